What follows belongs to an exercise in optimizing a design on an open flow for small area; a production flow would make more cautious choices. In this exercise RTL edits were held to simulation tests only and were not proved equivalent to the original. Order is by start time. A run may have started before the one above it ended, and the first run may already hold edits. The series may have gaps, and a smaller design here may also do less where the tests do not look. No driver is modelled on the clock port, so clocking that relies on it looks cheaper here than on a real chip. Power is estimated from default activity; no workload was simulated.

==> flow/design.v <==
module top(
    input clk,
    input rstb,
    input uart_rx,
    output uart_tx,
    output logic [7:0] led_out,
    output logic [3:0] led_enb
);
    logic [26:0] cnt;
    wire led_tick = &cnt[23:0];
    logic [2:0] m7;
    always @(posedge clk or negedge rstb) begin
        if(~rstb) begin
            cnt <= 0;
            m7 <= 0;
        end else begin
            cnt <= cnt + 1;
            m7 <= {m7[1:0], ~(m7[2] ^ m7[1])};
        end
    end
    wire rx_en = (cnt[1:0] == 2'd3) && (m7 == 3'b100);    
    wire tx_en = rx_en && (cnt[5:2] == 4'hf);             
    wire ph1 = (cnt[1:0] == 2'd1) && (m7 == 3'b001);      
    wire ph2 = (cnt[1:0] == 2'd2) && (m7 == 3'b011);      
    logic rx_run;
    logic [3:0] bit_sel;
    logic [3:0] sample;
    logic [7:0] rx_data;
    always @(posedge clk or negedge rstb) begin
        if(~rstb) begin
            rx_run <= 0;
            bit_sel <= 0;
            sample <= 0;
        end else begin
            rx_run <= rx_run ? !(bit_sel == 4'd9 && sample == 4'd9) : !uart_rx;
            if(rx_en) begin
                if(!rx_run) begin
                    bit_sel <= 0;
                    sample <= 0;
                end else begin
                    sample <= sample + 1;
                    if(sample == 4'hf) bit_sel <= bit_sel + 1;
                end
            end
        end
    end
    always @(posedge clk) begin
        if(rx_en && rx_run && sample == 4'd8) rx_data <= {uart_rx, rx_data[7:1]};
    end
    wire rx_hold = rx_run && bit_sel == 4'd8 && sample == 4'd9;
    wire take1 = rx_hold && ph1;
    wire take2 = rx_hold && ph2;
    logic [2:0] cmd;
    wire hi_zero = rx_data[7:2] == 0;
    always @(posedge clk or negedge rstb) begin
        if(~rstb) begin
            cmd <= 0;
        end else if(take2) begin
            case(cmd)
                3'b000: cmd <= (hi_zero && !rx_data[1]) ? {1'b0, rx_data[0], !rx_data[0]} : 3'b000;
                3'b001: cmd <= hi_zero ? {1'b1, rx_data[1:0]} : 3'b011;
                default: cmd <= 3'b000;
            endcase
        end
    end
    logic [7:0] digit_ctrl;
    logic [7:0] digit_status;
    logic digit_run;
    always @(posedge clk or negedge rstb) begin
        if(~rstb) begin
            digit_ctrl <= 0;
        end else if(take1 && cmd[2]) begin
            digit_ctrl <= (cmd[1:0] == 2'b00) ? rx_data : 8'h0;
        end
    end
    always @(posedge clk or negedge rstb) begin
        if(~rstb) begin
            digit_run <= 0;
        end else if(take2 && rx_data[0] && cmd[2] && (cmd[1] ^ cmd[0])) begin
            digit_run <= cmd[0];
        end
    end
    always @(posedge clk or negedge rstb) begin
        if(~rstb) begin
            digit_status <= 0;
        end else if(digit_run && led_tick) begin
            digit_status <= digit_status + 1;
        end
    end
    logic [9:0] tx_sh;
    wire [7:0] answer = !hi_zero ? 8'h0 :
                        (rx_data[1:0] == 2'd0) ? digit_ctrl :
                        (rx_data[1:0] == 2'd3) ? digit_status : 8'h0;
    always @(posedge clk or negedge rstb) begin
        if(~rstb) begin
            tx_sh <= 10'h3ff;
        end else if(take1 && cmd == 3'b010) begin
            tx_sh <= {answer, 2'b01};
        end else if(tx_en) begin
            tx_sh <= {1'b1, tx_sh[9:1]};
        end
    end
    assign uart_tx = tx_sh[0];
    wire [1:0] digit = cnt[17:16];
    wire [7:0] loop = 8'h1 << cnt[26:24];
    assign led_enb = ~(4'h1 << digit);
    assign led_out = digit == 2'd0 ? digit_ctrl :
                     digit == 2'd1 ? digit_status :
                     digit == 2'd2 ? loop : ~loop;
endmodule
==> flow/run.sh <==
#!/bin/bash
# synth_recipe.tcl (not shown) runs the flow's synth.tcl, then flattens the netlist and writes it again
# the make line also repeats each setting of config.mk as NAME=value (left out here)
make -C /OpenROAD-flow-scripts/flow DESIGN_CONFIG=/design/flow/config.mk WORK_HOME=/design/flow/orfs CLKGATE_MAP_FILE= SYNTH_SCRIPT=/design/flow/synth_recipe.tcl finish
==> flow/config.mk <==
export PLATFORM = sky130hd
export DESIGN_NAME = top
export DESIGN_NICKNAME = top
export VERILOG_FILES = /design/flow/design.v
export SDC_FILE = /design/flow/constraint.sdc
export NUM_CORES = 4
export LEC_CHECK = 0
export CAP_MARGIN = 20
export CORE_MARGIN = 2
export CORE_UTILIZATION = 40
export SLEW_MARGIN = 20
==> flow/constraint.sdc <==
create_clock -name core_clock -period 5.0 [get_ports {clk}]
set_input_delay 1.0000 -clock core_clock [delete_from_list [all_inputs] [get_ports {clk}]]
set_output_delay 1.0000 -clock core_clock [all_outputs]
set_load 0.01 [all_outputs]
==> results of run 1 <==
-- final cells by class --
cell class	instances	area (um2)	area share (%)
multi-input cells	269	1860	41.9
clock buffers	9	124	2.79
clock inverters	7	71.3	1.60
inverters	23	86.3	1.94
flip-flops and latches	77	1980	44.5
repair buffers	16	153	3.43
well taps	133	166	3.74
-- per-stage QoR --
stage / hold slack (ns) / worst slack, ns
floorplan: 0.360 / 2.77
global placement: 0.375 / 1.85
detailed placement: 0.401 / 1.79
CTS: 0.410 / 1.36
global route: 0.421 / 1.22
finish: 0.402 / 1.37
-- per-layer routing --
metal | up-vias | GRT usage (%) | routed length (um)
li1 | 1388 | - | -
met1 | 1353 | 20.1 | 3780
met2 | 39 | 25.1 | 3750
met3 | 18 | 2.69 | 225
met4 | 0 | 7.53 | 192
met5 | - | 0 | 0
-- cell families (layout without fill, tap and decap cells) --
logic type / after synthesis / after routing / share of synthesized area, %
buffers and inverters: 39 / 55 / 3.92
adders and majority gates: 13 / 13 / 4.07
DFF: 77 / 77 / 49.6
muxes: 21 / 21 / 5.33
and+or+nand+nor: 143 / 143 / 20.0
xor gates and xnor gates: 33 / 33 / 7.24
AOI/OAI and AO/OA: 59 / 59 / 9.87
-- cell usage in the layout, fill, tap and decap left out, types with 12 or more instances in the layout --
| cell | instances |
|---|---|
| nand2_1 | 42 |
| o21ai_0 | 12 |
| xnor2_1 | 18 |
| ha_1 | 13 |
| o22ai_1 | 13 |
| mux2i_1 | 19 |
| nor2_1 | 21 |
| inv_1 | 23 |
| clkdlybuf4s50_1 | 14 |
| xor2_1 | 15 |
| dfrtp_1 | 59 |
| nand3_1 | 22 |
-- state kept, by name, indices dropped and copies added, names as in the netlist, 4 cells and up --
register,count
digit_ctrl,8
tx_sh,10
bit_sel,4
digit_status,8
cnt,27
rx_data,8
sample,4
-- worst min path at each step --
stage,start,to,cells after the start
floorplan,m7[0]$_DFF_PN0_,m7[1]$_DFF_PN0_,0
global placement,m7[0]$_DFF_PN0_,m7[1]$_DFF_PN0_,0
detailed placement,m7[0]$_DFF_PN0_,m7[1]$_DFF_PN0_,0
CTS,m7[0]$_DFF_PN0_,m7[1]$_DFF_PN0_,0
global route,m7[0]$_DFF_PN0_,m7[1]$_DFF_PN0_,0
finish,m7[0]$_DFF_PN0_,m7[1]$_DFF_PN0_,0
-- worst reg2reg max path, stage by stage, from the launching register on --
cell       delay [ns]
dfrtp_1          0.45
ha_1             0.36
nand4bb_1        0.52
nor2_2           0.74
mux2i_1          0.28
mux2i_1          0.09
==> notes.md, run 1 <==
r2r setup slk 2.49 ns; remaining antenna violation count after routing 0; CP Data Required Time 4.00 ns; Setup crit end led_out[0]; Max-cap violations 0; CTS tree built; Core Region 0.00973 mm2; Cell Chain, Critical Path nand2b_1 > o32ai_1 > nor2_1 > a21oi_1 > clkdlybuf4s50_1; DR WL/cell around 15 um; FF+latch count, synth 77; final setup TNS 0 ns; Rel. slew slack between 30 and 40%; Synth Flop Type dfrtp_1; Hold Buf Count CTS 0; syn avg cell area between 10 and 15 um2; Total Routing Usage GR 15.5%; worst-case reg-to-reg path depth 5; part of the cycle the worst path needs 72.6%; global-route wire length before repair approximately 13000 um; diode count 0; htree depth 3; DR pass1 iterations 4; Arr. time, crit path 2.63 ns; RSZ-0062 raised after global routing false; vias in the first global route around 2700; most common cell in the netlist dfrtp_1; Commonest cells post-synth dfrtp_1 (59), nand2_1 (42), inv_1 (23), nand3_1 (22), nor2_1 (22); f_max approximately 0.28 GHz; Final nets 412; Crit Path Class register to output pin; fillers 915; share of layout cells above drive strength 1 between 10% and 20%; dpl cells 518; Overflow after GRT 0; crit-path leading delay family flip-flops; via count 2798; GP Congestion 0.775; Routed WL 7940 um; Layout Cells excl Fill 534; dpl hpwl 5530 um; post-synth top area share between 30% and 40%; Seq/Total Area, Yosys 49.6%; largest net degree at the start of global routing 40; Die ar. 0.0108 mm2; Async SR Flop Fraction 89.6%; CTS clock-pin slew for the worst setup and hold paths 0.09 ns; cell area after synthesis 0.00399 mm2; Clock Tree Root clkbuf_8; DRC 0; die span in x 104 um; Max Clock Skew 0.0210 ns; Fin. Hold Viols 0; Resized cells post-CTS 0; cell depth of the worst setup path 5; Initial Util 41.0%; Synth area leader dfrtp_1; Layout area overhead 11.3%; worst r2r dst tx_sh[6]$_DFFE_PN1P_; Yosys Warn Count 1; syn_nets 401; final instance area 0.00444 mm2; slowest library cell on the worst path dfrtp_1; Clock Path Buffers 2; Post-CTS Setup Inserts 0; min Tclk post-route roughly 3.6 ns; Worst Path Buf+Inv 1; placed cell area 0.00425 mm2; # rows 36; I/O Buffers 15; initial antenna violation count 0; crit path capture type output pin; CP max FO 26; Setup crit start cnt[17]$_DFF_PN0_; Top Ports 16; Post-synth EDFFs 8; Vias/cell 5.24; fin. max-slew vios 0; final setup fails 0; final core utilization 45.7%; Hold Crit Class register to register; worst slew pin tran between 0.9 and 1 ns; Critical Path Max Stage Delay 0.83 ns; worst reg2reg startpoint cnt[0]$_DFF_PN0_; violation count after the first detailed-route iteration 127; Die Y just over 100 um; Critical Path Source Type register; Worst-Skew Late Latency 0.38 ns; status finished clean; synth top area cells dfrtp_1 (37%), dfstp_2 (6.6%), edfxtp_1 (6.0%); clock tree sinks 77; Num CTS Buffers 9; post-synth cell types 49; Gate Count Post-Synth approximately 390
Power of run 1 is not shown: the default activity estimate is doubtful for this run.
==> inputs of run 2 (changes only) <==
--- a/flow/config.mk
+++ b/flow/config.mk
@@ -8,4 +8,7 @@
 export CAP_MARGIN = 20
 export CORE_MARGIN = 2
 export CORE_UTILIZATION = 40
+export CTS_BUF_LIST = sky130_fd_sc_hd__clkbuf_8
+export CTS_CLUSTER_DIAMETER = 150
+export CTS_CLUSTER_SIZE = 40
 export SLEW_MARGIN = 20
==> notes.md, run 2 <==
DR WL/cell 14.9 um (unchanged); CP max FO 26 (unchanged); htree depth 3 (unchanged); final core utilization 45.7% (unchanged); via count 2798 (unchanged); part of the cycle the worst path needs 72.6% (unchanged); Num CTS Buffers 9 (unchanged); syn_nets 401 (unchanged); fillers 915 (unchanged); Async SR Flop Fraction 89.6% (unchanged); largest net degree at the start of global routing 40 (unchanged); Synth area leader dfrtp_1; Crit Path Class register to output pin; worst slew pin tran 0.992 ns (unchanged); Fin. Hold Viols 0 (unchanged); Hold Buf Count CTS 0 (unchanged); I/O Buffers 15 (unchanged); Post-CTS Setup Inserts 0 (unchanged); Seq/Total Area, Yosys 49.6% (unchanged); Initial Util 41.0% (unchanged); Clock Path Buffers 2 (unchanged); Setup crit start cnt[17]$_DFF_PN0_; FF+latch count, synth 77 (unchanged); most frequent cells in the layout dfrtp_1 (59), nand2_1 (42), inv_1 (23); Core Region 0.00973 mm2 (unchanged); final instance area 0.00444 mm2 (unchanged); most common cell in the netlist dfrtp_1; Yosys Warn Count 1 (unchanged); die span in x 104 um (unchanged); Largest regs cnt: 27 flops, tx_sh: 10 flops; dpl hpwl 5530 um (unchanged); remaining antenna violation count after routing 0 (unchanged); Vias/cell 5.24 (unchanged); placed cell area 0.00425 mm2 (unchanged); Arr. time, crit path 2.63 ns (about the same); CP Data Required Time 4.00 ns (about the same); Final nets 412 (unchanged); cell area after synthesis 0.00399 mm2 (unchanged); CTS clock-pin slew for the worst setup and hold paths 0.09 ns (about the same); Clock Tree Root clkbuf_8; global-route wire length before repair 13300 um (unchanged); Die ar. 0.0108 mm2 (unchanged); status finished clean; most flop-heavy register cnt; Hold Crit Class register to register; diode count 0 (unchanged); Max Clock Skew 0.0210 ns (unchanged); final setup fails 0 (unchanged); crit path capture type output pin; post-synth cell types 49 (unchanged); commonest non-fill, non-tap cell in the layout dfrtp_1; Resized cells post-CTS 0 (unchanged); Total Routing Usage GR 15.5% (unchanged); Die Y 104 um (unchanged); post-route setup slack 1.37 ns (unchanged); violation count after the first detailed-route iteration 127 (unchanged); Routed WL 7940 um (unchanged); worst reg2reg startpoint cnt[0]$_DFF_PN0_; syn avg cell area 10.4 um2 (unchanged); Gate Count Post-Synth 385 (unchanged); # rows 36 (unchanged); max reg flops 27 (unchanged); clock tree sinks 77 (unchanged); Worst-Skew Late Latency 0.38 ns (about the same); initial antenna violation count 0 (unchanged); Rel. slew slack 33.6% (unchanged); GP Congestion 0.775 (unchanged); Layout area overhead 11.3% (unchanged); final setup TNS 0 ns (unchanged); CTS tree built; Overflow after GRT 0 (unchanged); Commonest cells post-synth dfrtp_1 (59), nand2_1 (42), inv_1 (23), nand3_1 (22), nor2_1 (22); DRC 0 (unchanged); Max-cap violations 0 (unchanged); Post-synth EDFFs 8 (unchanged); share of layout cells above drive strength 1 10.7% (unchanged); DR pass1 iterations 4 (unchanged); min Tclk post-route 3.63 ns (unchanged); setup slack after placement 1.79 ns (unchanged); synth top area cells dfrtp_1 (37%), dfstp_2 (6.6%), edfxtp_1 (6.0%); Top Ports 16 (unchanged); post-synth top area share 37.0% (unchanged); Synth Flop Type dfrtp_1; Critical Path Source Type register; RSZ-0062 raised after global routing false; fin. max-slew vios 0 (unchanged); f_max 0.276 GHz (unchanged); hold path startpoint m7[0]$_DFF_PN0_; vias in the first global route 2734 (unchanged)
## run 2: cell counts after synthesis
No cell type changed its count.
## run 2: path summary, 6_finish.rpt
check,end,slack [ns],depth (start not counted)
max in group asynchronous,tx_sh[8]$_DFFE_PN1P_,3.35,2
hold / removal,m7[1]$_DFF_PN0_,0.40,0
setup reg to reg,tx_sh[6]$_DFFE_PN1P_,2.49,5
min in group asynchronous,cnt[24]$_DFF_PN0_,0.67,1
setup / recovery,led_out[0],1.37,5
hold reg to reg,m7[1]$_DFF_PN0_,0.40,0
## run 2: cell families after synthesis
family / after synthesis / synth area share, %
buffers and inverters: 39 / 3.92
adder cells (fa/ha/maj): 13 / 4.07
multiplexers: 21 / 5.33
XOR/XNOR: 33 / 7.24
AND/OR/NAND/NOR: 143 / 20.0
AO/OA/AOI/OAI: 59 / 9.87
flip-flops: 77 / 49.6
## run 2: per-layer routing
layer  share of wire [%]  wire length [um]  global-route usage [%]  vias up
li1                    -                 -                       -     1388
met3                 2.8               225                    2.69       18
met2                  47              3750                    25.1       39
met1                  48              3780                    20.1     1353
met5                   0                 0                       0        -
met4                 2.4               192                    7.53        0
## run 2: through the flow
step                      std cells  hold WS (ns)
final                           534         0.402
after global routing            534         0.421
after CTS                       534         0.410
after detailed placement        518         0.401
after global placement          518         0.375
after floorplan                 385         0.360
## run 2: area by class of cell
class | count | area [um2] | area share, %
Tap cell | 133 | 166 | 3.74
Sequential cell | 77 | 1980 | 44.5
Clock inverter | 7 | 71.3 | 1.60
Clock buffer | 9 | 124 | 2.79
Timing Repair Buffer | 16 | 153 | 3.43
Inverter | 23 | 86.3 | 1.94
Multi-Input combinational cell | 269 | 1860 | 41.9
## run 2: worst max-delay path: stages, from the launching register on
cell,delay [ns]
dfrtp_1,0.83
nand2b_1,0.32
o32ai_1,0.29
nor2_1,0.06
a21oi_1,0.19
clkdlybuf4s50_1,0.57
Power of run 2 is not shown: the default activity estimate is doubtful for this run.
==> inputs of run 3 (changes only) <==
==> flow/flow/run.sh (new file) <==
#!/bin/bash
# Standard synthesis, then the combinational logic re-mapped by ABC for
# area, then the standard layout from floorplan to finish.
set -euo pipefail
RES=$PWD/orfs/results/$FLOW_PLATFORM/top/base
bash standard.sh synth > std_synth.log 2>&1
cp $RES/1_2_yosys.v std_1_2_yosys.v
export LIB=$FLOW_HOME/platforms/sky130hd/lib/sky130_fd_sc_hd__tt_025C_1v80.lib
export RES
export DONT_USE="$(make -s -C $FLOW_HOME DESIGN_CONFIG=$FLOW_CONFIG print-DONT_USE_CELLS 2>/dev/null | sed 's/^DONT_USE_CELLS[:=] *//')"
export ABC_SCRIPT="+strash;dch;amap;topo"
yosys -c flow/remap.tcl > remap.log 2>&1
rm -f $RES/1_synth.odb $RES/1_synth.sdc
export CTS_ARGS="-sink_clustering_enable -repair_clock_nets -dont_use_dummy_load"
bash standard.sh finish > std_finish.log 2>&1
==> flow/flow/remap.tcl (new file) <==
# Re-map the combinational logic of the standard synthesis for area.
# The flip-flops (and tie cells) are kept as they are, with their names.
set lib $::env(LIB)
set res $::env(RES)
set dont_use {}
foreach c $::env(DONT_USE) { lappend dont_use -dont_use $c }
yosys read_liberty -ignore_miss_func $lib
yosys read_verilog $res/1_2_yosys.v
yosys hierarchy -top top
yosys setattr -mod -set keep_hierarchy 1 sky130_fd_sc_hd__df* sky130_fd_sc_hd__edf* sky130_fd_sc_hd__sdf* sky130_fd_sc_hd__sedf* sky130_fd_sc_hd__conb*
yosys flatten
yosys opt_clean -purge
yosys stat -liberty $lib
yosys abc -liberty $lib {*}$dont_use -script $::env(ABC_SCRIPT)
yosys opt_clean -purge
yosys hilomap -singleton -hicell sky130_fd_sc_hd__conb_1 HI -locell sky130_fd_sc_hd__conb_1 LO
yosys insbuf -buf sky130_fd_sc_hd__buf_4 A X
yosys stat -liberty $lib
yosys select top
yosys write_verilog -noattr -nohex -nodec -selected $res/1_2_yosys.v
==> flow/standard.sh (new file) <==
#!/bin/bash
# synth_recipe.tcl (not shown) runs the flow's synth.tcl, then flattens the netlist and writes it again
# the make line also repeats each setting of config.mk as NAME=value (left out here)
make -C /OpenROAD-flow-scripts/flow DESIGN_CONFIG=/design/flow/config.mk WORK_HOME=/design/flow/orfs CLKGATE_MAP_FILE= SYNTH_SCRIPT=/design/flow/synth_recipe.tcl "${@:-finish}"
--- a/flow/config.mk
+++ b/flow/config.mk
@@ -8,7 +8,4 @@
 export CAP_MARGIN = 20
 export CORE_MARGIN = 2
 export CORE_UTILIZATION = 40
-export CTS_BUF_LIST = sky130_fd_sc_hd__clkbuf_8
-export CTS_CLUSTER_DIAMETER = 150
-export CTS_CLUSTER_SIZE = 40
 export SLEW_MARGIN = 20
removed: flow/run.sh
==> notes.md, run 3 <==
status finished clean; via count 2730 (-2.4%); CTS tree built; Total Routing Usage GR 16.1% (+0.56 points); Yosys Warn Count 1 (unchanged); die span in x 97.2 um (-6.4%); initial antenna violation count 0 (unchanged); clock tree sinks 77 (unchanged); Hold Buf Count CTS 0 (unchanged); Resized cells post-CTS 0 (unchanged); worst-case reg-to-reg path depth 14 (+9); Worst-Skew Late Latency 0.35 ns (-0.03 ns); Crit Path Class register to register; CP max FO 8 (-69%); Final nets 401 (-2.7%); Initial Util 40.6% (-0.39 points); min Tclk post-route 3.90 ns (+0.272 ns); cell area after synthesis 0.00348 mm2 (-13%); most flop-heavy register cnt; Post-CTS Setup Inserts 0 (unchanged); Layout area overhead 12.3%; Rel. slew slack 39.9% (+6.3 points); DR pass1 iterations 4 (unchanged); share of layout cells above drive strength 1 5.81% (-4.9 points); f_max 0.256 GHz (-7.0%); syn_nets 372 (-7.2%); worst r2r dst digit_status[7]$_DFFE_PN0P_; CP Data Required Time 5.25 ns (+1.25 ns); remaining antenna violation count after routing 0 (unchanged); diode count 0 (unchanged); Critical Path Source Type register; Max-cap violations 0 (unchanged); CTS clock-pin slew for the worst setup and hold paths 0.08 ns (about the same); Hold Crit Class register to register; RSZ-0062 raised after global routing false; crit path capture type register; Die Y 97.2 um (-6.4%); max reg flops 27 (unchanged); Max Clock Skew 0.0242 ns (+0.00320 ns); Gate Count Post-Synth 369 (-4.2%); dpl hpwl 5300 um (-4.1%); worst slew pin tran 0.902 ns (-0.0898 ns); Die ar. 0.00945 mm2 (-12%); r2r setup slk 1.10 ns (-1.39 ns); Setup crit end digit_status[7]$_DFFE_PN0P_; Clock Tree Root clkbuf_8; violation count after the first detailed-route iteration 119 (-6.3%); Top Ports 16 (unchanged); final setup TNS 0 ns (unchanged); DRC 0 (unchanged); Num CTS Buffers 9 (unchanged); Vias/cell 5.42 (+3.4%); DR WL/cell 14.3 um (-3.6%); largest net degree at the start of global routing 43 (+7.5%); most frequent cells in the layout nor2_1 (72), dfrtp_1 (59), clkinv_1 (52); final setup fails 0 (unchanged); I/O Buffers 15 (unchanged); Fin. Hold Viols 0 (unchanged); Routed WL 7230 um (-9.0%); # rows 34 (-5.6%); fin. max-slew vios 0 (unchanged); global-route wire length before repair 12200 um (-8.2%); syn avg cell area 9.42 um2 (-9.2%); Core Region 0.00855 mm2 (-12%); Arr. time, crit path 4.15 ns (+1.52 ns); worst reg2reg startpoint cnt[0]$_DFF_PN0_; part of the cycle the worst path needs 78.0% (+5.4 points); Largest regs cnt: 27 flops, tx_sh: 10 flops; htree depth 3 (unchanged); Setup crit start cnt[0]$_DFF_PN0_; vias in the first global route 2517 (-7.9%); commonest non-fill, non-tap cell in the layout nor2_1; GP Congestion 0.875 (+13%); Overflow after GRT 0 (unchanged); Clock Path Buffers 2 (unchanged)
run 3: how the worst min path moves through the flow:
stage,endpoint,startpoint,slack (ns),depth (start not counted)
6_report,m7[2]$_DFF_PN0_,m7[1]$_DFF_PN0_,0.44,0
5_1_grt,m7[2]$_DFF_PN0_,m7[1]$_DFF_PN0_,0.48,0
4_1_cts,m7[2]$_DFF_PN0_,m7[1]$_DFF_PN0_,0.45,0
3_5_place_dp,m7[1]$_DFF_PN0_,m7[0]$_DFF_PN0_,0.44,0
3_3_place_gp,rx_data[6]$_DFFE_PP_,rx_data[7]$_DFFE_PP_,0.44,0
2_1_floorplan,m7[1]$_DFF_PN0_,m7[0]$_DFF_PN0_,0.40,0
run 3: per-layer routing:
| metal | GRT usage (%) | vias to the layer above | part of all wire (%) |
|---|---|---|---|
| met5 | 0 | - | 0 |
| met4 | 7.69 | 0 | 2.7 |
| met3 | 2.59 | 18 | 4.1 |
| met2 | 24.0 | 56 | 45 |
| met1 | 23.0 | 1269 | 49 |
| li1 | - | 1387 | - |
run 3: through the flow:
step / hold WS, ns / setup WS [ns] / area [um2] / util [%] / instances
after floorplan: 0.395 / 1.64 / 3480 / - / 369
after global placement: 0.443 / 1.22 / 3780 / 44.2 / 495
after detailed placement: 0.443 / 1.12 / 3780 / 44.2 / 495
after CTS: 0.448 / 1.08 / 3900 / 45.6 / 504
after global routing: 0.476 / 0.603 / 3900 / 45.6 / 504
final: 0.444 / 1.10 / 3900 / 45.6 / 504
run 3: layout make-up:
| type | count | area [um2] |
|---|---|---|
| multi-input cells | 240 | 1300 |
| fillers | 824 | 4650 |
| well taps | 108 | 135 |
| repair buffers | 18 | 168 |
| inverters | 52 | 195 |
| clock buffers | 9 | 124 |
| flip-flops and latches | 77 | 1980 |
run 3: critical path, stage by stage (launching register included):
cell and delay [ns]:
dfrtp_1 0.33, clkinv_1 0.12, nor2_1 0.24, clkinv_1 0.14, nor2_1 0.19, clkinv_1 0.13
nor3b_1 0.40, clkinv_1 0.18, or3_1 0.44, or4_1 0.46, nor4_1 0.49, clkinv_1 0.18
nor3_1 0.29, nor2_1 0.07, a21oi_1 0.14
Power of run 3 is not shown: the default activity estimate is doubtful for this run.
==> inputs of run 4 (changes only) <==
--- a/flow/flow/run.sh
+++ b/flow/flow/run.sh
@@ -12,4 +12,5 @@
 yosys -c flow/remap.tcl > remap.log 2>&1
 rm -f $RES/1_synth.odb $RES/1_synth.sdc
 export CTS_ARGS="-sink_clustering_enable -repair_clock_nets -dont_use_dummy_load"
+export BUFFER_PORTS_ARGS="-buffer_cell sky130_fd_sc_hd__buf_1"
 bash standard.sh finish > std_finish.log 2>&1
--- a/flow/config.mk
+++ b/flow/config.mk
@@ -7,5 +7,6 @@
 export LEC_CHECK = 0
 export CAP_MARGIN = 20
 export CORE_MARGIN = 2
-export CORE_UTILIZATION = 40
+export CORE_UTILIZATION = 70
+export PLACE_DENSITY = 0.9
 export SLEW_MARGIN = 20
==> notes.md, run 4 <==
worst reg2reg startpoint cnt[0]$_DFF_PN0_; Hold Buf Count CTS 0 (unchanged); final setup TNS 0 ns (unchanged); Overflow after GRT 0 (unchanged); initial antenna violation count 0 (unchanged); Fin. Hold Viols 0 (unchanged); violation count after the first detailed-route iteration 246 (+110%); Arr. time, crit path 4.29 ns (+0.14 ns); syn_nets 372 (unchanged); r2r setup slk 0.98 ns (-0.12 ns); final setup fails 0 (unchanged); part of the cycle the worst path needs 80.4% (+2.4 points); CTS clock-pin slew for the worst setup and hold paths 0.06 ns (-0.02 ns); worst-case reg-to-reg path depth 14 (unchanged); Max Clock Skew 0.0116 ns (-0.0126 ns); htree depth 3 (unchanged); clock tree sinks 77 (unchanged); remaining antenna violation count after routing 0 (unchanged); # rows 25 (-26%); RSZ-0062 raised after global routing false; global-route wire length before repair 12200 um (about the same); GP Congestion 0.901 (+3.0%); hold path startpoint m7[0]$_DFF_PN0_; I/O Buffers 15 (unchanged); DRC 0 (unchanged); Num CTS Buffers 9 (unchanged); Rel. slew slack 45.4% (+5.6 points); syn avg cell area 9.42 um2 (unchanged); CP max FO 8 (unchanged); fin. max-slew vios 0 (unchanged); status finished clean; Crit Path Class register to register; Clock Tree Root clkbuf_8; Critical Path Source Type register; Worst-Skew Late Latency 0.34 ns (about the same); Yosys Warn Count 1 (unchanged); cell area after synthesis 0.00348 mm2 (unchanged); Gate Count Post-Synth 369 (unchanged); f_max 0.249 GHz (-3.0%); Top Ports 16 (unchanged); Initial Util 73.1% (+32 points); Die ar. 0.00555 mm2 (-41%); die span in x 74.5 um (-23%); via count 2904 (+6.4%); CP Data Required Time 5.26 ns (about the same); number of cells on the worst hold path 0 (unchanged); Routed WL 7280 um (+0.72%); DR pass1 iterations 5 (+1); Total Routing Usage GR 29.7% (+14 points); DR WL/cell 15.7 um (+9.6%); Largest regs cnt: 27 flops, tx_sh: 10 flops; Vias/cell 6.27 (+16%); Post-CTS Setup Inserts 0 (unchanged); Core Region 0.00475 mm2 (-44%); crit path capture type register; Layout area overhead 8.28%; Resized cells post-CTS 0 (unchanged); Max-cap violations 0 (unchanged); most flop-heavy register cnt; Clock Path Buffers 2 (unchanged); vias in the first global route 2749 (+9.2%); hold endpoint m7[1]$_DFF_PN0_; share of layout cells above drive strength 1 5.81% (unchanged); fillers 315 (-62%); worst slew pin tran 0.818 ns (-0.0835 ns); Die Y 74.5 um (-23%); CTS tree built; diode count 0 (unchanged); Final nets 401 (unchanged); dpl hpwl 5110 um (-3.7%); worst r2r dst digit_status[7]$_DFFE_PN0P_; Hold Crit Class register to register; min Tclk post-route 4.02 ns (+0.121 ns); most frequent cells in the layout nor2_1 (72), dfrtp_1 (59), clkinv_1 (52); commonest non-fill, non-tap cell in the layout nor2_1; largest net degree at the start of global routing 70 (+63%); max reg flops 27 (unchanged)
run 4: worst max path at each step:
stage | slack [ns] | cells past startpoint | end | from
floorplan | 1.64 | 14 | digit_status[7]$_DFFE_PN0P_ | cnt[0]$_DFF_PN0_
global placement | 1.35 | 14 | digit_status[7]$_DFFE_PN0P_ | cnt[0]$_DFF_PN0_
detailed placement | 1.09 | 14 | digit_status[7]$_DFFE_PN0P_ | cnt[0]$_DFF_PN0_
CTS | 1.03 | 14 | digit_status[7]$_DFFE_PN0P_ | cnt[0]$_DFF_PN0_
global route | 0.40 | 14 | digit_status[7]$_DFFE_PN0P_ | cnt[0]$_DFF_PN0_
finish | 0.98 | 14 | digit_status[7]$_DFFE_PN0P_ | cnt[0]$_DFF_PN0_
run 4: metal layers:
layer  GRT usage, %  up-vias  wire length (um)
li1               -     1388                 -
met1           37.1     1338              2940
met2           46.7      145              3500
met3           7.59       33               546
met4           18.5        0               295
met5              0        -                 0
run 4: final cells by class:
type	count	area (um2)	share of cell area [%]
repair buffers	18	80.1	2.13
well taps	67	83.8	2.23
multi-input cells	240	1300	34.6
flip-flops and latches	77	1980	52.6
clock buffers	9	124	3.29
inverters	52	195	5.19
run 4: critical path, stage by stage, from the launching register on:
cell      delay, ns
dfrtp_1        0.33
clkinv_1       0.12
nor2_1         0.23
clkinv_1       0.14
nor2_1         0.19
clkinv_1       0.13
nor3b_1        0.44
clkinv_1       0.19
or3_1          0.48
or4_1          0.48
nor4_1         0.50
clkinv_1       0.21
nor3_1         0.29
nor2_1         0.08
a21oi_1        0.12
run 4: stage by stage:
step	setup WS, ns	instances	hold slack (ns)	utilization, %	instance area [um2]
3_5_place_dp	1.09	454	0.443	76.6	3640
6_report	0.978	463	0.462	79.2	3760
3_3_place_gp	1.35	454	0.433	76.6	3640
5_1_grt	0.403	463	0.476	79.2	3760
4_1_cts	1.03	463	0.460	79.2	3760
2_1_floorplan	1.64	369	0.395	-	3480
Power of run 4 is not shown: the default activity estimate is doubtful for this run.
==> inputs of run 5 (changes only) <==
==> flow/flow/run.sh (replaced) <==
#!/bin/bash
# Standard synthesis, then its combinational logic re-mapped by ABC for
# area (flip-flops kept with their names and cells), then the standard
# layout from floorplan to finish with smaller port buffers and no CTS
# dummy loads. Each tool writes its own log here.
set -euo pipefail
RES=$PWD/orfs/results/$FLOW_PLATFORM/top/base
bash standard.sh synth > std_synth.log 2>&1
cp $RES/1_2_yosys.v std_1_2_yosys.v
export LIB=$FLOW_HOME/platforms/sky130hd/lib/sky130_fd_sc_hd__tt_025C_1v80.lib
export RES
export DONT_USE="$(make -s -C $FLOW_HOME DESIGN_CONFIG=$FLOW_CONFIG print-DONT_USE_CELLS 2>/dev/null | sed 's/^DONT_USE_CELLS[:=] *//')"
I="strash;dc2;dch,-f;amap;"
export ABC_SCRIPT="+strash;&get,-n;&deepsyn,-T,20;&put;dch,-f;amap;${I}topo"
if ! timeout 600 yosys -c flow/remap.tcl > remap.log 2>&1; then
  cp std_1_2_yosys.v $RES/1_2_yosys.v
fi
rm -f $RES/1_synth.odb $RES/1_synth.sdc
export CTS_ARGS="-sink_clustering_enable -repair_clock_nets -dont_use_dummy_load"
export BUFFER_PORTS_ARGS="-buffer_cell sky130_fd_sc_hd__buf_1"
bash standard.sh finish > std_finish.log 2>&1
==> notes.md, run 5 <==
status finished clean; part of the cycle the worst path needs 86.9% (+6.5 points); Max-cap violations 0 (unchanged); Arr. time, crit path 4.61 ns (+0.32 ns); share of layout cells above drive strength 1 5.69% (-0.12 points); CP max FO 4 (-4); vias in the first global route 2573 (-6.4%); Routed WL 6790 um (-6.7%); setup slack after placement 0.744 ns (-0.345 ns); Total Routing Usage GR 29.5% (-0.26 points); min Tclk post-route 4.35 ns (+0.325 ns); Die Y 72.5 um (-2.7%); Top Ports 16 (unchanged); post-route setup slack 0.653 ns (-0.325 ns); fin. max-slew vios 0 (unchanged); crit path capture type register; Layout Cells excl Fill 421 (-9.1%); Core Region 0.00444 mm2 (-6.5%); initial antenna violation count 0 (unchanged); Resized cells post-CTS 0 (unchanged); syn_nets 347 (-6.7%); Critical Path Max Stage Delay 0.36 ns (-0.14 ns); RSZ-0062 raised after global routing false; htree depth 3 (unchanged); Clock Path Buffers 2 (unchanged); Crit Path Class register to register; Overflow after GRT 0 (unchanged); Post-CTS Setup Inserts 0 (unchanged); Hold Crit Class register to register; CP Data Required Time 5.27 ns (about the same); cell mode on critical path and3_1; syn avg cell area 9.54 um2 (+1.3%); die span in x 72.5 um (-2.7%); Yosys Warn Count 1 (unchanged); diode count 0 (unchanged); Rel. slew slack 30.4% (-15 points); DRC 0 (unchanged); Die ar. 0.00525 mm2 (-5.3%); I/O Buffers 15 (unchanged); via count 2675 (-7.9%); DR pass1 iterations 5 (unchanged); Hold Buf Count CTS 0 (unchanged); most frequent cells in the layout nor2_1 (79), dfrtp_1 (59), clkinv_1 (46); Fin. Hold Viols 0 (unchanged); dpl cells 412 (-9.3%); dpl hpwl 4680 um (-8.4%); met1 WL 2720 um (-7.4%); cell area after synthesis 0.00328 mm2 (-5.6%); Num CTS Buffers 9 (unchanged); Worst-Skew Late Latency 0.36 ns (+0.02 ns); Clock Tree Root clkbuf_8; CTS clock-pin slew for the worst setup and hold paths 0.06 ns (about the same); commonest non-fill, non-tap cell in the layout nor2_1; DR top layer met4; violation count after the first detailed-route iteration 211 (-14%); Worst Path Buf+Inv 2 (-3); GP Congestion 0.874 (-3.1%); Layout area overhead 7.74%; f_max 0.230 GHz (-7.5%); max reg flops 27 (unchanged); met3 WL 455 um (-17%); DR WL/cell 16.1 um (+2.6%); Gate Count Post-Synth 344 (-6.8%); slowest library cell on the worst path dfrtp_1; met2 wire length 3420 um (-2.2%); Critical Path Source Type register; # rows 24 (-4.0%); final setup fails 0 (unchanged); CTS tree built; crit-path leading delay family simple AND/OR/NAND/NOR gates; Final nets 374 (-6.7%); final setup TNS 0 ns (unchanged); Initial Util 73.8% (+0.74 points); clock tree sinks 77 (unchanged); worst slew pin tran 1.04 ns (+0.217 ns); r2r setup slk 0.65 ns (-0.33 ns); global-route wire length before repair 11600 um (-4.9%); Vias/cell 6.35 (+1.3%); remaining antenna violation count after routing 0 (unchanged); Max Clock Skew 0.0275 ns (+0.0160 ns); Largest regs cnt: 27 flops, tx_sh: 10 flops; most flop-heavy register cnt; largest net degree at the start of global routing 49 (-30%); Hold WS 0.409 ns (-0.0531 ns)
==> run 5: metal layers <==
metal,global-route usage [%],vias up
met2,47.2,126
met1,37.8,1277
met3,8.75,27
li1,-,1245
met5,0,-
met4,12.8,0
==> run 5: per-stage QoR <==
stage | area, um2 | utilization [%]
2_1_floorplan | 3280 | -
3_3_place_gp | 3410 | 76.8
3_5_place_dp | 3410 | 76.8
4_1_cts | 3540 | 79.6
5_1_grt | 3540 | 79.6
6_report | 3540 | 79.6
==> run 5: path summary, 6_finish.rpt <==
path	start	endpoint	depth (start not counted)
min reg2reg	m7[0]$_DFF_PN0_	m7[1]$_DFF_PN0_	0
max in group asynchronous	rstb	cnt[0]$_DFF_PN0_	2
min in group asynchronous	rstb	cnt[25]$_DFF_PN0_	1
min	m7[0]$_DFF_PN0_	m7[1]$_DFF_PN0_	0
max reg2reg	cnt[1]$_DFF_PN0_	digit_status[7]$_DFFE_PN0P_	25
max	cnt[1]$_DFF_PN0_	digit_status[7]$_DFFE_PN0P_	25
==> run 5: final cells by class <==
type / instances / area, um2
Sequential cell: 77 / 1980
Multi-Input combinational cell: 221 / 1130
Fill cell: 272 / 908
Inverter: 46 / 173
Clock buffer: 9 / 124
Timing Repair Buffer: 16 / 65.1
Tap cell: 52 / 65.1
==> run 5: worst register-to-register path, cell delays in order, from the launching register on <==
cell and delay [ns]:
dfrtp_1 0.36, and3_1 0.23, and3_1 0.22, nand2_1 0.12, nor2b_1 0.20, and3_1 0.23, and3_1 0.20, and3_1 0.21
and3_1 0.20, nand2_1 0.11, clkinv_1 0.07, and3_1 0.18, and3_1 0.21, and3_1 0.21, nand2_1 0.12, clkinv_1 0.09
nand2_1 0.07, nor2_1 0.19, nand2_1 0.12, nor2_1 0.18, nand2_1 0.12, nor2_1 0.17, nand2_1 0.12, nor2_1 0.19
nor2_1 0.06, a21oi_1 0.11
Power of run 5 is not shown: the default activity estimate is doubtful for this run.
==> inputs of run 6 (changes only) <==
--- a/flow/flow/run.sh
+++ b/flow/flow/run.sh
@@ -16,6 +16,7 @@
   cp std_1_2_yosys.v $RES/1_2_yosys.v
 fi
 rm -f $RES/1_synth.odb $RES/1_synth.sdc
-export CTS_ARGS="-sink_clustering_enable -repair_clock_nets -dont_use_dummy_load"
+export CTS_ARGS="-sink_clustering_enable -repair_clock_nets -dont_use_dummy_load -buf_list sky130_fd_sc_hd__clkbuf_4"
 export BUFFER_PORTS_ARGS="-buffer_cell sky130_fd_sc_hd__buf_1"
+export POST_CTS_TCL=$PWD/flow/post_cts.tcl
 bash standard.sh finish > std_finish.log 2>&1
==> flow/flow/post_cts.tcl (new file) <==
# Upsize the clock buffers whose flip-flop clock pins see a slew above
# the threshold (estimated from placement parasitics).
proc my_upsize_clock_leaves {thr cell} {
  estimate_parasitics -placement
  foreach c [get_cells -filter "ref_name=~*clkbuf*"] {
    set out [get_pins -of_objects $c -filter "direction==output"]
    set w 0
    foreach p [get_pins -of_objects [get_nets -of_objects $out] -filter "direction==input"] {
      if {[get_property $p lib_pin_name] ne "CLK"} continue
      set v [get_property $p slew_max]
      if {$v > $w} { set w $v }
    }
    puts "clock buffer [get_full_name $c] [get_property $c ref_name] load slew $w"
    if {$w > $thr && [get_property $c ref_name] ne $cell} {
      puts "  upsizing to $cell"
      replace_cell $c [get_lib_cells */$cell]
      set changed 1
    }
  }
  if {[info exists changed]} {
    detailed_placement
    check_placement
    estimate_parasitics -placement
  }
}
my_upsize_clock_leaves 0.095 sky130_fd_sc_hd__clkbuf_8
==> notes.md, run 6 <==
syn avg cell area 9.54 um2 (unchanged); vias in the first global route 2478 (-3.7%); min Tclk post-route 4.30 ns (-0.0455 ns); final setup TNS 0 ns (unchanged); met1 WL 2740 um (+0.44%); Core Region 0.00444 mm2 (unchanged); Top Ports 16 (unchanged); I/O Buffers 15 (unchanged); worst reg2reg startpoint cnt[1]$_DFF_PN0_; initial antenna violation count 0 (unchanged); violation count after the first detailed-route iteration 213 (+0.95%); Gate Count Post-Synth 344 (unchanged); CP max FO 4 (unchanged); fin. max-slew vios 0 (unchanged); slowest library cell on the worst path dfrtp_1; die span in x 72.5 um (unchanged); Max-cap violations 0 (unchanged); diode count 0 (unchanged); multi-input logic area 0.00113 mm2 (unchanged); DR pass1 iterations 4 (-1); Critical Path Source Type register; Crit Path Class register to register; # rows 24 (unchanged); Layout area overhead 6.79%; Fin. Hold Viols 0 (unchanged); via count 2591 (-3.1%); Routed WL 6350 um (-6.4%); cell mode on critical path and3_1; syn_nets 347 (unchanged); dpl hpwl 4680 um (unchanged); Critical Path Max Stage Delay 0.36 ns (about the same); max reg flops 27 (unchanged); Initial Util 73.8% (unchanged); Total Routing Usage GR 28.0% (-1.4 points); Rel. slew slack 29.5% (-0.96 points); GP Congestion 0.874 (unchanged); final setup fails 0 (unchanged); met2 wire length 3160 um (-7.4%); clock tree sinks 77 (unchanged); Arr. time, crit path 4.64 ns (+0.03 ns); part of the cycle the worst path needs 86.0% (-0.91 points); Hold Crit Class register to register; Setup crit start cnt[1]$_DFF_PN0_; Largest regs cnt: 27 flops, tx_sh: 10 flops; register area 0.00198 mm2 (unchanged); Worst-Skew Late Latency 0.41 ns (+0.05 ns); remaining antenna violation count after routing 0 (unchanged); CP Data Required Time 5.34 ns (+0.07 ns); Max Clock Skew 0.0203 ns (-0.00719 ns); share of layout cells above drive strength 1 5.69% (unchanged); global-route wire length before repair 11100 um (-4.7%); crit path capture type register; DRC 0 (unchanged); Overflow after GRT 0 (unchanged); CTS tree built; commonest non-fill, non-tap cell in the layout nor2_1; DR WL/cell 15.1 um (-6.4%); largest net degree at the start of global routing 49 (unchanged); DR top layer met4; Final nets 374 (unchanged); Vias/cell 6.15 (-3.1%); crit-path leading delay family simple AND/OR/NAND/NOR gates; Worst Path Buf+Inv 2 (unchanged); Die ar. 0.00525 mm2 (unchanged); worst slew pin tran 1.05 ns (+0.0143 ns); status finished clean; f_max 0.232 GHz (+1.1%); cell area after synthesis 0.00328 mm2 (unchanged); hold path startpoint m7[0]$_DFF_PN0_; fillers 279 (+2.6%); CTS clock-pin slew for the worst setup and hold paths 0.09 ns (+0.03 ns); Die Y 72.5 um (unchanged); most flop-heavy register cnt; Yosys Warn Count 1 (unchanged); met3 WL 329 um (-28%); most frequent cells in the layout nor2_1 (79), dfrtp_1 (59), clkinv_1 (46); RSZ-0062 raised after global routing false
run 6: per-stage QoR:
step	instance area, um2	hold slack, ns	std cells	setup WS (ns)	utilization [%]
after floorplan	3280	0.361	344	1.25	-
after global placement	3410	0.368	412	1.02	76.8
after detailed placement	3410	0.375	412	0.744	76.8
after global routing	3500	0.419	421	0.122	78.9
final	3500	0.403	421	0.698	78.9
run 6: layer usage:
| metal | global-route usage [%] | up-vias |
|---|---|---|
| met3 | 7.50 | 14 |
| met5 | 0 | - |
| met1 | 37.3 | 1241 |
| li1 | - | 1247 |
| met2 | 44.6 | 89 |
| met4 | 10.9 | 0 |
run 6: final timing paths:
kind | endpoint | slack, ns | cells after the start
setup reg to reg | digit_status[7]$_DFFE_PN0P_ | 0.70 | 25
setup / recovery | digit_status[7]$_DFFE_PN0P_ | 0.70 | 25
hold reg to reg | m7[1]$_DFF_PN0_ | 0.40 | 0
hold / removal | m7[1]$_DFF_PN0_ | 0.40 | 0
max in group asynchronous | tx_sh[2]$_DFFE_PN1P_ | 3.50 | 2
min in group asynchronous | cnt[16]$_DFF_PN0_ | 0.54 | 1
run 6: worst register-to-register path, delay by kind of cell (launching register included):
kind	cells	cell delay, ns
and+or+nand+nor	22	3.61
DFF	1	0.36
buffers and inverters	2	0.15
AOI/OAI and AO/OA	1	0.11
run 6: area by class of cell:
| class | instances | share of cell area [%] |
|---|---|---|
| clock buffers | 9 | 2.64 |
| inverters | 46 | 4.93 |
| multi-input cells | 221 | 32.2 |
| flip-flops and latches | 77 | 56.5 |
| well taps | 52 | 1.86 |
| repair buffers | 16 | 1.86 |
Power of run 6 is not shown: the default activity estimate is doubtful for this run.
==> inputs of run 7 (changes only) <==
--- a/flow/flow/run.sh
+++ b/flow/flow/run.sh
@@ -10,9 +10,36 @@
 export LIB=$FLOW_HOME/platforms/sky130hd/lib/sky130_fd_sc_hd__tt_025C_1v80.lib
 export RES
 export DONT_USE="$(make -s -C $FLOW_HOME DESIGN_CONFIG=$FLOW_CONFIG print-DONT_USE_CELLS 2>/dev/null | sed 's/^DONT_USE_CELLS[:=] *//')"
+# Four ABC runs with different seeds of its deepsyn search, in parallel;
+# the smallest netlist is kept (the standard one if every run fails).
 I="strash;dc2;dch,-f;amap;"
-export ABC_SCRIPT="+strash;&get,-n;&deepsyn,-T,20;&put;dch,-f;amap;${I}topo"
-if ! timeout 600 yosys -c flow/remap.tcl > remap.log 2>&1; then
+export REMAP_IN=$PWD/std_1_2_yosys.v
+for s in 0 1 2 3; do
+  ( export ABC_SCRIPT="+strash;&get,-n;&deepsyn,-T,20,-S,$s;&put;dch,-f;amap;${I}topo"
+    export REMAP_OUT=$PWD/remap_$s.v
+    timeout 600 yosys -c flow/remap.tcl > remap_$s.log 2>&1 || rm -f remap_$s.v ) &
+done
+wait
+# A netlist whose logic shrank to under half of the standard synthesis's
+# logic is taken as a failed run.
+std_area=$(grep "Chip area for module '.top'" orfs/reports/$FLOW_PLATFORM/top/base/synth_stat.txt | head -1 | awk '{print $NF}' || true)
+best=""; best_area=""
+for s in 0 1 2 3; do
+  [ -s remap_$s.v ] && [ -s remap_$s.v.area ] || continue
+  a=$(grep "Chip area for module '.top'" remap_$s.v.area | head -1 | awk '{print $NF}' || true)
+  [ -n "$a" ] || continue
+  ff=$(grep "Chip area for module '.top'" remap_$s.log | head -1 | awk '{print $NF}' || true)
+  if [ -n "$std_area" ] && [ -n "$ff" ] && awk "BEGIN{exit !(($a - $ff) < 0.5 * ($std_area - $ff))}"; then
+    echo "remap seed $s: area $a rejected (standard $std_area, flip-flops $ff)" >> remap_choice.log; continue
+  fi
+  echo "remap seed $s: area $a" >> remap_choice.log
+  if [ -z "$best" ] || awk "BEGIN{exit !($a < $best_area)}"; then best=$s; best_area=$a; fi
+done
+if [ -n "$best" ]; then
+  echo "kept seed $best" >> remap_choice.log
+  cp remap_$best.v $RES/1_2_yosys.v
+else
+  echo "kept the standard netlist" >> remap_choice.log
   cp std_1_2_yosys.v $RES/1_2_yosys.v
 fi
 rm -f $RES/1_synth.odb $RES/1_synth.sdc
==> flow/flow/remap.tcl (replaced) <==
# Re-map the combinational logic of the standard synthesis for area.
# The flip-flops (and tie cells) are kept as they are, with their names.
set lib $::env(LIB)
set in $::env(REMAP_IN)
set out $::env(REMAP_OUT)
set dont_use {}
foreach c $::env(DONT_USE) { lappend dont_use -dont_use $c }
yosys read_liberty -ignore_miss_func $lib
yosys read_verilog $in
yosys hierarchy -top top
yosys setattr -mod -set keep_hierarchy 1 sky130_fd_sc_hd__df* sky130_fd_sc_hd__edf* sky130_fd_sc_hd__sdf* sky130_fd_sc_hd__sedf* sky130_fd_sc_hd__conb*
yosys flatten
yosys opt_clean -purge
yosys stat -liberty $lib
yosys abc -liberty $lib {*}$dont_use -script $::env(ABC_SCRIPT)
yosys opt_clean -purge
yosys hilomap -singleton -hicell sky130_fd_sc_hd__conb_1 HI -locell sky130_fd_sc_hd__conb_1 LO
yosys insbuf -buf sky130_fd_sc_hd__buf_4 A X
yosys stat -liberty $lib
yosys select top
yosys tee -o $out.area stat -liberty $lib
yosys write_verilog -noattr -nohex -nodec -selected $out
==> notes.md, run 7 <==
status finished clean; min Tclk post-route 4.30 ns (unchanged); Top Ports 16 (unchanged); cell area after synthesis 0.00328 mm2 (unchanged); part of the cycle the worst path needs 86.0% (unchanged); CTS clock-pin slew for the worst setup and hold paths 0.09 ns (about the same); worst-case reg-to-reg path depth 25 (unchanged); DRC 0 (unchanged); remaining antenna violation count after routing 0 (unchanged); diode count 0 (unchanged); violation count after the first detailed-route iteration 213 (unchanged); Rel. slew slack 29.5% (unchanged); Critical Path Source Type register; syn_nets 347 (unchanged); CP Data Required Time 5.34 ns (about the same); final setup fails 0 (unchanged); CTS tree built; fin. max-slew vios 0 (unchanged); final instance area 0.00350 mm2 (unchanged); GP Congestion 0.874 (unchanged); crit path capture type register; Max Clock Skew 0.0203 ns (unchanged); DR pass1 iterations 4 (unchanged); clock tree sinks 77 (unchanged); global-route wire length before repair 11100 um (unchanged); die span in x 72.5 um (unchanged); most frequent cells in the layout nor2_1 (79), dfrtp_1 (59), clkinv_1 (46); I/O Buffers 15 (unchanged); most flop-heavy register cnt; Overflow after GRT 0 (unchanged); Hold Crit Class register to register; Vias/cell 6.15 (unchanged); DR WL/cell 15.1 um (unchanged); syn avg cell area 9.54 um2 (unchanged); max reg flops 27 (unchanged); hold endpoint m7[1]$_DFF_PN0_; Total Routing Usage GR 28.0% (unchanged); Gate Count Post-Synth 344 (unchanged); RSZ-0062 raised after global routing false; via count 2591 (unchanged); Routed WL 6350 um (unchanged); Largest regs cnt: 27 flops, tx_sh: 10 flops; Layout area overhead 6.79% (unchanged); largest net degree at the start of global routing 49 (unchanged); vias in the first global route 2478 (unchanged); number of cells on the worst hold path 0 (unchanged); Core Region 0.00444 mm2 (unchanged); r2r setup slk 0.70 ns (about the same); Max-cap violations 0 (unchanged); Die Y 72.5 um (unchanged); Final nets 374 (unchanged); dpl hpwl 4680 um (unchanged); Worst-Skew Late Latency 0.41 ns (about the same); multi-input logic area 0.00113 mm2 (unchanged); worst slew pin tran 1.05 ns (unchanged); share of layout cells above drive strength 1 5.69% (unchanged); placed cell area 0.00341 mm2 (unchanged); worst r2r dst digit_status[7]$_DFFE_PN0P_; Arr. time, crit path 4.64 ns (about the same); Die ar. 0.00525 mm2 (unchanged); CP max FO 4 (unchanged); f_max 0.232 GHz (unchanged); fillers 279 (unchanged); Initial Util 73.8% (unchanged); Crit Path Class register to register; commonest non-fill, non-tap cell in the layout nor2_1; Yosys Warn Count 1 (unchanged); # rows 24 (unchanged); hold path startpoint m7[0]$_DFF_PN0_; register area 0.00198 mm2 (unchanged); initial antenna violation count 0 (unchanged); worst reg2reg startpoint cnt[1]$_DFF_PN0_; Fin. Hold Viols 0 (unchanged); final setup TNS 0 ns (unchanged)
run 7: how the worst max path moves through the flow:
stage,from,end,slack [ns],cells past startpoint
2_1_floorplan,cnt[1]$_DFF_PN0_,digit_status[7]$_DFFE_PN0P_,1.25,25
3_3_place_gp,cnt[1]$_DFF_PN0_,digit_status[7]$_DFFE_PN0P_,1.02,25
3_5_place_dp,cnt[0]$_DFF_PN0_,digit_status[7]$_DFFE_PN0P_,0.74,25
5_1_grt,cnt[1]$_DFF_PN0_,digit_status[7]$_DFFE_PN0P_,0.12,25
6_report,cnt[1]$_DFF_PN0_,digit_status[7]$_DFFE_PN0P_,0.70,25
run 7: per-layer routing:
layer  routed length [um]  part of all wire, %  track usage [%]
met2                 3160                   50             44.6
met5                    0                    0                0
met4                  125                  2.0             10.9
met1                 2740                   43             37.3
met3                  329                  5.2             7.50
run 7: final cells by class:
type | instances | share of cell area [%]
sequential | 77 | 56.5
multi-input combinational | 221 | 32.2
inverter | 46 | 4.93
clock buffer | 9 | 2.64
timing repair buffer | 16 | 1.86
tap | 52 | 1.86
run 7: metrics by stage:
stage	utilization, %	hold WS (ns)	setup WS, ns	std cells
finish	78.9	0.403	0.698	421
detailed placement	76.8	0.375	0.744	412
global route	78.9	0.419	0.122	421
floorplan	-	0.361	1.25	344
global placement	76.8	0.368	1.02	412
run 7: critical path, cell delays in order, from the launching register on:
cell and delay [ns]:
dfrtp_1 0.36, and3_1 0.22, and3_1 0.21, nand2_1 0.11
nor2b_1 0.20, and3_1 0.22, and3_1 0.20, and3_1 0.21
and3_1 0.20, nand2_1 0.11, clkinv_1 0.07, and3_1 0.18
and3_1 0.22, and3_1 0.21, nand2_1 0.12, clkinv_1 0.08
nand2_1 0.06, nor2_1 0.18, nand2_1 0.12, nor2_1 0.18
nand2_1 0.12, nor2_1 0.17, nand2_1 0.12, nor2_1 0.18
nor2_1 0.06, a21oi_1 0.11
Power of run 7 is not shown: the default activity estimate is doubtful for this run.
==> inputs of run 8 (changes only) <==
--- a/flow/flow/run.sh
+++ b/flow/flow/run.sh
@@ -10,21 +10,23 @@
 export LIB=$FLOW_HOME/platforms/sky130hd/lib/sky130_fd_sc_hd__tt_025C_1v80.lib
 export RES
 export DONT_USE="$(make -s -C $FLOW_HOME DESIGN_CONFIG=$FLOW_CONFIG print-DONT_USE_CELLS 2>/dev/null | sed 's/^DONT_USE_CELLS[:=] *//')"
-# Four ABC runs with different seeds of its deepsyn search, in parallel;
+# Eight ABC runs (two waves of four) with different seeds of its deepsyn search, in parallel;
 # the smallest netlist is kept (the standard one if every run fails).
-I="strash;dc2;dch,-f;amap;"
 export REMAP_IN=$PWD/std_1_2_yosys.v
-for s in 0 1 2 3; do
-  ( export ABC_SCRIPT="+strash;&get,-n;&deepsyn,-T,20,-S,$s;&put;dch,-f;amap;${I}topo"
-    export REMAP_OUT=$PWD/remap_$s.v
-    timeout 600 yosys -c flow/remap.tcl > remap_$s.log 2>&1 || rm -f remap_$s.v ) &
+M="amap,-F,5,-A,20"
+for wave in "0 1 2 3" "4 5 6 7"; do
+  for s in $wave; do
+    ( export ABC_SCRIPT="+strash;&get,-n;&deepsyn,-T,20,-S,$s;&put;dch,-f;$M;strash;dc2;dch,-f;$M;topo"
+      export REMAP_OUT=$PWD/remap_$s.v
+      timeout 600 yosys -c flow/remap.tcl > remap_$s.log 2>&1 || rm -f remap_$s.v ) &
+  done
+  wait
 done
-wait
 # A netlist whose logic shrank to under half of the standard synthesis's
 # logic is taken as a failed run.
 std_area=$(grep "Chip area for module '.top'" orfs/reports/$FLOW_PLATFORM/top/base/synth_stat.txt | head -1 | awk '{print $NF}' || true)
 best=""; best_area=""
-for s in 0 1 2 3; do
+for s in 0 1 2 3 4 5 6 7; do
   [ -s remap_$s.v ] && [ -s remap_$s.v.area ] || continue
   a=$(grep "Chip area for module '.top'" remap_$s.v.area | head -1 | awk '{print $NF}' || true)
   [ -n "$a" ] || continue
==> notes.md, run 8 <==
I/O Buffers 15 (unchanged); Die Y 72.1 um (-0.50%); r2r setup slk 0.54 ns (-0.16 ns); Critical Path Source Type register; Die ar. 0.00520 mm2 (-1.0%); final setup fails 0 (unchanged); Final nets 360 (-3.7%); Routed WL 6430 um (+1.2%); Fin. Hold Viols 0 (unchanged); dpl cells 398 (-3.4%); DR pass1 iterations 7 (+3); die span in x 72.1 um (-0.50%); cell mode on critical path and3_1; Hold Crit Class register to register; Core Region 0.00441 mm2 (-0.68%); diode count 0 (unchanged); Rel. slew slack 27.2% (-2.3 points); part of the cycle the worst path needs 89.2% (+3.2 points); Arr. time, crit path 4.81 ns (+0.17 ns); Hold WS 0.395 ns (-0.00828 ns); Layout Cells excl Fill 407 (-3.3%); power per cell area 275 mW/mm2; status finished clean; Total Routing Usage GR 27.2% (-0.81 points); Crit Path Class register to register; PnR Total Power 0.000956 W; DR WL/cell 15.8 um (+4.7%); CP Data Required Time 5.35 ns (about the same); syn_nets 333 (-4.0%); dpl hpwl 4660 um (-0.46%); global-route wire length before repair 10400 um (-5.9%); Critical Path Max Stage Delay 0.40 ns (+0.04 ns); most frequent cells in the layout nor2_1 (67), dfrtp_1 (59), clkinv_1 (51); Top Ports 16 (unchanged); # rows 24 (unchanged); clock tree sinks 77 (unchanged); share of layout cells above drive strength 1 6.48% (+0.79 points); Layout area overhead 7.21%; Max Clock Skew 0.0242 ns (+0.00389 ns); initial antenna violation count 0 (unchanged); Gate Count Post-Synth 330 (-4.1%); max reg flops 27 (unchanged); Yosys Warn Count 1 (unchanged); slowest library cell on the worst path dfrtp_1; number of cells on the worst hold path 0 (unchanged); crit path capture type register; Vias/cell 6.26 (+1.6%); CTS tree built; Worst-Skew Late Latency 0.43 ns (+0.02 ns); cell area after synthesis 0.00325 mm2 (-1.1%); register area 0.00198 mm2 (unchanged); fin. max-slew vios 0 (unchanged); fillers 256 (-8.2%); Worst Path Buf+Inv 1 (-1); min Tclk post-route 4.46 ns (+0.158 ns); syn avg cell area 9.84 um2 (+3.1%); commonest non-fill, non-tap cell in the layout nor2_1; remaining antenna violation count after routing 0 (unchanged); GP Congestion 0.876 (+0.26%); multi-input logic area 0.00108 mm2 (-4.3%); final core utilization 78.9% (about the same); Overflow after GRT 0 (unchanged); vias in the first global route 2325 (-6.2%); worst reg2reg startpoint cnt[0]$_DFF_PN0_; f_max 0.224 GHz (-3.5%); Setup crit start cnt[0]$_DFF_PN0_; DRC 0 (unchanged); most flop-heavy register cnt; worst r2r dst digit_status[7]$_DFFE_PN0P_; Largest regs cnt: 27 flops, tx_sh: 10 flops; CP max FO 4 (unchanged); Initial Util 73.6% (-0.29 points); via count 2546 (-1.7%); violation count after the first detailed-route iteration 247 (+16%); worst slew pin tran 1.08 ns (+0.0342 ns); Max-cap violations 0 (unchanged); final setup TNS 0 ns (unchanged); largest net degree at the start of global routing 43 (-12%); LEAKAGE between 1 and 1.5 nW; hold path startpoint m7[0]$_DFF_PN0_; RSZ-0062 raised after global routing false; hold endpoint m7[1]$_DFF_PN0_; crit-path leading delay family simple AND/OR/NAND/NOR gates; CTS clock-pin slew for the worst setup and hold paths 0.08 ns (about the same); worst-case reg-to-reg path depth 25 (unchanged); maximum VDD drop 0.283 mV
==> run 8: report_power, final <==
part	switching [W]	internal, W	leakage, nW
clock network	0.000188	0.000125	0.0544
registers	0	0.000631	0.975
logic	0.0000105	0.000000974	0.433
==> run 8: layout make-up <==
cell class                 instances  share of cell area (%)
timing repair buffer              16                    1.87
multi-input combinational        202                    31.1
sequential                        77                    56.9
clock buffer                       9                    2.84
tap                               52                    1.87
inverter                          51                    5.50
==> run 8: metrics by stage <==
step	instance area [um2]	setup slack (ns)
floorplan	3250	1.08
global placement	3380	0.829
detailed placement	3380	0.437
global route	3480	0.0403
finish	3480	0.540
==> run 8: how the worst max path moves through the flow <==
stage	end	slack, ns	cells after the start
after floorplan	digit_status[7]$_DFFE_PN0P_	1.08	25
after global placement	digit_status[7]$_DFFE_PN0P_	0.83	25
after detailed placement	digit_status[7]$_DFFE_PN0P_	0.44	25
after global routing	digit_status[7]$_DFFE_PN0P_	0.04	25
final	digit_status[7]$_DFFE_PN0P_	0.54	25
==> run 8: worst reg2reg max path, stage by stage, from the launching register on <==
cell      delay [ns]
dfrtp_1         0.40
and3_1          0.22
and3_1          0.20
nand2_1         0.10
nor2b_1         0.19
and3_1          0.23
and3_1          0.23
and3_1          0.22
and3_1          0.20
nand2_1         0.10
nor2_1          0.19
and2_1          0.20
and3_1          0.21
and3_1          0.20
nand2_1         0.12
clkinv_1        0.07
nand2_1         0.07
nor2_1          0.18
nand2_1         0.14
nor2_2          0.15
nand2_1         0.12
nor2_2          0.15
nand2_1         0.12
nor2_1          0.19
nor2_1          0.07
a21oi_1         0.12
==> run 8: metal layers <==
| metal | up-vias | track usage [%] | part of all wire, % |
|---|---|---|---|
| li1 | 1202 | - | - |
| met1 | 1223 | 35.0 | 43 |
| met2 | 99 | 41.4 | 48 |
| met3 | 22 | 9.03 | 4.8 |
| met4 | 0 | 14.7 | 4.1 |
| met5 | - | 0 | 0 |
==> inputs of run 9 (changes only) <==
--- a/flow/flow/post_cts.tcl
+++ b/flow/flow/post_cts.tcl
@@ -23,4 +23,4 @@
     estimate_parasitics -placement
   }
 }
-my_upsize_clock_leaves 0.095 sky130_fd_sc_hd__clkbuf_8
+my_upsize_clock_leaves 0.100 sky130_fd_sc_hd__clkbuf_8
--- a/flow/config.mk
+++ b/flow/config.mk
@@ -7,6 +7,6 @@
 export LEC_CHECK = 0
 export CAP_MARGIN = 20
 export CORE_MARGIN = 2
-export CORE_UTILIZATION = 70
-export PLACE_DENSITY = 0.9
+export CORE_UTILIZATION = 90
+export PLACE_DENSITY = 0.95
 export SLEW_MARGIN = 20
==> notes.md, run 9 <==
status aborted with a tool error; Stop stage global placement without I/O; First Err [ERROR GPL-0301] Utilization 105.576 % exceeds 100%.; Gate Count Post-Synth 330 (unchanged); syn_nets 333 (unchanged); Yosys Warn Count 1 (unchanged); Initial Util 95.8% (+22 points); die span in x 64.1 um (-11%); cell area after synthesis 0.00325 mm2 (unchanged); # rows 21 (-13%); Die Y 64.1 um (-11%); syn avg cell area 9.84 um2 (unchanged)
==> inputs of run 10 (changes only) <==
--- a/flow/config.mk
+++ b/flow/config.mk
@@ -7,6 +7,6 @@
 export LEC_CHECK = 0
 export CAP_MARGIN = 20
 export CORE_MARGIN = 2
-export CORE_UTILIZATION = 90
+export CORE_UTILIZATION = 80
 export PLACE_DENSITY = 0.95
 export SLEW_MARGIN = 20
==> notes.md, run 10 <==
Yosys Warn Count 1 (unchanged); fin. max-slew vios 0; diode count 0; Worst-Skew Late Latency between 0.4 and 0.5 ns; clock tree sinks 77; Vias/cell 6.52; DR WL/cell 17.9 um; CP Data Required Time 5.38 ns; Core Region 0.00394 mm2; Crit Path Class register to register; CTS tree built; die span in x 67.7 um (+5.7%); CP max FO 4; commonest non-fill, non-tap cell in the layout nor2_1; Total Routing Usage GR a little over a third; Fin. Hold Viols 0; Critical Path Max Stage Delay about 0.39 ns; syn avg cell area 9.84 um2 (unchanged); final setup fails 0; violation count after the first detailed-route iteration 299; Top Ports 16; Overflow after GRT 0; crit path capture type register; final setup TNS 0 ns; Layout area overhead 6.90%; RSZ-0062 raised after global routing false; min Tclk post-route 4.52 ns; Gate Count Post-Synth 330 (unchanged); Die ar. 0.00458 mm2; fillers 187; I/O Buffers 15; global-route wire length before repair approximately 11000 um; Initial Util 82.4% (-13 points); most flop-heavy register cnt; Arr. time, crit path 4.90 ns; remaining antenna violation count after routing 0; share of layout cells above drive strength 1 6.76%; status finished clean; Worst Path Buf+Inv 1; part of the cycle the worst path needs about nine tenths; syn_nets 333 (unchanged); Max Clock Skew 0.0374 ns; register area 0.00198 mm2; CTS clock-pin slew for the worst setup and hold paths 0.10 ns; initial antenna violation count 0; multi-input logic area around 0.0011 mm2; Hold Crit Class register to register; most frequent cells in the layout nor2_1 (68), dfrtp_1 (59), clkinv_1 (51); largest net degree at the start of global routing 41; DR pass1 iterations 6; Final nets 360; slowest library cell on the worst path dfrtp_1; GP Congestion about 0.85; dpl hpwl 5060 um; Die Y 67.7 um (+5.7%); max reg flops 27; Max-cap violations 0; cell area after synthesis 0.00325 mm2 (unchanged); via count about 2600; # rows 23 (+9.5%); Critical Path Source Type register; f_max around 0.22 GHz; Rel. slew slack around 30%; Largest regs cnt: 27 flops, tx_sh: 10 flops; worst slew pin tran 1.04 ns; vias in the first global route between 2000 and 2500; DRC 0; crit-path leading delay family simple AND/OR/NAND/NOR gates; Routed WL between 7000 and 8000 um
[run 10: layout make-up]
cell class,instances,share of cell area (%)
flip-flops and latches,77,57.0
multi-input cells,202,31.3
inverters,51,5.52
clock buffers,9,2.49
repair buffers,16,1.87
well taps,50,1.80
[run 10: path summary, 6_finish.rpt]
check / startpoint / end / slack (ns) / cells after the start
setup reg to reg: cnt[2]$_DFF_PN0_ / digit_status[7]$_DFFE_PN0P_ / 0.48 / 25
hold reg to reg: m7[0]$_DFF_PN0_ / m7[1]$_DFF_PN0_ / 0.40 / 0
max in group asynchronous: rstb / tx_sh[9]$_DFFE_PN1P_ / 3.43 / 2
hold / removal: m7[0]$_DFF_PN0_ / m7[1]$_DFF_PN0_ / 0.40 / 0
setup / recovery: cnt[2]$_DFF_PN0_ / digit_status[7]$_DFFE_PN0P_ / 0.48 / 25
min in group asynchronous: rstb / cnt[13]$_DFF_PN0_ / 0.59 / 1
[run 10: metrics by stage]
step | instance area (um2) | instances | hold slack (ns) | utilization (%) | setup slack, ns
final | 3470 | 405 | 0.401 | 88.0 | 0.479
after global placement | 3370 | 396 | 0.367 | 85.6 | 0.848
after detailed placement | 3370 | 396 | 0.378 | 85.6 | 0.405
after global routing | 3470 | 405 | 0.413 | 88.0 | 0.0547
after floorplan | 3250 | 330 | 0.361 | - | 1.08
[run 10: per-layer routing]
metal | GRT usage, % | share of wire, %
met5 | 0 | 0
met4 | 24.2 | 4.5
met3 | 10.8 | 6.5
met2 | 60.3 | 51
met1 | 39.5 | 37
Power of run 10 is not shown: the default activity estimate is doubtful for this run.
==> inputs of run 11 (changes only) <==
--- a/flow/flow/run.sh
+++ b/flow/flow/run.sh
@@ -10,11 +10,11 @@
 export LIB=$FLOW_HOME/platforms/sky130hd/lib/sky130_fd_sc_hd__tt_025C_1v80.lib
 export RES
 export DONT_USE="$(make -s -C $FLOW_HOME DESIGN_CONFIG=$FLOW_CONFIG print-DONT_USE_CELLS 2>/dev/null | sed 's/^DONT_USE_CELLS[:=] *//')"
-# Eight ABC runs (two waves of four) with different seeds of its deepsyn search, in parallel;
+# Twelve ABC runs (three waves of four) with different seeds of its deepsyn search, in parallel;
 # the smallest netlist is kept (the standard one if every run fails).
 export REMAP_IN=$PWD/std_1_2_yosys.v
 M="amap,-F,5,-A,20"
-for wave in "0 1 2 3" "4 5 6 7"; do
+for wave in "0 1 2 3" "4 5 6 7" "8 9 10 11"; do
   for s in $wave; do
     ( export ABC_SCRIPT="+strash;&get,-n;&deepsyn,-T,20,-S,$s;&put;dch,-f;$M;strash;dc2;dch,-f;$M;topo"
       export REMAP_OUT=$PWD/remap_$s.v
@@ -26,7 +26,7 @@
 # logic is taken as a failed run.
 std_area=$(grep "Chip area for module '.top'" orfs/reports/$FLOW_PLATFORM/top/base/synth_stat.txt | head -1 | awk '{print $NF}' || true)
 best=""; best_area=""
-for s in 0 1 2 3 4 5 6 7; do
+for s in 0 1 2 3 4 5 6 7 8 9 10 11; do
   [ -s remap_$s.v ] && [ -s remap_$s.v.area ] || continue
   a=$(grep "Chip area for module '.top'" remap_$s.v.area | head -1 | awk '{print $NF}' || true)
   [ -n "$a" ] || continue
--- a/flow/flow/post_cts.tcl
+++ b/flow/flow/post_cts.tcl
@@ -23,4 +23,4 @@
     estimate_parasitics -placement
   }
 }
-my_upsize_clock_leaves 0.100 sky130_fd_sc_hd__clkbuf_8
+my_upsize_clock_leaves 0.105 sky130_fd_sc_hd__clkbuf_8
==> notes.md, run 11 <==
fin. max-slew vios 0 (unchanged); final setup fails 0 (unchanged); violation count after the first detailed-route iteration 272 (-9.0%); commonest non-fill, non-tap cell in the layout nor2_1; Critical Path Source Type register; largest net degree at the start of global routing 41 (unchanged); placed cell area 0.00337 mm2 (unchanged); register area 0.00198 mm2 (unchanged); GP Congestion 0.853 (unchanged); syn_nets 333 (unchanged); Routed WL 7120 um (-1.6%); fillers 192 (+2.7%); Fin. Hold Viols 0 (unchanged); Hold Crit Class register to register; Gate Count Post-Synth 330 (unchanged); Die Y 67.7 um (unchanged); most frequent cells in the layout nor2_1 (68), dfrtp_1 (59), clkinv_1 (51); DR pass1 iterations 5 (-1); Rel. slew slack 30.3% (+0.46 points); most flop-heavy register cnt; DR WL/cell 17.6 um (-1.6%); Total Routing Usage GR 35.6% (-0.48 points); Overflow after GRT 0 (unchanged); final instance area 0.00346 mm2 (-0.36%); worst slew pin tran 1.04 ns (-0.00692 ns); post-route setup slack 0.448 ns (-0.0308 ns); status finished clean; part of the cycle the worst path needs 91.0% (+0.62 points); Final nets 360 (unchanged); Core Region 0.00394 mm2 (unchanged); share of layout cells above drive strength 1 6.76% (unchanged); via count 2639 (-0.076%); clock tree sinks 77 (unchanged); Die ar. 0.00458 mm2 (unchanged); CP max FO 4 (unchanged); global-route wire length before repair 11300 um (-1.3%); CP Data Required Time 5.37 ns (about the same); cell area after synthesis 0.00325 mm2 (unchanged); initial antenna violation count 0 (unchanged); Top Ports 16 (unchanged); Max-cap violations 0 (unchanged); # rows 23 (unchanged); Vias/cell 6.52 (about the same); crit path capture type register; DRC 0 (unchanged); setup slack after placement 0.405 ns (unchanged); final setup TNS 0 ns (unchanged); Yosys Warn Count 1 (unchanged); multi-input logic area 0.00109 mm2 (unchanged); final core utilization 87.7% (-0.32 points); CTS tree built; vias in the first global route 2507 (+0.68%); Crit Path Class register to register; Worst-Skew Late Latency 0.43 ns (about the same); syn avg cell area 9.84 um2 (unchanged); Max Clock Skew 0.0344 ns (-0.00299 ns); remaining antenna violation count after routing 0 (unchanged); CTS clock-pin slew for the worst setup and hold paths 0.11 ns (about the same); min Tclk post-route 4.55 ns (+0.0308 ns); max reg flops 27 (unchanged); dpl hpwl 5060 um (unchanged); f_max 0.220 GHz (-0.68%); diode count 0 (unchanged); die span in x 67.7 um (unchanged); Largest regs cnt: 27 flops, tx_sh: 10 flops; Initial Util 82.4% (unchanged); Layout area overhead 6.51%; Arr. time, crit path 4.92 ns (+0.02 ns); I/O Buffers 15 (unchanged)
[run 11: final timing paths]
| path | slack (ns) | to | depth (start not counted) | from |
|---|---|---|---|---|
| worst max-delay path | 0.45 | digit_status[7]$_DFFE_PN0P_ | 25 | cnt[0]$_DFF_PN0_ |
| worst min-delay path | 0.40 | m7[1]$_DFF_PN0_ | 0 | m7[0]$_DFF_PN0_ |
| worst max register to register | 0.45 | digit_status[7]$_DFFE_PN0P_ | 25 | cnt[0]$_DFF_PN0_ |
| worst min register to register | 0.40 | m7[1]$_DFF_PN0_ | 0 | m7[0]$_DFF_PN0_ |
| max in group asynchronous | 3.43 | tx_sh[0]$_DFFE_PN1P_ | 2 | rstb |
| min in group asynchronous | 0.58 | cnt[25]$_DFF_PN0_ | 1 | rstb |
[run 11: cell type report]
| class | instances | share of cell area, % |
|---|---|---|
| sequential | 77 | 57.2 |
| multi-input combinational | 202 | 31.4 |
| timing repair buffer | 16 | 1.88 |
| clock buffer | 9 | 2.13 |
| tap | 50 | 1.81 |
| inverter | 51 | 5.54 |
[run 11: per-stage QoR]
step | hold WS, ns | cells
after floorplan | 0.361 | 330
after global placement | 0.367 | 396
after detailed placement | 0.378 | 396
after global routing | 0.420 | 405
final | 0.403 | 405
[run 11: layer usage]
| metal | vias to the layer above | share of wire, % | track usage (%) |
|---|---|---|---|
| met1 | 1245 | 37 | 38.6 |
| met3 | 42 | 7.3 | 10.8 |
| li1 | 1198 | - | - |
| met4 | 0 | 4.9 | 29.3 |
| met2 | 154 | 51 | 57.1 |
| met5 | - | 0 | 0 |
[run 11: critical path, stage by stage (launching register included)]
cell and delay (ns):
dfrtp_1 0.40, and3_1 0.23, and3_1 0.21, nand2_1 0.11, nor2b_2 0.16, and3_4 0.21, and3_1 0.21, and3_1 0.22
and3_1 0.22, nand2_1 0.12, nor2_1 0.20, and2_1 0.21, and3_1 0.23, and3_1 0.21, nand2_1 0.11, clkinv_1 0.07
nand2_1 0.06, nor2_1 0.18, nand2_1 0.14, nor2_1 0.19, nand2_1 0.13, nor2_2 0.16, nand2_1 0.11, nor2_1 0.18
nor2_1 0.06, a21oi_1 0.11
Power of run 11 is not shown: the default activity estimate is doubtful for this run.
==> inputs of run 12 (changes only) <==
--- a/flow/flow/post_cts.tcl
+++ b/flow/flow/post_cts.tcl
@@ -23,4 +23,4 @@
     estimate_parasitics -placement
   }
 }
-my_upsize_clock_leaves 0.105 sky130_fd_sc_hd__clkbuf_8
+my_upsize_clock_leaves 0.110 sky130_fd_sc_hd__clkbuf_8
==> notes.md, run 12 <==
Initial Util 82.4% (about the same); Hold Crit Class register to register; CP max FO 5 (+1); Vias/cell 6.48 (-0.49%); via count 2626 (-0.49%); Layout Cells excl Fill 405 (unchanged); final core utilization 87.7% (about the same); die span in x 67.7 um (about the same); Crit Path Class register to register; largest net degree at the start of global routing 70 (+71%); status finished clean; clock tree sinks 77 (unchanged); initial antenna violation count 0 (unchanged); fin. max-slew vios 0 (unchanged); Yosys Warn Count 1 (unchanged); Largest regs cnt: 27 flops, tx_sh: 10 flops; Max-cap violations 0 (unchanged); dpl cells 395 (-0.25%); I/O Buffers 15 (unchanged); DR pass1 iterations 5 (unchanged); # rows 23 (unchanged); Top Ports 16 (unchanged); Fin. Hold Viols 0 (unchanged); min Tclk post-route 4.46 ns (-0.0870 ns); Total Routing Usage GR 35.6% (about the same); Critical Path Source Type register; Layout area overhead 6.39%; Core Region 0.00394 mm2 (unchanged); DR WL/cell 17.5 um (-0.30%); GP Congestion 0.819 (-4.0%); Die ar. 0.00459 mm2 (about the same); most frequent cells in the layout nor2_1 (71), dfrtp_1 (59), clkinv_1 (53); commonest non-fill, non-tap cell in the layout nor2_1; Routed WL 7090 um (-0.30%); Rel. slew slack 25.1% (-5.2 points); part of the cycle the worst path needs 89.3% (-1.7 points); Die Y 67.7 um (about the same); max reg flops 27 (unchanged); Arr. time, crit path 4.74 ns (-0.18 ns); most flop-heavy register cnt; Worst-Skew Late Latency 0.42 ns (about the same); global-route wire length before repair 11500 um (+1.4%); violation count after the first detailed-route iteration 341 (+25%); DRC 0 (unchanged); Max Clock Skew 0.0328 ns (-0.00164 ns); vias in the first global route 2465 (-1.7%); worst slew pin tran 1.11 ns (+0.0753 ns); diode count 0 (unchanged); dpl hpwl 5070 um (+0.22%); syn_nets 332 (-0.30%); remaining antenna violation count after routing 0 (unchanged); crit path capture type register; syn avg cell area 9.88 um2 (+0.38%); RSZ-0062 raised after global routing false; Gate Count Post-Synth 329 (-0.30%); CTS clock-pin slew for the worst setup and hold paths 0.10 ns (about the same); CTS tree built; final setup TNS 0 ns (unchanged); share of layout cells above drive strength 1 6.48% (-0.28 points); CP Data Required Time 5.27 ns (-0.10 ns); f_max 0.224 GHz (+1.9%); final setup fails 0 (unchanged); cell area after synthesis 0.00325 mm2 (about the same); Final nets 360 (unchanged); Overflow after GRT 0 (unchanged)
run 12: worst max-delay path, cell delays in order, from the launching register on:
cell and delay [ns]:
dfrtp_1 0.41, and3_1 0.23, and3_1 0.22, nand2_1 0.12, nor2b_1 0.20, and3_2 0.26
and3_1 0.24, and3_1 0.22, and3_1 0.20, nand2_1 0.12, clkinv_1 0.07, and3_1 0.19
and3_1 0.22, and3_1 0.21, nand2_1 0.12, nor2_1 0.16, nand2_1 0.12, nor2_1 0.18
nand2_1 0.11, nor2_1 0.17, nand2_1 0.11, nor2_1 0.17, nand2_1 0.11, clkinv_1 0.08
o22ai_1 0.08
run 12: worst paths after layout:
path	startpoint	to	slack, ns	cells past startpoint
setup / recovery	cnt[1]$_DFF_PN0_	digit_status[7]$_DFFE_PN0P_	0.54	24
hold / removal	m7[0]$_DFF_PN0_	m7[1]$_DFF_PN0_	0.43	0
setup reg to reg	cnt[1]$_DFF_PN0_	digit_status[7]$_DFFE_PN0P_	0.54	24
hold reg to reg	m7[0]$_DFF_PN0_	m7[1]$_DFF_PN0_	0.43	0
max in group asynchronous	rstb	digit_ctrl[6]$_DFFE_PN0P_	3.67	2
min in group asynchronous	rstb	cnt[26]$_DFF_PN0_	0.74	2
run 12: layout make-up:
type	count	area (um2)
multi-input combinational	199	1070
sequential	77	1980
timing repair buffer	17	70.1
fill	187	485
tap	50	62.6
clock buffer	9	73.8
inverter	53	199
run 12: per-layer routing:
layer,vias to the layer above,wire [um],global-route usage (%)
met3,14,571,8.33
met2,130,3580,56.7
li1,1212,-,-
met1,1270,2810,46.3
met5,-,0,0
met4,0,131,17.3
run 12: metrics by stage:
| stage | worst slack, ns | hold slack (ns) | area [um2] |
|---|---|---|---|
| after detailed placement | 0.646 | 0.374 | 3380 |
| after global placement | 0.971 | 0.374 | 3380 |
| final | 0.535 | 0.427 | 3460 |
| after global routing | 0.0191 | 0.432 | 3460 |
| after floorplan | 1.21 | 0.361 | 3250 |
Power of run 12 is not shown: the default activity estimate is doubtful for this run.
==> inputs of run 13 (changes only) <==
--- a/flow/config.mk
+++ b/flow/config.mk
@@ -7,6 +7,6 @@
 export LEC_CHECK = 0
 export CAP_MARGIN = 20
 export CORE_MARGIN = 2
-export CORE_UTILIZATION = 80
+export CORE_UTILIZATION = 85
 export PLACE_DENSITY = 0.95
 export SLEW_MARGIN = 20
==> notes.md, run 13 <==
status complete, but fails checks; checks failing in the layout checks negative setup slack; Arr. time, crit path 5.43 ns (+0.69 ns); GP Congestion 0.891 (+8.8%); final setup TNS -0.0596 ns (-0.0596 ns); initial antenna violation count 0 (unchanged); Critical Path Max Stage Delay 0.44 ns (+0.03 ns); Total Routing Usage GR 52.1% (+17 points); global-route wire length before repair 15600 um (+36%); slowest library cell on the worst path dfrtp_1; Max Clock Skew 0.0314 ns (-0.00141 ns); vias in the first global route 3022 (+23%); dpl cells 394 (-0.25%); CTS tree built; Hold WS 0.413 ns (-0.0138 ns); via count 3363 (+28%); cell mode on critical path nand2_1; CTS clock-pin slew for the worst setup and hold paths 0.11 ns (about the same); Rel. slew slack 41.9% (+17 points); part of the cycle the worst path needs 101% (+12 points); final setup fails 1 (+1); Final nets 362 (+0.56%); Max-cap violations 0 (unchanged); Crit Path Class register to register; max reg flops 27 (unchanged); register area 0.00198 mm2 (about the same); Layout area overhead 8.55%; syn_nets 333 (+0.30%); Overflow after GRT 0 (unchanged); crit-path leading delay family simple AND/OR/NAND/NOR gates; DRC 0 (unchanged); largest net degree at the start of global routing 47 (-33%); die span in x 65.8 um (-2.8%); Worst-Skew Late Latency 0.44 ns (+0.02 ns); violation count after the first detailed-route iteration 761 (+120%); Yosys Warn Count 1 (unchanged); I/O Buffers 15 (unchanged); Gate Count Post-Synth 330 (+0.30%); worst slew pin tran 0.869 ns (-0.244 ns); f_max 0.198 GHz (-12%); clock tree sinks 77 (unchanged); Fin. Hold Viols 0 (unchanged); Largest regs cnt: 27 flops, tx_sh: 10 flops; fin. max-slew vios 0 (unchanged); commonest non-fill, non-tap cell in the layout nor2_1; Critical Path Source Type register; most frequent cells in the layout nor2_1 (64), dfrtp_1 (58), clkinv_1 (51); DR WL/cell 28.5 um (+63%); Layout Cells excl Fill 405 (unchanged); Vias/cell 8.30 (+28%); min Tclk post-route 5.06 ns (+0.595 ns); setup slack after placement -0.0565 ns (-0.702 ns); Initial Util 88.7% (+6.3 points); share of layout cells above drive strength 1 10.6% (+4.2 points); syn avg cell area 9.84 um2 (-0.38%); CP max FO 4 (-1); Routed WL 11500 um (+63%); post-route setup slack -0.0596 ns (-0.595 ns); r2r setup slk -0.06 ns (-0.60 ns); Die Y 65.8 um (-2.8%); # rows 22 (-4.3%); CP Data Required Time 5.37 ns (+0.10 ns); fillers 77 (-59%); Worst Path Buf+Inv 1 (-1); DR pass1 iterations 11 (+6); cell area after synthesis 0.00325 mm2 (about the same); multi-input logic area 0.00113 mm2 (+5.8%); crit path capture type register; remaining antenna violation count after routing 0 (unchanged); dpl hpwl 5910 um (+17%); Core Region 0.00366 mm2 (-7.1%); Die ar. 0.00433 mm2 (-5.6%); most flop-heavy register cnt; Top Ports 16 (unchanged); Hold Crit Class register to register; diode count 0 (unchanged)
run 13: final cells by class:
| type | instances | area share [%] |
|---|---|---|
| repair buffers | 18 | 2.20 |
| multi-input cells | 202 | 32.2 |
| well taps | 48 | 1.70 |
| inverters | 51 | 5.43 |
| flip-flops and latches | 77 | 56.2 |
| clock buffers | 9 | 2.27 |
run 13: stage by stage:
step                instance area, um2  util, %
detailed placement                3370     92.1
global route                      3520     96.3
global placement                  3370     92.1
finish                            3520     96.3
floorplan                         3250        -
run 13: worst register-to-register path, stage by stage (launching register included):
cell and delay (ns):
dfrtp_1 0.44, and3_2 0.26, and3_2 0.25, nand2_1 0.12, nor2b_2 0.24, and3_4 0.25, and3_1 0.28, and3_4 0.26
and3_1 0.26, nand2_1 0.20, nor2_4 0.18, and2_4 0.20, and3_2 0.24, and3_1 0.23, nand2_1 0.12, clkinv_1 0.09
nand2_1 0.10, nor2_2 0.19, nand2_1 0.17, nor2_4 0.15, nand2_1 0.15, nor2_4 0.16, nand2_2 0.13, nor2_4 0.16
nor2_1 0.06, a21oi_1 0.12
run 13: final timing paths:
path                                   from                          end  cells past startpoint
min                         m7[0]$_DFF_PN0_              m7[1]$_DFF_PN0_                      0
max in group asynchronous              rstb         tx_sh[7]$_DFFE_PN1P_                      2
max reg2reg                cnt[1]$_DFF_PN0_  digit_status[7]$_DFFE_PN0P_                     25
min reg2reg                 m7[0]$_DFF_PN0_              m7[1]$_DFF_PN0_                      0
min in group asynchronous              rstb            cnt[19]$_DFF_PN0_                      1
max                        cnt[1]$_DFF_PN0_  digit_status[7]$_DFFE_PN0P_                     25
run 13: metal layers:
layer / up-vias / track usage, % / part of all wire [%]
met5: - / 0 / 0
met4: 0 / 44.8 / 13
met3: 188 / 19.9 / 17
met2: 502 / 78.2 / 42
met1: 1469 / 58.3 / 28
li1: 1204 / - / -
Power of run 13 is not shown: the default activity estimate is doubtful for this run.

separate check: timing with driven ports:
The flow's constraints put no driver on any port. The routed layouts listed below were extracted and timed again, unchanged, in two steps. Step 1 assumes that a clkbuf_16 drives the clock port and a buf_2 every other input. Step 2 times the ports against the registers' clock, not the clock port: input delays grow and output delays shrink by t, the midpoint of the rising clock arrivals with the driver on. a / b / c = ideal / step 1 / step 2; a / b = the first two.
run	t, ns	setup WS [ns]	worst hold slack (ns)	worst data-port slew with drivers (ns)
run 1	0.399	1.371 / 1.338 / 1.738	0.402 / 0.402 / 0.402	0.04
run 2	0.399	1.371 / 1.338 / 1.738	0.402 / 0.402 / 0.402	0.04
run 3	0.365	1.099 / 1.099 / 1.099	0.444 / 0.444 / 0.444	0.03
run 4	0.368	0.978 / 0.978 / 0.978	0.462 / 0.462 / 0.462	0.03
run 5	0.367	0.653 / 0.653 / 0.653	0.409 / 0.409 / 0.409	0.03
run 6	0.423	0.698 / 0.698 / 0.698	0.403 / 0.403 / 0.403	0.03
run 7	0.423	0.698 / 0.698 / 0.698	0.403 / 0.403 / 0.403	0.03
run 8	0.444	0.540 / 0.540 / 0.540	0.395 / 0.395 / 0.395	0.03
run 10	0.451	0.479 / 0.479 / 0.479	0.401 / 0.401 / 0.401	0.04
run 11	0.442	0.448 / 0.448 / 0.448	0.403 / 0.403 / 0.403	0.04
run 12	0.430	0.535 / 0.535 / 0.535	0.427 / 0.427 / 0.427	0.03
run 13	0.443	-0.060 / -0.060 / -0.060	0.413 / 0.413 / 0.413	0.03
